This is an optimization exercise on Yosys and OpenROAD, whose aim is small area, not a production implementation. At most, simulation tests tie the RTL to the original design; equivalence was not proved. Runs are listed by start time; runs that overlapped did not see each other's results, and the first one shown may already differ from the original design. Some runs may be left out. An edit can pass the tests and still lose a function that they never use. Function not checked in runs 3 to 7: the RTL went through the layout flow alone. The clock port is modelled as an ideal driver; clocking choices that lean on that would not hold on a real chip. Power is estimated from default activity; no workload was simulated.

==> run.sh <==
#!/bin/bash
# synth_recipe.tcl (not shown) runs the flow's synth.tcl, then flattens the netlist and writes it again
# the make line also repeats each setting of config.mk as NAME=value (left out here)
make -C /OpenROAD-flow-scripts/flow DESIGN_CONFIG=/design/flow/config.mk WORK_HOME=/design/flow/orfs CLKGATE_MAP_FILE= SYNTH_SCRIPT=/design/flow/synth_recipe.tcl finish
==> config.mk <==
export PLATFORM = sky130hd
export DESIGN_NAME = tic_tac_toe_top
export DESIGN_NICKNAME = tic_tac_toe_top
export VERILOG_FILES = /design/flow/design.v
export SDC_FILE = /design/flow/constraint.sdc
export NUM_CORES = 4
export LEC_CHECK = 0
export CAP_MARGIN = 20
export CORE_MARGIN = 2
export CORE_UTILIZATION = 40
export SLEW_MARGIN = 20
==> constraint.sdc <==
create_clock -name core_clock -period 5.0 [get_ports {clk}]
set_input_delay 1.0000 -clock core_clock [delete_from_list [all_inputs] [get_ports {clk}]]
set_output_delay 1.0000 -clock core_clock [all_outputs]
set_load 0.01 [all_outputs]
==> design.v <==
`timescale 1ns / 1ps
module submission(
    input last_player,  
    output [4:1] x, 
    input [4:1] y, 
    input reset,  
    input reset2,  
    output player_out, 
    input clk, 
    output [3:0] z 
    );
reg [3:0] Z;
reg play;
wire sclk_en;
clk_div3 clk_div(
   .clk(clk),
   .rst(reset),
   .sclk_en(sclk_en)
);
reg[1:0] PS, NS;
parameter st_1 = 2'b00, st_2 = 2'b01, st_3 = 2'b10, st_4 = 2'b11;
reg [4:1]col;
always@(posedge clk)
   if (reset)
      PS <= st_1;
   else if (sclk_en)
      PS <= NS;
always@(*)
begin
   begin
      case(PS)       
         st_1:begin
            col = 4'b0111;
            NS = st_2;
         end
         st_2:begin
            col = 4'b1011;
            NS = st_3;
         end
         st_3:begin
            col = 4'b1101;
            NS = st_4;
         end
         st_4:begin
            col = 4'b1110;
            NS = st_1;
         end
         default: begin col = 4'b0111; NS = st_2; end
      endcase
   end
   if (last_player == 1'b0)
      begin
      play = 1'b1;
      end
   else if(last_player == 1'b1)
      begin
      play = 1'b0;
      end 
   else
      begin
      play = 1'b0;
      end
end
always@(posedge clk)
begin
   if (reset)
      Z <= 4'b0000;
   else if (sclk_en)
   begin
      if (col[1] == 0 && y[3] == 0) 
         begin
         Z <= 4'b0001;
         end
      else if (col[1] == 0 && y[2] == 0)
         begin
         Z <= 4'b0100;
         end
      else if (col[1] == 0 && y[1] == 0)
         begin
         Z <= 4'b0111;
         end
      else if (col[2] == 0 && y[3] == 0)
         begin
         Z <= 4'b0010;
         end
      else if (col[2] == 0 && y[2] == 0)
         begin
         Z <= 4'b0101;
         end
      else if (col[2] == 0 && y[1] == 0)
         begin
         Z <= 4'b1000;
         end
      else if (col[3] == 0 && y[3] == 0)
         begin
         Z <= 4'b0011;
         end
      else if (col[3] == 0 && y[2] == 0)
         begin
         Z <= 4'b0110;
         end
      else if (col[3] == 0 && y[1] == 0)
         begin
         Z <= 4'b1001;
         end 
      else if (col[4] == 0 && y[4] == 0)  
         begin
         Z <= 4'b1111;
         end
      else 
         begin
         Z <= 4'b1111;
         end
      if (reset2 == 1)
         begin
         Z <= 4'b0000;
         end
   end
end
assign x = col;
assign player_out = play;  
assign z = Z;  
endmodule
module clk_div3 (
   input clk,
   input rst,
   output sclk_en
);
localparam integer MAX_COUNT = 100; 
integer div_cnt;
reg tmp_clk; 
always @ (posedge clk)              
begin
   if (rst)
      begin
      tmp_clk <= 1'b0;
      div_cnt <= 0;
      end
   else if (div_cnt == MAX_COUNT) 
      begin
      tmp_clk <= ~tmp_clk; 
      div_cnt <= 0;
      end 
   else
      div_cnt <= div_cnt + 1;  
end 
assign sclk_en = (div_cnt == MAX_COUNT) && !tmp_clk;  
endmodule
`timescale 1ns / 1ps
module game(
input reset,
input [4:0] move,  
input clk,
output last_player,
output [1:0] pos1,pos2,pos3,pos4,pos5,pos6,pos7,pos8,pos9 
    );
reg [17:0] pos_reg;
reg last_play;
always@(posedge clk)
    begin
    if(reset)
        begin
        pos_reg <= 18'b000000000000000000;
        last_play <= 1'b1;
        end
    else if(move == 5'b00001 && pos_reg[1:0] == 2'b00)  
        begin
        pos_reg[1:0] <= 2'b01;  
        last_play <= 1'b0;
        end
    else if(move == 5'b00010 && pos_reg[3:2] == 2'b00)
        begin
        pos_reg[3:2] <= 2'b01;  
        last_play <= 1'b0;
        end
    else if(move == 5'b00011 && pos_reg[5:4] == 2'b00)
        begin
        pos_reg[5:4] <= 2'b01;  
        last_play <= 1'b0;
        end
    else if(move == 5'b00100 && pos_reg[7:6] == 2'b00)
        begin
        pos_reg[7:6] <= 2'b01;  
        last_play <= 1'b0;
        end
    else if(move == 5'b00101 && pos_reg[9:8] == 2'b00)
        begin
        pos_reg[9:8] <= 2'b01;  
        last_play <= 1'b0;
        end
    else if(move == 5'b00110 && pos_reg[11:10] == 2'b00)
        begin
        pos_reg[11:10] <= 2'b01;  
        last_play <= 1'b0;
        end
    else if(move == 5'b00111 && pos_reg[13:12] == 2'b00)
         begin
         pos_reg[13:12] <= 2'b01;  
         last_play <= 1'b0;
         end
    else if(move == 5'b01000 && pos_reg[15:14] == 2'b00)
         begin
         pos_reg[15:14] <= 2'b01;  
         last_play <= 1'b0;
         end
    else if(move == 5'b01001 && pos_reg[17:16] == 2'b00)
         begin
         pos_reg[17:16] <= 2'b01;  
         last_play <= 1'b0;
         end
    else if(move == 5'b10001 && pos_reg[1:0] == 2'b00) 
         begin
         pos_reg[1:0] <= 2'b10;  
         last_play <= 1'b1;
         end
    else if(move == 5'b10010 && pos_reg[3:2] == 2'b00)
         begin
         pos_reg[3:2] <= 2'b10;  
         last_play <= 1'b1;
         end
    else if(move == 5'b10011 && pos_reg[5:4] == 2'b00)
         begin
         pos_reg[5:4] <= 2'b10;  
         last_play <= 1'b1;
         end
    else if(move == 5'b10100 && pos_reg[7:6] == 2'b00)
         begin
         pos_reg[7:6] <= 2'b10;  
         last_play <= 1'b1;
         end
    else if(move == 5'b10101 && pos_reg[9:8] == 2'b00)
         begin
         pos_reg[9:8] <= 2'b10;  
         last_play <= 1'b1;
         end
    else if(move == 5'b10110 && pos_reg[11:10] == 2'b00)
         begin
         pos_reg[11:10] <= 2'b10;  
         last_play <= 1'b1;
         end
    else if(move == 5'b10111 && pos_reg[13:12] == 2'b00)
          begin
          pos_reg[13:12] <= 2'b10;  
          last_play <= 1'b1;
          end
    else if(move == 5'b11000 && pos_reg[15:14] == 2'b00)
          begin
          pos_reg[15:14] <= 2'b10;  
          last_play <= 1'b1;
          end
    else if(move == 5'b11001 && pos_reg[17:16] == 2'b00)
          begin
          pos_reg[17:16] <= 2'b10;  
          last_play <= 1'b1;
          end
    else if (move == 5'b10000 || move == 5'b00000)  
          begin
          pos_reg <= 18'b000000000000000000;
          last_play <= 1'b1;
          end
    else
        begin
        pos_reg <= pos_reg;
        end
    end
assign pos1 = pos_reg[1:0];  
assign pos2 = pos_reg[3:2];
assign pos3 = pos_reg[5:4];
assign pos4 = pos_reg[7:6];
assign pos5 = pos_reg[9:8];
assign pos6 = pos_reg[11:10];
assign pos7 = pos_reg[13:12];
assign pos8 = pos_reg[15:14];
assign pos9 = pos_reg[17:16];
assign last_player = last_play;
endmodule
`timescale 1ns / 1ps
module win_detector(
input clk,
input rst,
input [1:0] pos1,pos2,pos3,pos4,pos5,pos6,pos7,pos8,pos9,
output [1:0] win,
output reset
    );
wire finclk_en;
wire auto_reset;
clk_div4 clk_div4(
.clk(clk),
.rst(rst),
.sclk_en(finclk_en)
);
count_to_five count_to_five(
.clk(clk),
.rst(rst),
.en(finclk_en),
.in(win),
.reset(auto_reset)
);
reg res;
reg [1:0]  win_signal;
always@(posedge clk)
    begin
    if (rst)
    begin
    win_signal <= 2'b00;
    res <= 0;
    end
    else if (auto_reset == 0)
    begin
    if(pos1 == 2'b01 && pos2 == 2'b01 && pos3 == 2'b01 ||  
        pos4 == 2'b01 && pos5 == 2'b01 && pos6 == 2'b01 ||
        pos7 == 2'b01 && pos8 == 2'b01 && pos9 == 2'b01 ||
        pos1 == 2'b01 && pos5 == 2'b01 && pos9 == 2'b01 ||
        pos7 == 2'b01 && pos5 == 2'b01 && pos3 == 2'b01 ||
        pos1 == 2'b01 && pos4 == 2'b01 && pos7 == 2'b01 ||
        pos2 == 2'b01 && pos5 == 2'b01 && pos8 == 2'b01 ||
        pos3 == 2'b01 && pos6 == 2'b01 && pos9 == 2'b01)
        begin
            win_signal <= 2'b01;
            res <= 0;
        end
    else if(pos1 == 2'b10 && pos2 == 2'b10 && pos3 == 2'b10 ||  
            pos4 == 2'b10 && pos5 == 2'b10 && pos6 == 2'b10 ||
            pos7 == 2'b10 && pos8 == 2'b10 && pos9 == 2'b10 ||
            pos1 == 2'b10 && pos5 == 2'b10 && pos9 == 2'b10 ||
            pos7 == 2'b10 && pos5 == 2'b10 && pos3 == 2'b10 ||
            pos1 == 2'b10 && pos4 == 2'b10 && pos7 == 2'b10 ||
            pos2 == 2'b10 && pos5 == 2'b10 && pos8 == 2'b10 ||
            pos3 == 2'b10 && pos6 == 2'b10 && pos9 == 2'b10)
            begin
                win_signal <= 2'b10;
                res <= 0;
            end
    else if(pos1 > 0 && pos2 > 0 && pos3 > 0 && pos4 > 0 &&
            pos5 > 0 && pos6 > 0 && pos7 > 0 && pos8 > 0 &&
            pos9 > 0 && win_signal != 2'b10 && win_signal != 2'b10)  
        begin 
        win_signal <= 2'b11;
        res <= 0;
        end
    else 
        begin
        win_signal <= 2'b00;
        res <= 0;
        end
    end
    else if(auto_reset == 1)
        begin 
        win_signal <= 2'b00;
        res <= 1;
        end
end
assign reset = res;
assign win = win_signal;
endmodule
module clk_div4 (
   input clk,
   input rst,
   output sclk_en
);
localparam integer MAX_COUNT = 1000; 
integer div_cnt;
reg tmp_clk; 
always @ (posedge clk)              
begin
   if (rst)
      begin
      tmp_clk <= 1'b0;
      div_cnt <= 0;
      end
   else if (div_cnt == MAX_COUNT) 
      begin
      tmp_clk <= ~tmp_clk; 
      div_cnt <= 0;
      end 
   else
      div_cnt <= div_cnt + 1;  
end 
assign sclk_en = (div_cnt == MAX_COUNT) && !tmp_clk;  
endmodule
module count_to_five (input clk,  
input rst,
input en,
input [1:0] in,
output reset
);
reg PS,NS;
parameter [1:0] IDLE = 2'b00, COUNT = 2'b01;
reg res;
integer  cnt_dig;
always@(posedge clk)
if (rst)
    PS <= IDLE;
else if (en)
    PS <= NS;
always@(posedge clk)
begin
    if (rst)
        begin
        NS <= IDLE;
        res <= 0;
        cnt_dig <= 0;
        end
    else if (en)
    case(PS)
        IDLE:
            begin
            if (in == 2'b00)
                begin
                res <= 0;
                NS <= IDLE;
                end
            else   
                begin
                NS <= COUNT;
                res <= 0;
                cnt_dig <= 0;
                end
            end
         COUNT:
            begin
            if(cnt_dig < 12)  
                begin
                cnt_dig <= cnt_dig + 1;
                NS <= COUNT;
                res <= 0;
                end
            else if (cnt_dig == 12)  
                begin
                NS <= IDLE;
                res <= 1;
                end
            end
         default:
            begin
             if (in == 2'b00)
                 begin
                 res <= 0;
                 NS <= IDLE;
                 end
             else
                 begin
                 NS <= COUNT;
                 res <= 0;
                 end
             end
         endcase
end
assign reset = res;
endmodule
module BC_DEC(    input CLK,
                  input RST,
                  input [1:0] pos1,pos2,pos3,pos4,pos5,pos6,pos7,pos8,pos9,
                  input [1:0] win,
                  input player,  
                  output [3:0] DISP_EN,
                  output [7:0] SEGMENTS);
   reg  [1:0] cnt_dig; 
   reg [3:0]   digit;
   reg [7:0] seg;
   wire   sclk_en;
   wire disp_clk; 
   clk_div my_clk(.clk(CLK),  
                  .rst(RST),
                  .sclk_en(sclk_en));
   clk_div2 clock_for_display(.clk(CLK),
                    .rst(RST),
                    .disp_clk(disp_clk)); 
  always@ (posedge CLK)
   begin
         if (RST)
            cnt_dig <= 2'b00;
         else if (sclk_en)
            cnt_dig <= cnt_dig + 1;
   end 
   assign DISP_EN = (cnt_dig==0)? 4'b1110: 
                    (cnt_dig==1)? 4'b1101:
                    (cnt_dig==2)? 4'b1011: 
                    (cnt_dig==3)? 4'b0111: 4'b1111;
   always @ (posedge CLK)
   begin
   if (RST)
      seg <= 8'b11111111;
   else if (sclk_en)
   begin
   seg <= 8'b11111111;
   if (win == 0)  
    begin
      case (cnt_dig)
        3:begin  
            case (player)
            0:seg <= 8'b10011111;
            1:seg <= 8'b00100101;
            endcase
          end
        2:begin 
         case (pos3)
            0:seg[4] <= 1;
            1:seg[4] <= 0;
            2:seg[4] <= disp_clk;
            default: seg[4] <= 1;
          endcase
          case (pos6)
             0:seg[1] <= 1;
             1:seg[1] <= 0;
             2:seg[1] <= disp_clk;
             default: seg[1] <= 1;
          endcase
          case (pos9)
             0:seg[7] <= 1;
             1:seg[7] <= 0;
             2:seg[7] <= disp_clk;
             default: seg[7] <= 1;
          endcase
         end
        1:begin  
          case (pos2)
             0:seg[4] <= 1;
             1:seg[4] <= 0;
             2:seg[4] <= disp_clk;
             default: seg[4] <= 1;
           endcase
           case (pos5)
              0:seg[1] <= 1;
              1:seg[1] <= 0;
              2:seg[1] <= disp_clk;
              default: seg[1] <= 1;
           endcase
           case (pos8)
              0:seg[7] <= 1;
              1:seg[7] <= 0;
              2:seg[7] <= disp_clk;
              default: seg[7] <= 1;
           endcase
          end
         0:  
         begin 
          case (pos1)
             0:seg[4] <= 1;
             1:seg[4] <= 0;
             2:seg[4] <= disp_clk;
             default: seg[4] <= 1;
           endcase
           case (pos4)
              0:seg[1] <= 1;
              1:seg[1] <= 0;
              2:seg[1] <= disp_clk;
              default: seg[1] <= 1;
           endcase
           case (pos7)
              0:seg[7] <= 1;
              1:seg[7] <= 0;
              2:seg[7] <= disp_clk;
              default: seg[7] <= 1;
           endcase
          end
          default: seg <= 8'b11111111;
        endcase
      end
    else if(win == 1) 
        begin
        case(cnt_dig)
           1:seg <= {1'b1,disp_clk,disp_clk,5'b11111};
           2:seg <= {1'b1,disp_clk,disp_clk,5'b11111};
           3:seg <= {1'b1,disp_clk,disp_clk,5'b11111};
           0:seg <= {1'b1,disp_clk,disp_clk,5'b11111};
           default: seg <= 8'b11111111;
        endcase
        end 
    else if(win == 2) 
         begin
         case(cnt_dig)
            1:seg <= {disp_clk,disp_clk,1'b1,disp_clk,disp_clk,1'b1,disp_clk,1'b1};
            2:seg <= {disp_clk,disp_clk,1'b1,disp_clk,disp_clk,1'b1,disp_clk,1'b1};
            3:seg <= {disp_clk,disp_clk,1'b1,disp_clk,disp_clk,1'b1,disp_clk,1'b1};
            0:seg <= {disp_clk,disp_clk,1'b1,disp_clk,disp_clk,1'b1,disp_clk,1'b1};
            default: seg <= 8'b11111111;
          endcase
          end
    else if(win == 3) 
        begin
         case(cnt_dig)
            1:seg <= 8'b01100001;
            2:seg <= 8'b11111111;
            3:seg <= 8'b11100001;
            0:seg <= 8'b10011111;
            default: seg <= 8'b11111111;
          endcase
          end
    end
    end 
assign SEGMENTS = seg;
endmodule
module clk_div (  input clk,
                  input rst,
                  output sclk_en);
  localparam integer MAX_COUNT = 22; 
  integer div_cnt;
  reg tmp_clk; 
   always @ (posedge clk)              
   begin
         if (rst) begin
            tmp_clk <= 1'b0;
            div_cnt <= 0;
         end else if (div_cnt == MAX_COUNT) 
         begin
            tmp_clk <= ~tmp_clk; 
            div_cnt <= 0;
         end else
            div_cnt <= div_cnt + 1;  
   end 
   assign sclk_en = (div_cnt == MAX_COUNT) && !tmp_clk; 
endmodule
module clk_div2 (  input clk,
                  input rst,
                  output disp_clk);
  localparam integer MAX_COUNT = 1000; 
  integer div_cnt;
  reg tmp_clk; 
   always @ (posedge clk)              
   begin
         if (rst) begin
            tmp_clk <= 1'b0;
            div_cnt <= 0;
         end else if (div_cnt == MAX_COUNT) 
         begin
            tmp_clk <= ~tmp_clk; 
            div_cnt <= 0;
         end else
            div_cnt <= div_cnt + 1;  
   end 
   assign disp_clk = tmp_clk; 
endmodule
`timescale 1ns / 1ps
module tic_tac_toe_top(
    input reset,
    input clk,
    output [3:0] DISP_EN,
    output [7:0] SEGMENTS,
    output [4:1] COL,
    input [4:1] ROW
    );
wire [3:0] zz;
wire reset2;
wire pp;
wire last_player;
submission submit_move(
.last_player(last_player),
.reset(reset),
.x(COL),
.y(ROW),
.clk(clk),
.player_out(pp),
.z(zz),
.reset2(reset2)
);
wire[1:0] pos1,pos2,pos3,pos4,pos5,pos6,pos7,pos8,pos9;
wire [1:0] win;
game game_controller(
.clk(clk),
.reset(reset),
.move({pp,zz}),  
.pos1(pos1),
.pos2(pos2),
.pos3(pos3),
.pos4(pos4),
.pos5(pos5),
.pos6(pos6),
.pos7(pos7),
.pos8(pos8),
.pos9(pos9),
.last_player(last_player)
);
win_detector win_detector(
.clk(clk),
.rst(reset),
.pos1(pos1),
.pos2(pos2),
.pos3(pos3),
.pos4(pos4),
.pos5(pos5),
.pos6(pos6),
.pos7(pos7),
.pos8(pos8),
.pos9(pos9),
.win(win),
.reset(reset2)
);
BC_DEC seven_segment_display(
.player({!last_player}),
.pos1(pos1),
.pos2(pos2),
.pos3(pos3),
.pos4(pos4),
.pos5(pos5),
.pos6(pos6),
.pos7(pos7),
.pos8(pos8),
.pos9(pos9),
.win(win),
.CLK(clk),
.RST(reset),
.DISP_EN(DISP_EN),
.SEGMENTS(SEGMENTS)
);
endmodule
==> results of run 1 <==
## metrics by stage
stage,instance area [um2],util,setup WS [ns]
final,11300,0.464,1.91
after global routing,11300,0.464,1.81
after CTS,11300,0.464,1.89
after detailed placement,10400,0.427,2.29
after global placement,10400,0.427,2.35
after floorplan,10000,-,2.76
## per-layer routing
layer,track usage,vias up
li1,-,4225
met1,0.231,3720
met2,0.261,115
met3,0.0217,35
met4,0.0438,0
met5,0,-
## synth_stat cells (all sizes together), types with 3 or more instances
master,instances,share of area
nand3,63,0.032
a31oi,6,0.0037
ha,22,0.027
nand2,87,0.033
nor4,44,0.030
clkbuf,32,0.012
nor4b,8,0.0076
nor2,211,0.079
nor3,33,0.017
o211ai,8,0.0060
nand2b,38,0.024
o21ai,22,0.011
mux2i,19,0.019
o22ai,13,0.0081
or3,19,0.012
a21oi,25,0.012
xor2,65,0.057
a21o,3,0.0022
inv,44,0.016
xnor2,54,0.047
dfxtp,204,0.41
or2,8,0.0050
nor2b,11,0.0069
a211o,3,0.0026
or4,10,0.0079
buf,13,0.0074
and3,22,0.014
a22oi,16,0.012
nand4,45,0.029
and2,10,0.0062
and4,18,0.016
## final cells by class
class,instances,area share
clock buffer,28,0.0570
clock inverter,15,0.0223
inverter,44,0.0146
multi-input combinational,915,0.492
sequential,204,0.360
tap,324,0.0357
timing repair buffer,22,0.0183
## worst max-delay path by stage
stage / start / endpoint / slack, ns / cells past startpoint
floorplan: win_detector.count_to_five.cnt_dig[14] / win_detector.count_to_five.cnt_dig[11] / 2.76 / 8
global placement: win_detector.count_to_five.cnt_dig[14] / win_detector.count_to_five.cnt_dig[8] / 2.35 / 6
detailed placement: win_detector.count_to_five.cnt_dig[14] / win_detector.count_to_five.cnt_dig[8] / 2.29 / 6
CTS: seven_segment_display.cnt_dig[0] / DISP_EN[0] / 1.89 / 4
global route: seven_segment_display.cnt_dig[0] / DISP_EN[0] / 1.81 / 4
finish: seven_segment_display.cnt_dig[0] / DISP_EN[0] / 1.91 / 4
## logic make-up after synthesis
| group | after synthesis |
|---|---|
| AND/OR/NAND/NOR | 636 |
| flip-flops | 204 |
| XOR/XNOR | 119 |
| AO/OA/AOI/OAI | 117 |
| buffers and inverters | 89 |
| adder cells (fa/ha/maj) | 22 |
| multiplexers | 20 |
| other | 1 |
## power breakdown
| part | total, mW | internal, mW | leakage [nW] | switching (mW) |
|---|---|---|---|---|
| Combinational | 0.0678 | 0.0218 | 1.86 | 0.0460 |
| Sequential | 1.64 | 1.63 | 1.65 | 0.0106 |
| Clock | 1.96 | 1.28 | 0.444 | 0.673 |
| Total | 3.67 | 2.94 | 3.95 | 0.729 |
==> out/qor.txt, run 1 <==
Seq/Total Area, Yosys -> 0.408
Largest net degree at the start of global routing -> 44
Reg2reg start -> win_detector.count_to_five.cnt_dig[14]
Slew Viols, Final -> 0
Reg2Reg Depth -> 6
Crit Path Max Fanout -> 6
Hold path depth -> 1
Async S/R FF share, synth -> 0
Met1 WL -> 10500 um
Post-CTS Resized -> 0
Clock buffer depth -> 3
Required time worst endpoint -> 4.00 ns
Mux cell area share after synthesis -> 0.0201
Antenna-violating nets left -> 0
Row Count -> 57
Maxcap violations -> 0
FF-to-FF setup slack -> 2.28 ns
Post-CTS Setup Inserts -> 0
RSZ-0062 raised after global routing -> no
Highest Clock Rate -> 324 MHz
HP Start -> win_detector.clk_div4.div_cnt[0]
Non-filler instance count after layout -> 1552
Initial antenna violation count -> 0
WL met3 -> 707 um
Leakage -> 3.95 nW
Clock-pin slew on the worst setup and hold paths -> 0.05 ns
Multi-input gate area -> 5580 um2
GRT Overall Usage -> 0.163
Seq cells post-synth -> 204
Outcome -> finished clean
Vias in the first global route -> 7583
Post-synth EDFFs -> 0
Fin. Hold Viols -> 0
Mapped Area -> 10000 um2
CP arrival -> 2.09 ns
Worst slew margin -> 0.414
Synth Area in Compound Gates -> 0.0778
Port Buf Inserts -> 19
CP dominant cell by count -> inv_1
Synth Flop Type -> dfxtp_1
Fill cell count -> 2330
Hpwl dp -> 14300 um
Minimum clock period -> 3.09 ns
Register area -> 4080 um2
Final nets -> 1239
Main combinational cell family by area after synthesis -> simple AND/OR/NAND/NOR gates
Fraction of layout cells with a size suffix above 1 -> 0.0570
CTS sink count -> 204
Final GP Congestion -> 0.870
Area growth syn-to-layout -> 13.3%
Mapped Cells -> 1208
Worst-Margin Slew -> 0.871 ns
Worst VDD drop -> 191 uV
Post-synthesis adder-cell area fraction -> 0.0275
Die X -> 162 um
Synth unique cells -> 64
Met2 WL post-DR -> 9130 um
Clock root buffer -> clkbuf_16
Tot Pwr -> 3.67 mW
TNS Setup -> 0 ns
Diodes inserted -> 0
YS warnings -> 9
Synth Area in XOR/XNOR -> 0.104
Routed length per placed instance -> 13.4 um
Worst setup path class -> flop to primary output
GRT overflow -> 0
DR pass1 iterations -> 5
Hold Path End -> win_detector.clk_div4.div_cnt[0]
Total core area -> 24500 um2
Hold slack -> 0.456 ns
Power per cell area -> 323 nW/um2
H-tree Lvls -> 1
Net Count, Synth -> 1236
Most frequent cells in the layout -> 211 x nor2_1, 204 x dfxtp_1, 87 x nand2_1
Worst hold path class -> flop to flop
CP peak stage delay -> 0.57 ns
Fin crit share -> 0.618
Crit path buffers/inverters -> 3
Die area -> 26300 um2
Top Metal Used -> met4
Vias per std cell -> 5.22
Worst clock skew -> 0.0185 ns
Die height -> 162 um
CTS Buf Count -> 24
Critical Path Sink Type -> primary output
Post-CTS Hold Buffers -> 0
Reg-to-reg endpoint -> win_detector.count_to_five.cnt_dig[8]
DRC viols -> 0
Skew-Pair Late Insertion Delay -> 0.51 ns
CP max-delay cell -> clkdlybuf4s50_1
Final Setup Violations -> 0
Final WL -> 20900 um
Critical-path cell list -> inv_1 -> ha_1 -> inv_1 -> clkdlybuf4s50_1
CTS tree -> built
Syn Area/Cell -> 8.29 um2
Commonest non-fill, non-tap cell in the layout -> nor2_1
Vias -> 8095
Initial core utilization -> 0.409
Placed Cells -> 1509
I/O Pins -> 22
Critical path launch point type -> flop
Simple-gate share of the synthesized area -> 0.326
Family with the most delay on the worst path -> buffers and inverters
DRT iter0 DRCs -> 458
First-pass GRT wire length -> 36700 um
==> inputs of run 2 (changes only) <==
==> design.v (replaced) <==
module tic_tac_toe_top(
    input reset,
    input clk,
    output [3:0] DISP_EN,
    output [7:0] SEGMENTS,
    output [4:1] COL,
    input [4:1] ROW
    );
reg       p;       
reg [4:0] dcnt;    
reg [1:0] dig;     
reg [6:0] kcnt;    
reg [1:0] ps;      
reg [9:0] acnt;    
reg       act;     
reg [3:0] k;       
reg [8:0] occ;     
reg [8:0] own;     
reg       turn;    
reg [1:0] wreg;    
reg [7:1] seg;
wire disp_en = ~p & (&dcnt);
wire kp_en   = ~p & (&kcnt);
wire fin_en  = ~p & (&acnt);
wire blink   = ~(p ^ acnt[0]);
wire auto_reset = act & k[3] & k[2] & k[1];
wire [1:0] win = auto_reset ? 2'b00 : wreg;
assign COL = (ps == 2'd0) ? 4'b0111 :
             (ps == 2'd1) ? 4'b1011 :
             (ps == 2'd2) ? 4'b1101 : 4'b1110;
wire r3 = ~ROW[3];
wire r2 = ROW[3] & ~ROW[2];
wire r1 = ROW[3] & ROW[2] & ~ROW[1];
wire c1 = (ps == 2'd3), c2 = (ps == 2'd2), c3 = (ps == 2'd1);
wire [8:0] sel = {c3 & r1, c2 & r1, c1 & r1,
                  c3 & r2, c2 & r2, c1 & r2,
                  c3 & r3, c2 & r3, c1 & r3};
wire take = |(sel & ~occ);
wire [8:0] b1 = occ & ~own;
wire [8:0] b2 = occ & own;
function line(input [8:0] b);
   line = (b[0] & b[1] & b[2]) | (b[3] & b[4] & b[5]) | (b[6] & b[7] & b[8]) |
          (b[0] & b[4] & b[8]) | (b[6] & b[4] & b[2]) | (b[0] & b[3] & b[6]) |
          (b[1] & b[4] & b[7]) | (b[2] & b[5] & b[8]);
endfunction
wire l1 = line(b1);
wire l2 = line(b2);
wire full = &occ;
wire [8:0] sv = ~occ | (own & {9{blink}});
reg [7:1] nseg;
always @(*) begin
   nseg = 7'b1111111;
   case (win)
      2'b00: case (dig)
         2'd3: nseg = turn ? 7'b0010010 : 7'b1001111;
         2'd2: begin nseg[4] = sv[2]; nseg[1] = sv[5]; nseg[7] = sv[8]; end
         2'd1: begin nseg[4] = sv[1]; nseg[1] = sv[4]; nseg[7] = sv[7]; end
         2'd0: begin nseg[4] = sv[0]; nseg[1] = sv[3]; nseg[7] = sv[6]; end
      endcase
      2'b01: nseg = {1'b1, blink, blink, 4'b1111};
      2'b10: nseg = {blink, blink, 1'b1, blink, blink, 1'b1, blink};
      2'b11: case (dig)
         2'd1: nseg = 7'b0110000;
         2'd2: nseg = 7'b1111111;
         2'd3: nseg = 7'b1110000;
         2'd0: nseg = 7'b1001111;
      endcase
   endcase
end
always @(posedge clk) begin
   if (reset) begin
      p <= 1'b0;
      dcnt <= 5'd9;
      dig <= 2'd0;
      kcnt <= 7'd27;
      ps <= 2'd0;
      acnt <= 10'd23;
      act <= 1'b0;
      k <= 4'd0;
      occ <= 9'd0;
      turn <= 1'b0;
      seg <= 7'b1111111;
   end else begin
      p <= ~p;
      dcnt <= (&dcnt) ? 5'd9 : dcnt + 5'd1;
      kcnt <= (&kcnt) ? 7'd27 : kcnt + 7'd1;
      acnt <= (&acnt) ? 10'd23 : acnt + 10'd1;
      if (disp_en) begin
         dig <= dig + 2'd1;
         seg <= nseg;
      end
      if (kp_en) begin
         ps <= ps + 2'd1;
         if (auto_reset) begin
            occ <= 9'd0;
            turn <= 1'b0;
         end else if (take) begin
            occ <= occ | sel;
            turn <= ~turn;
         end
      end
      if (fin_en) begin
         if (act)
            {act, k} <= {act, k} + 5'd1;
         else
            act <= |win;
      end
   end
end
always @(posedge clk) begin
   own <= (own & occ) | ({9{turn}} & ~occ);
   if (~p)
      wreg <= l1 ? 2'b01 : l2 ? 2'b10 : full ? 2'b11 : 2'b00;
end
assign DISP_EN = (dig == 2'd0) ? 4'b1110 :
                 (dig == 2'd1) ? 4'b1101 :
                 (dig == 2'd2) ? 4'b1011 : 4'b0111;
assign SEGMENTS = {seg, 1'b1};
endmodule
==> run 2 against run 1 <==
  * Sequential share of layout area grew 1.3 points
  * Hold slack got worse by 0.051 ns
  * Clock-buffer cell count decreased by 16
  * Still clean on timing, DRC and antenna
  * Largest power group is now sequential cells
  * Via count is 69% lower
  * Wire length shrank 69%
  * Core utilization is 1.9 points higher
  * Worst setup slack gained 0.22 ns
  * Sequential power down 68%
  * Combinational power rose by 3.7%
  * First-iteration DRC count fell by 68%
==> out/qor.txt, run 2 <==
Outcome -> finished clean
Required time worst endpoint -> 4.00 ns
Hpwl dp -> 4580 um
Hold path depth -> 1
I/O Pins -> 22
YS warnings -> 1
Slew Viols, Final -> 0
CTS Buf Count -> 9
Port Buf Inserts -> 19
DRT iter0 DRCs -> 148
Mapped Cells -> 339
Final GP Congestion -> 0.917
Most frequent cell after synthesis -> dfxtp_1
Antenna-violating nets left -> 0
Diodes inserted -> 0
Async S/R FF share, synth -> 0
Hold Path End -> dcnt[0]
GRT overflow -> 0
Mux cell area share after synthesis -> 0.00331
Worst setup path class -> flop to primary output
Die height -> 90.9 um
Maxcap violations -> 0
Largest net degree at the start of global routing -> 30
Non-filler instance count after layout -> 467
H-tree Lvls -> 3
Seq cells post-synth -> 60
Leakage -> 1.26 nW
Commonest non-fill, non-tap cell in the layout -> dfxtp_1
Post-CTS Setup Inserts -> 0
Area contributors post-synth -> dfxtp_1 32%, edfxtp_1 11%, ha_1 7.0%
Simple-gate share of the synthesized area -> 0.245
Routed length per placed instance -> 13.9 um
Fin crit share -> 0.574
CTS sink count -> 60
Worst hold path class -> flop to flop
GRT Overall Usage -> 0.166
Row Count -> 31
CP arrival -> 1.87 ns
Synth cell count leaders -> 49 x dfxtp_1, 39 x nand2_1, 28 x inv_1
Highest Clock Rate -> 349 MHz
Skew-Pair Late Insertion Delay -> 0.34 ns
DRC viols -> 0
Reg2reg start -> ps[0]
Syn Area/Cell -> 8.91 um2
Reg-to-reg endpoint -> occ[1]
Critical path launch point type -> flop
Placed Cells -> 451
Post-synth EDFFs -> 11
TNS Setup -> 0 ns
Final Setup Violations -> 0
FF-to-FF setup slack -> 2.97 ns
Post-synth top area cell -> dfxtp_1
Vias -> 2487
Clock-pin slew on the worst setup and hold paths -> 0.06 ns
Minimum clock period -> 2.87 ns
Synth Area in XOR/XNOR -> 0.0580
Net Count, Synth -> 362
Area growth syn-to-layout -> 16.5%
Post-CTS Hold Buffers -> 0
Worst VDD drop -> 204 uV
Main combinational cell family by area after synthesis -> simple AND/OR/NAND/NOR gates
Vias per std cell -> 5.33
Total core area -> 7290 um2
Initial core utilization -> 0.414
Post-CTS Resized -> 0
Worst-Margin Slew -> 0.672 ns
Clock buffer depth -> 2
Synth Area in Compound Gates -> 0.140
Die area -> 8270 um2
RSZ-0062 raised after global routing -> no
Final WL -> 6510 um
Synth Flop Type -> dfxtp_1
Die X -> 90.9 um
Vias in the first global route -> 2319
CTS tree -> built
Worst clock skew -> 0.00563 ns
Mapped Area -> 3020 um2
Final nets -> 386
HP Start -> dcnt[0]
Most frequent cells in the layout -> 49 x dfxtp_1, 39 x nand2_1, 28 x inv_1
Seq/Total Area, Yosys -> 0.434
First-pass GRT wire length -> 11200 um
DR pass1 iterations -> 5
Fraction of layout cells with a size suffix above 1 -> 0.0625
Post-synthesis adder-cell area fraction -> 0.0704
Power per cell area -> 309 nW/um2
Clock root buffer -> clkbuf_8
Initial antenna violation count -> 0
Worst slew margin -> 0.552
Synth unique cells -> 51
Fin. Hold Viols -> 0
Yosys top cell area share -> 0.325
Critical Path Sink Type -> primary output
Reg2Reg Depth -> 7
Crit Path Max Fanout -> 6
==> run 2: worst max-delay path, stage by stage (launching register included) <==
cell             delay [ns]
dfxtp_1                0.45
inv_1                  0.13
ha_1                   0.31
inv_1                  0.11
clkdlybuf4s50_1        0.53
==> run 2: where the power goes <==
part / total [mW] / switching, mW / internal, mW
registers: 0.531 / 0.0217 / 0.510
clock network: 0.485 / 0.191 / 0.294
logic: 0.0703 / 0.0378 / 0.0325
==> run 2: cell type report <==
class / count / area (um2)
multi-input combinational: 244 / 1570
sequential: 60 / 1310
clock buffer: 12 / 145
clock inverter: 4 / 71.3
timing repair buffer: 20 / 198
tap: 99 / 124
fill: 762 / 3770
inverter: 28 / 105
==> run 2: logic make-up (layout without fill, tap and decap cells) <==
kind of cell               count (synthesis)  after routing
adders and majority gates                 17             17
other                                      1              1
muxes                                      1              1
buffers and inverters                     35             64
AOI/OAI and AO/OA                         64             64
xor gates and xnor gates                  20             20
DFF                                       60             60
and+or+nand+nor                          141            141
==> run 2: per-layer routing <==
layer	GRT usage	vias up	part of all wire
li1	-	1255	-
met1	0.231	1157	0.48
met2	0.248	61	0.46
met3	0.0359	14	0.042
met4	0.0745	0	0.017
met5	0	-	0
==> run 2: how the worst max path moves through the flow <==
| stage | from | end | slack (ns) |
|---|---|---|---|
| final | dig[0] | DISP_EN[0] | 2.13 |
| after global routing | dig[0] | DISP_EN[0] | 1.99 |
| after CTS | dig[0] | DISP_EN[0] | 2.10 |
| after detailed placement | ROW[3] | turn | 2.29 |
| after global placement | ROW[3] | turn | 2.28 |
| after floorplan | ROW[3] | turn | 2.97 |
==> run 2: through the flow <==
| stage | hold WS (ns) | total power [mW] | cell area (um2) | util | setup slack [ns] |
|---|---|---|---|---|---|
| floorplan | 0.376 | 0.595 | 3020 | - | 2.97 |
| global placement | 0.387 | 0.611 | 3300 | 0.453 | 2.28 |
| detailed placement | 0.391 | 0.612 | 3300 | 0.453 | 2.29 |
| CTS | 0.407 | 1.10 | 3520 | 0.483 | 2.10 |
| global route | 0.426 | 1.14 | 3520 | 0.483 | 1.99 |
| finish | 0.404 | 1.09 | 3520 | 0.483 | 2.13 |
==> inputs of run 3 (changes only) <==
--- a/design.v
+++ b/design.v
@@ -14,2 +14,3 @@
 reg [9:0] acnt;    
+reg       blink;
 reg       act;     
@@ -21,11 +22,13 @@
 reg [7:1] seg;
-wire disp_en = ~p & (&dcnt);
-wire kp_en   = ~p & (&kcnt);
-wire fin_en  = ~p & (&acnt);
-wire blink   = ~(p ^ acnt[0]);
+wire dterm = (dcnt == 5'b10010);
+wire kterm = (kcnt == 7'b1101001);
+wire aterm = (acnt == 10'b1010011011);
+wire disp_en = ~p & dterm;
+wire kp_en   = ~p & kterm;
+wire fin_en  = ~p & aterm;
 wire auto_reset = act & k[3] & k[2] & k[1];
 wire [1:0] win = auto_reset ? 2'b00 : wreg;
-assign COL = (ps == 2'd0) ? 4'b0111 :
-             (ps == 2'd1) ? 4'b1011 :
-             (ps == 2'd2) ? 4'b1101 : 4'b1110;
+wire g0 = (dig == 2'b00), g1 = (dig == 2'b01), g2 = (dig == 2'b11), g3 = (dig == 2'b10);
+wire q0 = (ps == 2'b00), q1 = (ps == 2'b01), q2 = (ps == 2'b11), q3 = (ps == 2'b10);
+assign COL = {~q0, ~q1, ~q2, ~q3};
 wire r3 = ~ROW[3];
@@ -33,3 +36,3 @@
 wire r1 = ROW[3] & ROW[2] & ~ROW[1];
-wire c1 = (ps == 2'd3), c2 = (ps == 2'd2), c3 = (ps == 2'd1);
+wire c1 = q3, c2 = q2, c3 = q1;
 wire [8:0] sel = {c3 & r1, c2 & r1, c1 & r1,
@@ -53,16 +56,15 @@
    case (win)
-      2'b00: case (dig)
-         2'd3: nseg = turn ? 7'b0010010 : 7'b1001111;
-         2'd2: begin nseg[4] = sv[2]; nseg[1] = sv[5]; nseg[7] = sv[8]; end
-         2'd1: begin nseg[4] = sv[1]; nseg[1] = sv[4]; nseg[7] = sv[7]; end
-         2'd0: begin nseg[4] = sv[0]; nseg[1] = sv[3]; nseg[7] = sv[6]; end
-      endcase
+      2'b00: begin
+         if (g3) nseg = turn ? 7'b0010010 : 7'b1001111;
+         if (g2) begin nseg[4] = sv[2]; nseg[1] = sv[5]; nseg[7] = sv[8]; end
+         if (g1) begin nseg[4] = sv[1]; nseg[1] = sv[4]; nseg[7] = sv[7]; end
+         if (g0) begin nseg[4] = sv[0]; nseg[1] = sv[3]; nseg[7] = sv[6]; end
+      end
       2'b01: nseg = {1'b1, blink, blink, 4'b1111};
       2'b10: nseg = {blink, blink, 1'b1, blink, blink, 1'b1, blink};
-      2'b11: case (dig)
-         2'd1: nseg = 7'b0110000;
-         2'd2: nseg = 7'b1111111;
-         2'd3: nseg = 7'b1110000;
-         2'd0: nseg = 7'b1001111;
-      endcase
+      2'b11: begin
+         if (g1) nseg = 7'b0110000;
+         if (g3) nseg = 7'b1110000;
+         if (g0) nseg = 7'b1001111;
+      end
    endcase
@@ -72,7 +74,8 @@
       p <= 1'b0;
-      dcnt <= 5'd9;
-      dig <= 2'd0;
-      kcnt <= 7'd27;
-      ps <= 2'd0;
-      acnt <= 10'd23;
+      dcnt <= 5'b11111;
+      dig <= 2'b00;
+      kcnt <= 7'b1111111;
+      ps <= 2'b00;
+      acnt <= 10'b1111111111;
+      blink <= 1'b0;
       act <= 1'b0;
@@ -84,7 +87,9 @@
       p <= ~p;
-      dcnt <= (&dcnt) ? 5'd9 : dcnt + 5'd1;
-      kcnt <= (&kcnt) ? 7'd27 : kcnt + 7'd1;
-      acnt <= (&acnt) ? 10'd23 : acnt + 10'd1;
+      dcnt <= dterm ? 5'b11111 : {dcnt[3:0], dcnt[4] ^ dcnt[2]};
+      kcnt <= kterm ? 7'b1111111 : {kcnt[5:0], kcnt[6] ^ kcnt[5]};
+      acnt <= aterm ? 10'b1111111111 : {acnt[8:0], acnt[9] ^ acnt[6]};
+      if (aterm)
+         blink <= ~blink;
       if (disp_en) begin
-         dig <= dig + 2'd1;
+         dig <= {dig[0], ~dig[1]};
          seg <= nseg;
@@ -92,3 +97,3 @@
       if (kp_en) begin
-         ps <= ps + 2'd1;
+         ps <= {ps[0], ~ps[1]};
          if (auto_reset) begin
@@ -114,5 +119,3 @@
 end
-assign DISP_EN = (dig == 2'd0) ? 4'b1110 :
-                 (dig == 2'd1) ? 4'b1101 :
-                 (dig == 2'd2) ? 4'b1011 : 4'b0111;
+assign DISP_EN = {~g3, ~g2, ~g1, ~g0};
 assign SEGMENTS = {seg, 1'b1};
==> run 3 against run 2 <==
  * Register-to-register slack got worse by 0.02 ns
  * Clock skew is 0.0030 ns higher
  * Flip-flop and latch count grew 1
  * Combinational power down 62%
  * Cell count decreased by 9.0%
  * Sequential power decreased by 3.8%
  * Via count shrank 9.1%
  * Worst setup slack worse by 0.069 ns
  * Power down 9.5%
  * Largest cell class unchanged
  * Die area shrank 6.7%
  * Non-clock buffer count did not move
  * Global-route usage rose by 0.81 points
==> out/qor.txt, run 3 <==
Outcome -> finished clean
Critical path launch point type -> flop
Post-CTS Hold Buffers -> 0
Final Setup Violations -> 0
DRC viols -> 0
Most frequent cells in the layout -> 50 x dfxtp_1, 29 x nand2_1, 21 x nor2_1, 21 x inv_1, 19 x clkdlybuf4s50_1
Initial core utilization -> 0.413
Pre-CTS setup slack -> 2.25 ns
Net Count, Synth -> 319
Area contributors post-synth -> dfxtp_1 36%, edfxtp_1 12%, nand2_1 3.9%
Most frequent cell after synthesis -> dfxtp_1
DRT iter0 DRCs -> 111
Clock buffer depth -> 2
Family with the most delay on the worst path -> flip-flops
Crit path buffers/inverters -> 2
Port Buf Inserts -> 19
Highest Clock Rate -> 340 MHz
CP arrival -> 1.94 ns
Post-synth EDFFs -> 11
Async S/R FF share, synth -> 0
Required time worst endpoint -> 4.00 ns
DR pass1 iterations -> 4
Mapped Cells -> 308
RSZ-0062 raised after global routing -> no
Post-synth top area cell -> dfxtp_1
Seq cells post-synth -> 61
I/O Pins -> 22
Minimum clock period -> 2.94 ns
Yosys top cell area share -> 0.356
YS warnings -> 1
Fraction of layout cells with a size suffix above 1 -> 0.0881
CTS tree -> built
Final worst-path setup slack -> 2.06 ns
Clock root buffer -> clkbuf_8
Hpwl dp -> 4270 um
Diodes inserted -> 0
Final nets -> 335
Vias per std cell -> 5.32
Fin crit share -> 0.588
Vias -> 2260
Post-CTS Resized -> 0
HP Start -> acnt[8]
Die height -> 87.8 um
CP peak stage delay -> 0.61 ns
Synth Flop Type -> dfxtp_1
Die area -> 7710 um2
Power per cell area -> 301 nW/um2
Setup crit start -> ps[1]
Maxcap violations -> 0
Fill cell count -> 660
Worst-Margin Slew -> 0.703 ns
H-tree Lvls -> 3
Synth unique cells -> 54
TNS Setup -> 0 ns
Reg2reg start -> ps[1]
Fin. Hold Viols -> 0
Final GP Congestion -> 0.819
Worst setup path class -> flop to primary output
Commonest non-fill, non-tap cell in the layout -> dfxtp_1
GRT Overall Usage -> 0.174
CTS sink count -> 61
Critical-path cell list -> nor2b_1 -> inv_1 -> clkdlybuf4s50_1
Worst clock skew -> 0.00868 ns
Vias in the first global route -> 2092
Critical Path Sink Type -> primary output
Worst VDD drop -> 234 uV
Routed length per placed instance -> 14.6 um
First-pass GRT wire length -> 10200 um
Die X -> 87.8 um
Worst slew margin -> 0.532
Worst hold path class -> flop to flop
Initial antenna violation count -> 0
Syn Area/Cell -> 9.12 um2
Mapped Area -> 2810 um2
Hold slack -> 0.429 ns
Seq/Total Area, Yosys -> 0.474
CP max-delay cell -> dfxtp_1
Synth cell count leaders -> 50 x dfxtp_1, 29 x nand2_1, 21 x inv_1, 21 x nor2_1, 15 x a21oi_1
Slew Viols, Final -> 0
Post-CTS Setup Inserts -> 0
Area growth syn-to-layout -> 16.4%
Final WL -> 6220 um
Clock-pin slew on the worst setup and hold paths -> 0.07 ns
Row Count -> 30
Largest net degree at the start of global routing -> 30
Total core area -> 6790 um2
Leakage -> 1.12 nW
Skew-Pair Late Insertion Delay -> 0.35 ns
CTS Buf Count -> 9
Antenna-violating nets left -> 0
Crit Path Max Fanout -> 12
GRT overflow -> 0
[run 3: cell families (layout without fill, tap and decap cells)]
group	after synthesis	after routing	share of synthesized area
compound gates	64	64	0.151
xor+xnor	8	8	0.0249
fa+ha+maj	5	5	0.0223
buf+inv	36	57	0.0499
flops	61	61	0.474
mux	5	5	0.0178
other cells	1	1	0.00134
simple gates	128	128	0.259
[run 3: final cells by class]
type	instances	area (um2)	share of cell area
Tap cell	96	120	0.0367
Clock buffer	14	194	0.0593
Timing Repair Buffer	20	198	0.0604
Clock inverter	2	11.3	0.00344
Sequential cell	61	1330	0.407
Multi-Input combinational cell	211	1340	0.409
Inverter	21	78.8	0.0241
[run 3: power by group]
part           internal, mW  total [mW]  switching (mW)
logic                0.0114      0.0270          0.0156
clock network         0.251       0.445           0.194
registers             0.505       0.511         0.00588
total                 0.767       0.983           0.216
[run 3: worst paths after layout]
check	endpoint	depth (start not counted)	slack, ns
setup / recovery	COL[1]	3	2.06
hold / removal	acnt[9]	1	0.43
setup reg to reg	occ[4]	5	2.95
hold reg to reg	acnt[9]	1	0.43
[run 3: through the flow]
stage / utilization / std cells / area [um2] / power, mW
floorplan: - / 308 / 2810 / 0.540
global placement: 0.451 / 409 / 3070 / 0.549
detailed placement: 0.451 / 409 / 3070 / 0.549
CTS: 0.481 / 425 / 3270 / 0.994
global route: 0.481 / 425 / 3270 / 1.01
finish: 0.481 / 425 / 3270 / 0.983
[run 3: routing by layer]
layer  GRT usage  wire (um)  part of all wire  up-vias
met5           0          0                 0        -
met2       0.265       2870              0.46       55
li1            -          -                 -     1137
met1       0.226       2920              0.47     1056
met3      0.0566        332             0.053       12
met4      0.0783         93             0.015        0
==> inputs of run 4 (changes only) <==
--- a/config.mk
+++ b/config.mk
@@ -9,3 +9,6 @@
 export CORE_MARGIN = 2
-export CORE_UTILIZATION = 40
+export CORE_UTILIZATION = 70
+export CTS_BUF_LIST = sky130_fd_sc_hd__clkbuf_2 sky130_fd_sc_hd__clkbuf_4 sky130_fd_sc_hd__clkbuf_8
+export CTS_CLUSTER_DIAMETER = 200
+export CTS_CLUSTER_SIZE = 60
 export SLEW_MARGIN = 20
==> run 4 against run 3 <==
  * Still clean on timing, DRC and antenna
  * Flip-flop and latch count unchanged
  * Via count grew 4.7%
  * Non-clock buffer count is the same
  * Critical path type unchanged
  * Register-to-register slack got worse by 0.02 ns
  * Highest routed layer unchanged
  * Worst setup slack better by 0.026 ns
  * Area after synthesis unchanged
==> out/qor.txt, run 4 <==
Outcome -> finished clean
Initial antenna violation count -> 0
Synth unique cells -> 54
Yosys top cell area share -> 0.356
Row Count -> 23
Seq/Total Area, Yosys -> 0.474
YS warnings -> 1
Syn Area/Cell -> 9.12 um2
Die height -> 67.3 um
Post-CTS Setup Inserts -> 0
Minimum clock period -> 2.91 ns
Power per cell area -> 304 nW/um2
Die X -> 67.3 um
Most frequent cell after synthesis -> dfxtp_1
Highest Clock Rate -> 343 MHz
Seq cells post-synth -> 61
Worst VDD drop -> 284 uV
Critical path launch point type -> flop
Worst clock skew -> 0.00386 ns
DR pass1 iterations -> 5
Net Count, Synth -> 319
Final WL -> 6060 um
Die area -> 4540 um2
CTS Buf Count -> 9
Area contributors post-synth -> dfxtp_1 36%, edfxtp_1 12%, nand2_1 3.9%
Vias per std cell -> 6.24
Commonest non-fill, non-tap cell in the layout -> dfxtp_1
Worst-Margin Slew -> 0.837 ns
Total core area -> 3940 um2
Sw Share -> 0.209
Synth Flop Type -> dfxtp_1
Clock buffer depth -> 2
Reg-to-reg endpoint -> occ[4]
First-pass GRT wire length -> 9580 um
GRT overflow -> 0
Async S/R FF share, synth -> 0
Synth cell count leaders -> 50 x dfxtp_1, 29 x nand2_1, 21 x inv_1, 21 x nor2_1, 15 x a21oi_1
Tot Pwr -> 0.974 mW
Post-CTS Hold Buffers -> 0
CTS tree -> built
Clock root buffer -> clkbuf_8
I/O Pins -> 22
Antenna-violating nets left -> 0
Psw -> 0.203 mW
Port Buf Inserts -> 19
Most frequent cells in the layout -> 50 x dfxtp_1, 29 x nand2_1, 21 x nor2_1, 21 x inv_1, 19 x clkdlybuf4s50_1
Crit Path Max Fanout -> 12
Seq pwr share -> 0.525
Reg2reg start -> ps[1]
Vias in the first global route -> 2052
RSZ-0062 raised after global routing -> no
Required time worst endpoint -> 4.00 ns
Pre-CTS setup slack -> 2.19 ns
Clock power share -> 0.446
Routed length per placed instance -> 16.0 um
Final Setup Violations -> 0
Worst slew margin -> 0.437
Post-synth EDFFs -> 11
Largest net degree at the start of global routing -> 24
Fin crit share -> 0.583
Mapped Area -> 2810 um2
Final worst-path setup slack -> 2.09 ns
Vias -> 2366
Mapped Cells -> 308
CP arrival -> 1.91 ns
Leakage -> 1.12 nW
Reg2Reg Depth -> 5
Final nets -> 335
Final GP Congestion -> 0.880
Hpwl dp -> 4110 um
Clock-pin slew on the worst setup and hold paths -> 0.06 ns
Worst hold path class -> flop to flop
GRT Overall Usage -> 0.287
Post-synth top area cell -> dfxtp_1
Diodes inserted -> 0
CTS sink count -> 61
Area growth syn-to-layout -> 14.2%
CP Capture Point -> COL[1]
Maxcap violations -> 0
Slew Viols, Final -> 0
Fin. Hold Viols -> 0
FF-to-FF setup slack -> 2.93 ns
Logic pwr share -> 0.028
Skew-Pair Late Insertion Delay -> 0.33 ns
Worst setup path class -> flop to primary output
Initial core utilization -> 0.712
Fraction of layout cells with a size suffix above 1 -> 0.0912
Internal power -> 0.770 mW
Setup crit start -> ps[1]
Critical Path Sink Type -> primary output
Post-CTS Resized -> 0
TNS Setup -> 0 ns
Final Util -> 0.813
DRT iter0 DRCs -> 321
DRC viols -> 0
H-tree Lvls -> 3
[run 4: cell counts after synthesis]
No cell type changed its count.
[run 4: cell families after synthesis]
kind of cell	synth area share
AO/OA/AOI/OAI	0.151
buffers and inverters	0.0499
XOR/XNOR	0.0249
multiplexers	0.0178
other	0.00134
AND/OR/NAND/NOR	0.259
adder cells (fa/ha/maj)	0.0223
flip-flops	0.474
[run 4: final cells by class]
class	instances	area, um2
well taps	50	62.6
clock inverters	4	46.3
multi-input cells	211	1340
inverters	21	78.8
fillers	273	736
clock buffers	12	153
flip-flops and latches	61	1330
repair buffers	20	198
[run 4: worst min path at each step]
| stage | startpoint | end | cells past startpoint |
|---|---|---|---|
| floorplan | acnt[2] | acnt[3] | 1 |
| global placement | acnt[8] | acnt[9] | 1 |
| detailed placement | acnt[2] | acnt[3] | 1 |
| CTS | acnt[2] | acnt[3] | 1 |
| global route | dcnt[1] | dcnt[2] | 1 |
| finish | acnt[2] | acnt[3] | 1 |
[run 4: per-stage QoR]
stage          hold slack (ns)  instance area [um2]  cells
6_report                 0.432                 3210    379
5_1_grt                  0.462                 3210    379
4_1_cts                  0.436                 3210    379
3_5_place_dp             0.420                 3010    363
3_3_place_gp             0.414                 3010    363
2_1_floorplan            0.406                 2810    308
[run 4: critical path: stages, from the launching register on]
cell and delay (ns):
dfxtp_1 0.57, nor2b_1 0.41, inv_1 0.10, clkdlybuf4s50_1 0.49
[run 4: metal layers]
| layer | part of all wire | wire (um) | track usage | up-vias |
|---|---|---|---|---|
| li1 | - | - | - | 1137 |
| met3 | 0.062 | 378 | 0.0533 | 15 |
| met2 | 0.48 | 2940 | 0.472 | 101 |
| met4 | 0.021 | 126 | 0.140 | 0 |
| met1 | 0.43 | 2620 | 0.362 | 1113 |
| met5 | 0 | 0 | 0 | - |
[run 4: power by group through the flow]
stage | Sequential [mW] | Clock, mW | Combinational, mW
global route | 0.512 | 0.458 | 0.0298
finish | 0.512 | 0.435 | 0.0275
floorplan | 0.519 | 0 | 0.0203
detailed placement | 0.522 | 0 | 0.0267
CTS | 0.512 | 0.438 | 0.0272
global placement | 0.522 | 0 | 0.0258
==> inputs of run 5 (changes only) <==
==> flow/run.sh (new file) <==
#!/bin/bash
# Standard ORFS layout, with small port buffers and a small clock tree.
set -euo pipefail
bash standard.sh synth > synth.log 2>&1
bash standard.sh \
  "BUFFER_PORTS_ARGS=-buffer_cell sky130_fd_sc_hd__buf_1" \
  "CTS_ARGS=-sink_clustering_enable -repair_clock_nets -dont_use_dummy_load -buf_list sky130_fd_sc_hd__clkbuf_4 -sink_clustering_size 30 -sink_clustering_max_diameter 200" \
  finish > layout.log 2>&1
==> standard.sh (new file) <==
#!/bin/bash
# synth_recipe.tcl (not shown) runs the flow's synth.tcl, then flattens the netlist and writes it again
# the make line also repeats each setting of config.mk as NAME=value (left out here)
make -C /OpenROAD-flow-scripts/flow DESIGN_CONFIG=/design/flow/config.mk WORK_HOME=/design/flow/orfs CLKGATE_MAP_FILE= SYNTH_SCRIPT=/design/flow/synth_recipe.tcl "${@:-finish}"
--- a/config.mk
+++ b/config.mk
@@ -10,5 +10,2 @@
 export CORE_UTILIZATION = 70
-export CTS_BUF_LIST = sky130_fd_sc_hd__clkbuf_2 sky130_fd_sc_hd__clkbuf_4 sky130_fd_sc_hd__clkbuf_8
-export CTS_CLUSTER_DIAMETER = 200
-export CTS_CLUSTER_SIZE = 60
 export SLEW_MARGIN = 20
removed: run.sh
==> run 5 against run 4 <==
  * Wire length shrank 4.4%
  * Maximum frequency grew 10%
  * Synthesized cell count is the same
  * Sequential share of layout area grew 3.5 points
  * Highest routed layer unchanged
  * Area after synthesis is the same
  * Power shrank 21%
  * Via count shrank 3.1%
  * Global-route usage grew 0.17 points
  * Flip-flop and latch count is the same
  * Combinational power shrank 12%
  * Cell area shrank 7.8%
  * Worst setup slack gained 0.28 ns
  * Critical endpoint unchanged
==> out/qor.txt, run 5 <==
First-pass GRT wire length -> 9690 um
Final WL -> 5800 um
Yosys top cell area share -> 0.356
Worst slew margin -> 0.532
Worst clock skew -> 0.0197 ns
Met2 Track Usage GR -> 0.415
Highest Clock Rate -> 379 MHz
Clock root buffer -> clkbuf_4
Final nets -> 335
Die area -> 4540 um2
DRC viols -> 0
Final GP Congestion -> 0.873
Maxcap violations -> 0
Synth cell count leaders -> 50 x dfxtp_1, 29 x nand2_1, 21 x inv_1, 21 x nor2_1, 15 x a21oi_1
Power per cell area -> 260 nW/um2
GRT overflow -> 0
CTS tree -> built
Fraction of layout cells with a size suffix above 1 -> 0.0714
Worst setup path class -> flop to primary output
CTS sink count -> 61
RSZ-0062 raised after global routing -> no
Minimum clock period -> 2.64 ns
H-tree Lvls -> 3
YS warnings -> 1
CP peak stage delay -> 0.59 ns
Family with the most delay on the worst path -> flip-flops
Final Setup Violations -> 0
Vias in the first global route -> 2053
Post-CTS Hold Buffers -> 0
Synth unique cells -> 54
Initial antenna violation count -> 0
Post-synth EDFFs -> 11
Grt met1 use -> 0.398
Clock buffer depth -> 2
Post-CTS Resized -> 0
Initial core utilization -> 0.712
Area growth syn-to-layout -> 5.26%
Outcome -> finished clean
Vias -> 2292
Crit Path Max Fanout -> 12
Total core area -> 3940 um2
Port Buf Inserts -> 19
Leakage -> 0.992 nW
Skew-Pair Late Insertion Delay -> 0.40 ns
Worst hold path class -> flop to flop
Fin. Hold Viols -> 0
Critical Path Sink Type -> primary output
Net Count, Synth -> 319
Commonest non-fill, non-tap cell in the layout -> dfxtp_1
GRT Overall Usage -> 0.288
Required time worst endpoint -> 4.00 ns
Routed length per placed instance -> 15.6 um
Die X -> 67.3 um
Final Util -> 0.750
I/O Pins -> 22
Synth Flop Type -> dfxtp_1
Syn Area/Cell -> 9.12 um2
Worst-Margin Slew -> 0.702 ns
Async S/R FF share, synth -> 0
TNS Setup -> 0 ns
Seq/Total Area, Yosys -> 0.474
CP arrival -> 1.64 ns
Slew Viols, Final -> 0
Worst VDD drop -> 173 uV
CP max-delay cell -> dfxtp_1
Most frequent cells in the layout -> 50 x dfxtp_1, 29 x nand2_1, 21 x nor2_1, 21 x inv_1, 19 x buf_1
DR pass1 iterations -> 5
GRT met3 Usage -> 0.0700
Die height -> 67.3 um
Mapped Cells -> 308
Post-synth top area cell -> dfxtp_1
Most frequent cell after synthesis -> dfxtp_1
DRT iter0 DRCs -> 432
Post-CTS Setup Inserts -> 0
Clock-pin slew on the worst setup and hold paths -> 0.10 ns
Fin crit share -> 0.527
Diodes inserted -> 0
Busiest grt layer -> met2
Antenna-violating nets left -> 0
Hpwl dp -> 3940 um
Critical-path cell list -> nor2b_1 -> inv_1 -> buf_1
Area contributors post-synth -> dfxtp_1 36%, edfxtp_1 12%, nand2_1 3.9%
Critical path launch point type -> flop
Largest net degree at the start of global routing -> 38
CTS Buf Count -> 9
Seq cells post-synth -> 61
Row Count -> 23
Crit path buffers/inverters -> 2
Vias per std cell -> 6.16
Mapped Area -> 2810 um2
-- run 5: cell types whose count changed in the layout (fill, tap and decap cells not counted), sizes merged --
cell	previous run	this run
buf	1	20
bufinv	1	0
clkbuf	12	9
clkdlybuf4s50	19	0
clkinv	2	0
inv	22	21
-- run 5: kinds of logic after synthesis --
kind of cell             Yosys count  synth area share
other                              1           0.00134
adder cells (fa/ha/maj)            5            0.0223
buffers and inverters             36            0.0499
XOR/XNOR                           8            0.0249
multiplexers                       5            0.0178
AO/OA/AOI/OAI                     64             0.151
AND/OR/NAND/NOR                  128             0.259
flip-flops                        61             0.474
-- run 5: where the power goes --
part	internal, mW	leakage (nW)	switching [mW]
Sequential	0.505	0.540	0.00609
Clock	0.0835	0.0414	0.151
Combinational	0.00917	0.411	0.0151
-- run 5: path summary, 6_finish.rpt --
check        startpoint       to  slack, ns  depth (start not counted)
min             kcnt[1]  kcnt[2]       0.43                          1
max reg2reg       ps[1]   occ[4]       2.90                          5
min reg2reg     kcnt[1]  kcnt[2]       0.43                          1
max               ps[1]   COL[1]       2.36                          3
-- run 5: routing by layer --
metal / routed length (um) / share of wire
met5: 0 / 0
met4: 124 / 0.021
met3: 446 / 0.077
met2: 2640 / 0.46
met1: 2590 / 0.45
-- run 5: metrics by stage --
| step | hold WS [ns] | setup WS [ns] | std cells | total power, mW | area [um2] |
|---|---|---|---|---|---|
| floorplan | 0.406 | 2.98 | 308 | 0.540 | 2810 |
| global placement | 0.413 | 2.66 | 363 | 0.546 | 2890 |
| detailed placement | 0.419 | 2.60 | 363 | 0.546 | 2890 |
| CTS | 0.434 | 2.36 | 372 | 0.772 | 2960 |
| global route | 0.457 | 2.19 | 372 | 0.801 | 2960 |
| finish | 0.427 | 2.36 | 372 | 0.770 | 2960 |
-- run 5: cell type report --
cell class              count  area [um2]
clock buffers               9        67.6
fillers                   293         986
flip-flops and latches     61        1330
inverters                  21        78.8
multi-input cells         211        1340
repair buffers             20        78.8
well taps                  50        62.6
-- run 5: worst register-to-register path, stage by stage (launching register included) --
cell and delay [ns]:
dfxtp_1 0.59, nor2b_1 0.42, a32oi_1 0.15, a21boi_0 0.24
nor3b_1 0.41, a32o_1 0.23
==> inputs of run 6 (changes only) <==
==> flow/run.sh (replaced) <==
#!/bin/bash
# Standard ORFS layout, with small port buffers and a small clock tree.
set -euo pipefail
bash standard.sh synth > synth.log 2>&1
bash standard.sh \
  "BUFFER_PORTS_ARGS=-buffer_cell sky130_fd_sc_hd__buf_1" \
  "CTS_ARGS=-sink_clustering_enable -repair_clock_nets -dont_use_dummy_load -buf_list sky130_fd_sc_hd__clkbuf_8 -sink_clustering_size 64 -sink_clustering_max_diameter 200" \
  finish > layout.log 2>&1
==> run 6 against run 5 <==
  * Still clean on timing, DRC and antenna
  * Synthesized cell count stayed put
  * Global-route usage is 0.60 points higher
  * Worst setup slack better by 0.082 ns
  * Area after synthesis unchanged
  * Non-clock buffer count did not move
  * Via count is 0.65% higher
  * Clock skew shrank 0.0073 ns
  * Power grew 11%
  * Sequential share of layout area is 0.84 points lower
  * Register-to-register slack improved by 0.05 ns
  * Critical path type unchanged
  * Critical endpoint unchanged
==> out/qor.txt, run 6 <==
Grt met1 use -> 0.400
Synth unique cells -> 54
Antenna-violating nets left -> 0
Post-synth top area cell -> dfxtp_1
Total core area -> 3940 um2
Routed length per placed instance -> 16.0 um
Worst-Margin Slew -> 0.680 ns
Port Buf Inserts -> 19
GRT overflow -> 0
Synth Flop Type -> dfxtp_1
Worst setup path class -> flop to primary output
CP max-delay cell -> dfxtp_1
Mapped Area -> 2810 um2
Synth cell count leaders -> 50 x dfxtp_1, 29 x nand2_1, 21 x inv_1, 21 x nor2_1, 15 x a21oi_1
Yosys top cell area share -> 0.356
Sw Share -> 0.214
Row Count -> 23
DRT iter0 DRCs -> 445
Syn Area/Cell -> 9.12 um2
Net Count, Synth -> 319
Final nets -> 335
Post-CTS Resized -> 0
Clock-pin slew on the worst setup and hold paths -> 0.06 ns
Outcome -> finished clean
Post-CTS Hold Buffers -> 0
Async S/R FF share, synth -> 0
Largest net degree at the start of global routing -> 38
Initial core utilization -> 0.712
Pre-CTS setup slack -> 2.60 ns
Seq pwr share -> 0.597
CTS Buf Count -> 9
CP peak stage delay -> 0.57 ns
Worst hold path class -> flop to flop
Post-route cell area -> 3010 um2
Fraction of layout cells with a size suffix above 1 -> 0.0714
TNS Setup -> 0 ns
Leakage -> 1.02 nW
Mapped Cells -> 308
Busiest grt layer -> met2
Vias in the first global route -> 2070
Seq/Total Area, Yosys -> 0.474
Commonest non-fill, non-tap cell in the layout -> dfxtp_1
Fin. Hold Viols -> 0
Critical path launch point type -> flop
DR pass1 iterations -> 5
Most frequent cells in the layout -> 50 x dfxtp_1, 29 x nand2_1, 21 x nor2_1, 21 x inv_1, 19 x buf_1
Area contributors post-synth -> dfxtp_1 36%, edfxtp_1 12%, nand2_1 3.9%
Die area -> 4540 um2
Clock buffer depth -> 2
Diodes inserted -> 0
Met2 Track Usage GR -> 0.447
Hpwl dp -> 3940 um
Crit Path Max Fanout -> 12
Worst VDD drop -> 248 uV
Initial antenna violation count -> 0
Vias -> 2307
Tot Pwr -> 0.858 mW
H-tree Lvls -> 3
Power per cell area -> 285 nW/um2
Maxcap violations -> 0
Most frequent cell after synthesis -> dfxtp_1
Final Util -> 0.764
CP arrival -> 1.56 ns
Post-CTS Setup Inserts -> 0
GRT met3 Usage -> 0.0633
CTS sink count -> 61
Worst slew margin -> 0.547
Minimum clock period -> 2.56 ns
Final Setup Violations -> 0
Vias per std cell -> 6.20
Slew Viols, Final -> 0
Post-synth EDFFs -> 11
I/O Pins -> 22
Final WL -> 5960 um
CTS tree -> built
Final worst-path setup slack -> 2.44 ns
Clock power share -> 0.375
Clock root buffer -> clkbuf_8
GRT Overall Usage -> 0.294
Logic pwr share -> 0.028
Critical Path Sink Type -> primary output
Worst clock skew -> 0.0124 ns
YS warnings -> 1
Skew-Pair Late Insertion Delay -> 0.33 ns
Psw -> 0.183 mW
Required time worst endpoint -> 4.00 ns
Internal power -> 0.675 mW
Final GP Congestion -> 0.873
Highest Clock Rate -> 391 MHz
RSZ-0062 raised after global routing -> no
DRC viols -> 0
Critical-path cell list -> nor2b_1 -> inv_1 -> buf_1
DP Area -> 2890 um2
Area growth syn-to-layout -> 7.26%
Die X -> 67.3 um
First-pass GRT wire length -> 9890 um
Seq cells post-synth -> 61
Fin crit share -> 0.511
Die height -> 67.3 um
[run 6: cell counts after synthesis]
No cell type changed its count.
[run 6: logic make-up (layout without fill, tap and decap cells)]
| family | Yosys count | after routing | share of synthesized area |
|---|---|---|---|
| other | 1 | 1 | 0.00134 |
| adder cells (fa/ha/maj) | 5 | 5 | 0.0223 |
| buffers and inverters | 36 | 50 | 0.0499 |
| XOR/XNOR | 8 | 8 | 0.0249 |
| multiplexers | 5 | 5 | 0.0178 |
| AO/OA/AOI/OAI | 64 | 64 | 0.151 |
| flip-flops | 61 | 61 | 0.474 |
| AND/OR/NAND/NOR | 128 | 128 | 0.259 |
[run 6: routing by layer]
layer | vias to the layer above | wire length [um]
li1 | 1137 | -
met1 | 1073 | 2670
met2 | 81 | 2800
met3 | 16 | 371
met4 | 0 | 121
met5 | - | 0
[run 6: path summary, 6_finish.rpt]
check | cells past startpoint | slack (ns) | end | from
worst max-delay path | 3 | 2.44 | COL[1] | ps[1]
worst min-delay path | 1 | 0.42 | kcnt[2] | kcnt[1]
worst max register to register | 5 | 2.95 | occ[4] | ps[1]
worst min register to register | 1 | 0.42 | kcnt[2] | kcnt[1]
[run 6: through the flow]
stage,std cells,hold WS [ns]
5_1_grt,372,0.449
4_1_cts,372,0.429
3_5_place_dp,363,0.419
3_3_place_gp,363,0.413
6_report,372,0.424
2_1_floorplan,308,0.406
[run 6: power by group through the flow]
stage	clock (mW)	sequential, mW	combinational [mW]
6_report	0.321	0.512	0.0245
4_1_cts	0.322	0.512	0.0245
3_3_place_gp	0	0.522	0.0236
3_5_place_dp	0	0.522	0.0241
5_1_grt	0.346	0.513	0.0277
2_1_floorplan	0	0.519	0.0203
[run 6: worst max-delay path: cells and delay by family (launching register included)]
| kind | cells | cell delay [ns] |
|---|---|---|
| DFF | 1 | 0.57 |
| buffers and inverters | 2 | 0.24 |
| and+or+nand+nor | 1 | 0.41 |
[run 6: cell type report]
class,count,area [um2]
Multi-Input combinational cell,211,1340
Clock buffer,9,124
Sequential cell,61,1330
Timing Repair Buffer,20,78.8
Inverter,21,78.8
Tap cell,50,62.6
Fill cell,283,930
==> inputs of run 7 (changes only) <==
==> flow/run.sh (replaced) <==
#!/bin/bash
# Standard ORFS layout with area recovery after floorplan (restructure and
# downsizing), minimum-size port buffers and a clock tree of small buffers.
set -euo pipefail
W=$(pwd)
export FLOW_DIR=$W/flow
export AREA_LIB=$W/area.lib
export RESTRUCTURE_DIR=$W/restructure
mkdir -p $RESTRUCTURE_DIR
PLAT=$FLOW_HOME/platforms/sky130hd
python3 flow/filter_lib.py $PLAT/lib/sky130_fd_sc_hd__tt_025C_1v80.lib $AREA_LIB > filter_lib.log 2>&1
bash standard.sh synth > synth.log 2>&1
bash standard.sh \
  "POST_FLOORPLAN_TCL=$FLOW_DIR/post_floorplan.tcl" \
  "BUFFER_PORTS_ARGS=-buffer_cell sky130_fd_sc_hd__buf_1" \
  "CTS_ARGS=-sink_clustering_enable -repair_clock_nets -dont_use_dummy_load -buf_list sky130_fd_sc_hd__clkbuf_4" \
  finish > layout.log 2>&1
==> flow/downsize.tcl (new file) <==
# Size every combinational cell and flip-flop down to the smallest cell of the
# same family (same name up to the drive-strength suffix); repair_design and
# repair_timing later size up whatever then needs it.
proc cell_area {name} {
  set lc [get_lib_cells -quiet */$name]
  if {$lc == ""} { return -1 }
  if {[get_property $lc dont_use]} { return -1 }
  return [get_property $lc area]
}
set n_down 0
foreach inst [get_cells *] {
  set m [get_property $inst ref_name]
  if {![regexp {^(sky130_fd_sc_hd__[a-z0-9]+)_([0-9]+)$} $m -> base size]} continue
  if {[string match *clkbuf* $base] || [string match *clkinv* $base]} continue
  set best $m
  set ba [cell_area $m]
  foreach s {0 1 2} {
    set c ${base}_$s
    set a [cell_area $c]
    if {$a > 0 && $a < $ba} { set best $c; set ba $a }
  }
  if {$best != $m} {
    replace_cell $inst [get_lib_cells */$best]
    incr n_down
  }
}
puts "downsize: $n_down cells sized down"
==> flow/filter_lib.py (new file) <==
#!/usr/bin/env python3
"""Copy a Liberty file without the low-power (lpflow_*) and probe cells, which
include every cell the platform marks don't-use, so that restructure (ABC)
cannot map to them. Usage: filter_lib.py IN OUT"""
import re, sys
src, dst = sys.argv[1], sys.argv[2]
banned = re.compile(r'sky130_fd_sc_hd__(lpflow_|probe)')
text = open(src).read()
out, pos = [], 0
for m in re.finditer(r'\n\s*cell\s*\(\s*"?([A-Za-z0-9_]+)"?\s*\)\s*\{', text):
    if m.start() < pos:
        continue
    name = m.group(1)
    if not banned.match(name):
        continue
    # find the end of this cell group by brace matching
    depth, i = 0, m.end() - 1
    while True:
        c = text[i]
        if c == '{':
            depth += 1
        elif c == '}':
            depth -= 1
            if depth == 0:
                break
        i += 1
    out.append(text[pos:m.start()])
    pos = i + 1
out.append(text[pos:])
open(dst, 'w').write(''.join(out))
==> flow/post_floorplan.tcl (new file) <==
# Area recovery after floorplan: resynthesize the combinational logic for area
# with ABC (registers untouched), then size cells down.
restructure -liberty_file $::env(AREA_LIB) -target area \
  -tiehi_port {sky130_fd_sc_hd__conb_1 HI} -tielo_port {sky130_fd_sc_hd__conb_1 LO} \
  -work_dir $::env(RESTRUCTURE_DIR)
source $::env(FLOW_DIR)/downsize.tcl
report_design_area
==> run 7 against run 6 <==
  * Die area did not move
  * Wire length fell by 10%
  * Via count fell by 4.1%
  * Worst setup slack improved by 0.037 ns
  * Global-route usage fell by 2.6 points
  * First-iteration DRC count fell by 69%
  * Synthesized cell count did not move
  * Non-clock buffer count did not move
  * Combinational power rose by about 20%
  * Area after synthesis did not move
  * Cell count fell by 3.5%
  * Largest cell class is now flip-flops and latches
==> out/qor.txt, run 7 <==
Reg-to-reg endpoint -> occ[1]
Reg2reg start -> kcnt[5]
Reg2Reg Depth -> 5
Async S/R FF share, synth -> 0
Logic pwr share -> 0.037
Highest Clock Rate -> 397 MHz
Most frequent cells in the layout -> 50 x dfxtp_1, 42 x clkinv_1, 19 x buf_1
Tot Pwr -> 0.787 mW
Mapped Cells -> 308
Fill cell count -> 302
Vias -> 2212
Pre-CTS setup slack -> 2.50 ns
Post-synth EDFFs -> 11
Clock buffer depth -> 2
CP max-delay cell -> nor2_1
Final Util -> 0.703
Clock-pin slew on the worst setup and hold paths -> 0.10 ns
Die height -> 67.3 um
Seq pwr share -> 0.675
Critical path launch point type -> flop
Seq/Total Area, Yosys -> 0.474
Fraction of layout cells with a size suffix above 1 -> 0.0324
Final GP Congestion -> 1.01
Area contributors post-synth -> dfxtp_1 36%, edfxtp_1 12%, nand2_1 3.9%
Final WL -> 5350 um
Die area -> 4540 um2
Clock power share -> 0.288
Synth unique cells -> 54
GRT Overall Usage -> 0.268
Routed length per placed instance -> 14.9 um
First-pass GRT wire length -> 8890 um
Area growth syn-to-layout -> -1.29%
Fin. Hold Viols -> 0
Worst-Margin Slew -> 0.880 ns
Post-CTS Resized -> 0
Worst clock skew -> 0.0317 ns
Post-CTS Setup Inserts -> 0
HP Start -> kcnt[4]
CP arrival -> 1.52 ns
CP peak stage delay -> 0.40 ns
Syn Area/Cell -> 9.12 um2
Net Count, Synth -> 319
Clock root buffer -> clkbuf_4
Row Count -> 23
GRT overflow -> 0
Port Buf Inserts -> 19
Final nets -> 317
Post-route cell area -> 2770 um2
CTS Buf Count -> 9
Required time worst endpoint -> 4.00 ns
Hold Path End -> kcnt[5]
Minimum clock period -> 2.52 ns
Worst hold path class -> flop to flop
Internal power -> 0.609 mW
FF-to-FF setup slack -> 2.55 ns
DRC viols -> 0
Diodes inserted -> 0
Die X -> 67.3 um
DRT iter0 DRCs -> 139
Vias per std cell -> 6.16
Skew-Pair Late Insertion Delay -> 0.39 ns
Seq cells post-synth -> 61
Synth cell count leaders -> 50 x dfxtp_1, 29 x nand2_1, 21 x inv_1, 21 x nor2_1, 15 x a21oi_1
Leakage -> 0.874 nW
Commonest non-fill, non-tap cell in the layout -> dfxtp_1
Worst VDD drop -> 200 uV
CTS sink count -> 61
Final Setup Violations -> 0
Fin crit share -> 0.504
TNS Setup -> 0 ns
CTS tree -> built
Largest net degree at the start of global routing -> 32
DP Area -> 2710 um2
Post-synth top area cell -> dfxtp_1
Power per cell area -> 284 nW/um2
Initial core utilization -> 0.712
Hpwl dp -> 3890 um
Mapped Area -> 2810 um2
Final worst-path setup slack -> 2.48 ns
Worst setup path class -> flop to primary output
Total core area -> 3940 um2
Sw Share -> 0.227
H-tree Lvls -> 3
Critical-path cell list -> nor2_1 -> clkinv_1 -> buf_1
Most frequent cell after synthesis -> dfxtp_1
RSZ-0062 raised after global routing -> no
I/O Pins -> 22
Worst slew margin -> 0.407
Yosys top cell area share -> 0.356
Hold path depth -> 1
Outcome -> finished clean
DR pass1 iterations -> 4
YS warnings -> 1
Initial antenna violation count -> 0
Psw -> 0.178 mW
Post-CTS Hold Buffers -> 0
Vias in the first global route -> 1951
Synth Flop Type -> dfxtp_1
Crit Path Max Fanout -> 7
Critical Path Sink Type -> primary output
Antenna-violating nets left -> 0
Slew Viols, Final -> 0
Maxcap violations -> 0
run 7: cell count changes in the layout (fill, tap and decap cells not counted), sizes merged, moves of 5 or more:
cell,before,now
ha,5,0
o22ai,2,12
a21oi,15,10
or2,10,15
nor4,4,18
mux2i,5,0
nand4,9,3
nand2,29,11
inv,21,0
o221ai,0,5
clkinv,0,42
nor3,5,14
o21a,0,9
run 7: how the worst max path moves through the flow:
| stage | from | end | cells after the start |
|---|---|---|---|
| finish | dig[0] | DISP_EN[0] | 3 |
| global route | kcnt[5] | occ[7] | 5 |
| CTS | dig[1] | DISP_EN[0] | 3 |
| detailed placement | reset | occ[1] | 5 |
| global placement | reset | occ[1] | 5 |
| floorplan | reset | occ[7] | 5 |
run 7: final cells by class:
type,instances,area [um2],share of cell area
sequential,61,1330,0.480
multi-input combinational,177,1070,0.388
inverter,42,158,0.0569
timing repair buffer,20,78.8,0.0284
clock buffer,9,67.6,0.0244
tap,50,62.6,0.0226
run 7: routing by layer:
metal / vias to the layer above / track usage / share of wire
met5: - / 0 / 0
met4: 0 / 0.145 / 0.0088
met3: 4 / 0.0617 / 0.062
met2: 76 / 0.401 / 0.45
met1: 1023 / 0.360 / 0.48
li1: 1109 / - / -
run 7: metrics by stage:
| stage | std cells | hold slack, ns |
|---|---|---|
| after floorplan | 308 | 0.406 |
| after global placement | 350 | 0.413 |
| after detailed placement | 350 | 0.425 |
| after CTS | 359 | 0.437 |
| after global routing | 359 | 0.459 |
| final | 359 | 0.439 |
run 7: worst max-delay path: cells and delay by family, from the launching register on:
family / cells / cell delay [ns]
flops: 1 / 0.35
simple gates: 1 / 0.40
buf+inv: 2 / 0.39
run 7: cell families after synthesis:
kind of cell	Yosys count	share of synthesized area
simple gates	128	0.259
fa+ha+maj	5	0.0223
compound gates	64	0.151
other cells	1	0.00134
xor+xnor	8	0.0249
flops	61	0.474
buf+inv	36	0.0499
mux	5	0.0178
run 7: power by group through the flow:
stage	clock (mW)	combinational [mW]	sequential, mW
after floorplan	0	0.0203	0.519
after global placement	0	0.0287	0.542
final	0.227	0.0293	0.531
after global routing	0.253	0.0333	0.534
after detailed placement	0	0.0290	0.542
after CTS	0.234	0.0292	0.531
==> inputs of run 8 (changes only) <==
--- a/design.v
+++ b/design.v
@@ -21,3 +21,2 @@
 reg [1:0] wreg;    
-reg [7:1] seg;
 wire dterm = (dcnt == 5'b10010);
@@ -51,22 +50,20 @@
 wire full = &occ;
+reg [1:0] sm;      
+reg       sa, sb, sc;
 wire [8:0] sv = ~occ | (own & {9{blink}});
-reg [7:1] nseg;
-always @(*) begin
-   nseg = 7'b1111111;
-   case (win)
-      2'b00: begin
-         if (g3) nseg = turn ? 7'b0010010 : 7'b1001111;
-         if (g2) begin nseg[4] = sv[2]; nseg[1] = sv[5]; nseg[7] = sv[8]; end
-         if (g1) begin nseg[4] = sv[1]; nseg[1] = sv[4]; nseg[7] = sv[7]; end
-         if (g0) begin nseg[4] = sv[0]; nseg[1] = sv[3]; nseg[7] = sv[6]; end
-      end
-      2'b01: nseg = {1'b1, blink, blink, 4'b1111};
-      2'b10: nseg = {blink, blink, 1'b1, blink, blink, 1'b1, blink};
-      2'b11: begin
-         if (g1) nseg = 7'b0110000;
-         if (g3) nseg = 7'b1110000;
-         if (g0) nseg = 7'b1001111;
-      end
-   endcase
-end
+wire na = (win == 2'b00) ? (g3 ? ~turn : (g0 & sv[6]) | (g1 & sv[7]) | (g2 & sv[8])) :
+          (win == 2'b11) ? ~g1 : blink;
+wire nb = (win == 2'b00) ? (g3 ? ~turn : (g0 & sv[0]) | (g1 & sv[1]) | (g2 & sv[2])) :
+          (win == 2'b11) ? (g0 | g2) : blink;
+wire nc = (win == 2'b00) ? (g3 ? ~turn : (g0 & sv[3]) | (g1 & sv[4]) | (g2 & sv[5])) :
+          (win == 2'b11) ? (g0 | g2) : blink;
+wire m0 = (sm == 2'b00), m1 = (sm == 2'b01), m2 = (sm == 2'b10), m3 = (sm == 2'b11);
+wire x3 = g0, x0 = g1, x2 = g3;
+wire [7:1] seg = {sa | m1,
+                  m0 ? ~x3 : m3 ? ~x0 : sa,
+                  m0 ? (~x3 | ~sa) : m1 ? sa : m2 ? 1'b1 : ~x0,
+                  sb | m1,
+                  m0 ? (~x3 | sa) : m1 ? 1'b1 : m2 ? sa : sb,
+                  ~m3 | sb,
+                  sc | m1};
 always @(posedge clk) begin
@@ -84,3 +81,4 @@
       turn <= 1'b0;
-      seg <= 7'b1111111;
+      sm <= 2'b01;
+      {sa, sb, sc} <= 3'b111;
    end else begin
@@ -94,3 +92,4 @@
          dig <= {dig[0], ~dig[1]};
-         seg <= nseg;
+         sm <= win;
+         {sa, sb, sc} <= {na, nb, nc};
       end
==> run 8 against run 7 <==
  * Synthesized cell count shrank 0.97%
  * Via count grew 2.8%
  * Worst setup slack lost 0.38 ns
  * Critical path depth grew 3
  * Power shrank 6.3%
  * Clock power shrank 2%
  * Area after synthesis shrank 0.89%
  * Die area shrank 0.83%
  * Largest power group unchanged
==> out/qor.txt, run 8 <==
Post-synth EDFFs -> 11
Skew-Pair Late Insertion Delay -> 0.40 ns
Port Buf Inserts -> 19
Clock buffer depth -> 2
Hold Path End -> acnt[6]
Vias in the first global route -> 2101
Post-CTS Setup Inserts -> 0
Total core area -> 3740 um2
Seq/Total Area, Yosys -> 0.464
Worst slew margin -> 0.439
Register area -> 1290 um2
Vias per std cell -> 6.39
DR pass1 iterations -> 6
Area contributors post-synth -> dfxtp_1 35%, edfxtp_1 12%, nand2b_1 3.8%
Final nets -> 316
Most frequent cells in the layout -> 52 x clkinv_1, 48 x dfxtp_1, 19 x buf_1
Synth cell count leaders -> 48 x dfxtp_1, 22 x nand2_1, 21 x inv_1
Yosys top cell area share -> 0.345
Commonest non-fill, non-tap cell in the layout -> clkinv_1
Initial core utilization -> 0.744
Synth Flop Type -> dfxtp_1
HP Start -> acnt[5]
Placed Cells -> 347
Final Util -> 0.735
Routed length per placed instance -> 15.8 um
Post-CTS Hold Buffers -> 0
DP Area -> 2690 um2
Post-route cell area -> 2750 um2
Tot Pwr -> 0.737 mW
CTS tree -> built
First-pass GRT wire length -> 9250 um
Post-CTS Resized -> 0
CTS sink count -> 59
Non-filler instance count after layout -> 356
Net Count, Synth -> 316
Async S/R FF share, synth -> 0
CTS Buf Count -> 9
Initial antenna violation count -> 0
Multi-input gate area -> 1060 um2
Diodes inserted -> 0
GRT Overall Usage -> 0.278
YS warnings -> 1
Worst VDD drop -> 231 uV
Critical Path Sink Type -> flop
Leakage -> 0.848 nW
Power per cell area -> 268 nW/um2
Worst clock skew -> 0.0411 ns
Final Setup Violations -> 0
Fill cell count -> 294
Hpwl dp -> 4080 um
DRT iter0 DRCs -> 273
Slew Viols, Final -> 0
Die height -> 67.1 um
Maxcap violations -> 0
Die X -> 67.1 um
Fin crit share -> 0.579
Final WL -> 5640 um
Vias -> 2274
I/O Pins -> 22
Clock-pin slew on the worst setup and hold paths -> 0.11 ns
Seq cells post-synth -> 59
Reg2reg start -> k[2]
H-tree Lvls -> 3
CP arrival -> 3.16 ns
Die area -> 4500 um2
Worst setup path class -> flop to flop
Antenna-violating nets left -> 0
Most frequent cell after synthesis -> dfxtp_1
Post-synth top area cell -> dfxtp_1
Final GP Congestion -> 0.930
Largest net degree at the start of global routing -> 31
Critical path launch point type -> flop
Area growth syn-to-layout -> -1.12%
Minimum clock period -> 2.90 ns
Fin. Hold Viols -> 0
Mapped Area -> 2780 um2
Worst hold path class -> flop to flop
TNS Setup -> 0 ns
Highest Clock Rate -> 345 MHz
Fraction of layout cells with a size suffix above 1 -> 0.0325
DRC viols -> 0
Syn Area/Cell -> 9.13 um2
Reg2Reg Depth -> 6
GRT overflow -> 0
FF-to-FF setup slack -> 2.10 ns
Clock root buffer -> clkbuf_4
Crit Path Max Fanout -> 8
Synth unique cells -> 54
Outcome -> finished clean
Reg-to-reg endpoint -> occ[3]
Hold path depth -> 1
Required time worst endpoint -> 5.26 ns
Row Count -> 22
RSZ-0062 raised after global routing -> no
Mapped Cells -> 305
Worst-Margin Slew -> 0.834 ns
-- run 8: cell count changes after synthesis, sizes merged, moves of 4 or more --
cell	delta
a21boi	+10
nand2	-7
nand2b	+12
or4	+4
nand3	+4
a22o	-4
a21oi	-6
-- run 8: kinds of logic after synthesis --
logic type / Yosys count / synth area share
AND/OR/NAND/NOR: 129 / 0.270
AO/OA/AOI/OAI: 66 / 0.160
other: 1 / 0.00135
multiplexers: 3 / 0.0112
buffers and inverters: 35 / 0.0499
adder cells (fa/ha/maj): 5 / 0.0225
flip-flops: 59 / 0.464
XOR/XNOR: 7 / 0.0220
-- run 8: critical path: stages (launching register included) --
cell and delay (ns):
dfxtp_1 0.32, clkinv_1 0.11, nor4_1 0.76, clkinv_1 0.37
o21ai_0 0.75, clkinv_1 0.30, o21a_1 0.17
-- run 8: how the worst max path moves through the flow --
stage,from,end,slack (ns),cells after the start
global route,k[2],occ[3],1.83,6
finish,k[2],occ[3],2.10,6
detailed placement,k[2],occ[6],2.15,6
floorplan,ROW[2],occ[1],2.93,5
CTS,k[2],occ[3],2.13,6
global placement,k[2],occ[6],2.25,6
-- run 8: per-stage QoR --
| stage | setup WS [ns] | hold slack [ns] |
|---|---|---|
| final | 2.10 | 0.405 |
| after global routing | 1.83 | 0.423 |
| after CTS | 2.13 | 0.410 |
| after detailed placement | 2.15 | 0.419 |
| after global placement | 2.25 | 0.408 |
| after floorplan | 2.93 | 0.401 |
-- run 8: cell type report --
cell class	instances	area share
sequential	59	0.469
multi-input combinational	168	0.385
inverter	52	0.0709
timing repair buffer	20	0.0286
clock buffer	9	0.0245
tap	48	0.0218
-- run 8: where the power goes --
group / internal, mW / total [mW] / switching (mW)
logic: 0.00747 / 0.0212 / 0.0137
registers: 0.489 / 0.493 / 0.00412
clock network: 0.0835 / 0.223 / 0.140
total: 0.580 / 0.737 / 0.157
-- run 8: layer usage --
layer	global-route usage	wire [um]	share of wire
met1	0.352	2460	0.44
met2	0.426	2490	0.44
met3	0.0878	514	0.091
met4	0.138	174	0.031
met5	0	0	0
==> inputs of run 9 (changes only) <==
--- a/design.v
+++ b/design.v
@@ -17,4 +17,5 @@
 reg [3:0] k;       
-reg [8:0] occ;     
-reg [8:0] own;     
+reg [8:0] b1;      
+reg [8:0] b2;      
+wire [8:0] occ = b1 | b2;
 reg       turn;    
@@ -40,4 +41,2 @@
 wire take = |(sel & ~occ);
-wire [8:0] b1 = occ & ~own;
-wire [8:0] b2 = occ & own;
 function line(input [8:0] b);
@@ -52,3 +51,3 @@
 reg       sa, sb, sc;
-wire [8:0] sv = ~occ | (own & {9{blink}});
+wire [8:0] sv = ~b1 & (~b2 | {9{blink}});
 wire na = (win == 2'b00) ? (g3 ? ~turn : (g0 & sv[6]) | (g1 & sv[7]) | (g2 & sv[8])) :
@@ -79,3 +78,4 @@
       k <= 4'd0;
-      occ <= 9'd0;
+      b1 <= 9'd0;
+      b2 <= 9'd0;
       turn <= 1'b0;
@@ -98,6 +98,10 @@
          if (auto_reset) begin
-            occ <= 9'd0;
+            b1 <= 9'd0;
+            b2 <= 9'd0;
             turn <= 1'b0;
          end else if (take) begin
-            occ <= occ | sel;
+            if (turn)
+               b2 <= b2 | sel;
+            else
+               b1 <= b1 | sel;
             turn <= ~turn;
@@ -114,3 +118,2 @@
 always @(posedge clk) begin
-   own <= (own & occ) | ({9{turn}} & ~occ);
    if (~p)
==> run 9 against run 8 <==
  * Still clean on timing, DRC and antenna
  * Clock skew shrank 0.022 ns
  * Highest routed layer unchanged
  * Synthesized cell count grew 6.6%
  * Worst setup slack lost 0.035 ns
  * Largest cell class unchanged
  * Core utilization shrank 4.6 points
  * Wire length shrank 0.67%
  * Clock-buffer cell count is the same
  * Cell count grew 0.84%
  * Critical path type is now flop to primary output
  * Non-clock buffer count grew 1
  * Flip-flop and latch count is the same
  * Combinational power grew 13%
  * Critical path depth shrank 1
==> out/qor.txt, run 9 <==
Outcome -> finished clean
Maxcap violations -> 0
Largest regs -> acnt (10), b1 (9), b2 (9)
Antenna-violating nets left -> 0
H-tree Lvls -> 3
Final nets -> 317
Row Count -> 23
Clock root buffer -> clkbuf_4
Post-CTS Resized -> 0
Synth cell count leaders -> 57 x dfxtp_1, 49 x nand2_1, 28 x nor2_1
Vias in the first global route -> 2024
CTS Buf Count -> 9
Psw -> 0.161 mW
Slew Viols, Final -> 0
Yosys top cell area share -> 0.402
Minimum clock period -> 2.93 ns
Largest net degree at the start of global routing -> 34
Skew-Pair Late Insertion Delay -> 0.38 ns
Critical Path Sink Type -> primary output
I/O Pins -> 22
Reg2Reg Depth -> 5
Hold path depth -> 1
Synth unique cells -> 65
DRT iter0 DRCs -> 348
Post-synth top area cell -> dfxtp_1
Reg2reg start -> kcnt[5]
Sw Share -> 0.220
RSZ-0062 raised after global routing -> no
Worst VDD drop -> 196 uV
Power per cell area -> 269 nW/um2
CTS sink count -> 59
Pre-CTS setup slack -> 2.38 ns
Worst slew margin -> 0.409
Vias per std cell -> 6.31
GRT Overall Usage -> 0.273
Seq/Total Area, Yosys -> 0.423
Setup crit start -> dig[0]
Hpwl dp -> 3980 um
Worst hold path class -> flop to flop
Seq cells post-synth -> 59
Required time worst endpoint -> 4.00 ns
Area growth syn-to-layout -> -4.27%
Post-CTS Hold Buffers -> 0
TNS Setup -> 0 ns
CTS tree -> built
Fin. Hold Viols -> 0
Hold Path End -> acnt[6]
Worst-Margin Slew -> 0.878 ns
Critical path launch point type -> flop
Logic pwr share -> 0.033
Highest Clock Rate -> 341 MHz
Die height -> 67.7 um
Routed length per placed instance -> 15.6 um
Crit Path Max Fanout -> 8
GRT overflow -> 0
Initial antenna violation count -> 0
Hold slack -> 0.435 ns
Final GP Congestion -> 0.945
Leakage -> 0.837 nW
Internal power -> 0.570 mW
Commonest non-fill, non-tap cell in the layout -> dfxtp_1
Mapped Area -> 2840 um2
Clock power share -> 0.307
Async S/R FF share, synth -> 0
Syn Area/Cell -> 8.74 um2
Port Buf Inserts -> 19
FF-to-FF setup slack -> 2.67 ns
DR pass1 iterations -> 6
Final Setup Violations -> 0
Mapped Cells -> 325
Fraction of layout cells with a size suffix above 1 -> 0.0388
Final worst-path setup slack -> 2.07 ns
Most frequent cells in the layout -> 57 x dfxtp_1, 52 x clkinv_1, 20 x o32ai_1
Reg-to-reg endpoint -> b1[6]
Post-CTS Setup Inserts -> 0
Vias -> 2265
DRC viols -> 0
Initial core utilization -> 0.720
Synth Flop Type -> dfxtp_1
First-pass GRT wire length -> 9180 um
Final WL -> 5600 um
Final Util -> 0.690
Most flop-heavy register -> acnt
Die X -> 67.7 um
Diodes inserted -> 0
Post-synth EDFFs -> 2
Tot Pwr -> 0.731 mW
Most frequent cell after synthesis -> dfxtp_1
Seq pwr share -> 0.660
Fin crit share -> 0.586
Max reg flops -> 10
CP arrival -> 1.93 ns
Clock buffer depth -> 2
Total core area -> 3940 um2
Clock-pin slew on the worst setup and hold paths -> 0.09 ns
Net Count, Synth -> 336
YS warnings -> 1
Worst clock skew -> 0.0192 ns
Worst setup path class -> flop to primary output
HP Start -> acnt[5]
Die area -> 4580 um2
Area contributors post-synth -> dfxtp_1 40%, nand2_1 6.5%, nor2_1 3.7%
[run 9: area by class of cell]
class                           count  area (um2)
Sequential cell                    59        1200
Clock buffer                        9        67.6
Multi-Input combinational cell    168        1110
Fill cell                         341        1220
Tap cell                           50        62.6
Timing Repair Buffer               21        86.3
Inverter                           52         195
[run 9: layer usage]
metal | part of all wire | wire length [um] | vias up | global-route usage
met1 | 0.46 | 2600 | 1044 | 0.363
met3 | 0.061 | 341 | 8 | 0.0683
li1 | - | - | 1128 | -
met2 | 0.46 | 2590 | 85 | 0.408
met4 | 0.012 | 65 | 0 | 0.138
met5 | 0 | 0 | - | 0
[run 9: metrics by stage]
| stage | cell area (um2) | cells |
|---|---|---|
| floorplan | 2840 | 325 |
| global placement | 2650 | 350 |
| detailed placement | 2650 | 350 |
| CTS | 2720 | 359 |
| global route | 2720 | 359 |
| finish | 2720 | 359 |
[run 9: logic make-up after synthesis]
kind of cell,after synthesis,share of synthesized area
DFF,59,0.423
xor gates and xnor gates,7,0.0216
other,1,0.00132
and+or+nand+nor,157,0.300
buffers and inverters,24,0.0410
muxes,2,0.00705
AOI/OAI and AO/OA,70,0.184
adders and majority gates,5,0.0220
[run 9: worst max-delay path, cell delays in order (launching register included)]
cell      delay [ns]
dfxtp_1         0.43
clkinv_1        0.13
nor2_1          0.47
o221ai_1        0.23
o41a_1          0.15
buf_1           0.13
[run 9: worst max path at each step]
stage,end,slack [ns],cells after the start
floorplan,b1[0],2.68,6
global placement,b1[7],2.31,5
detailed placement,turn,2.38,9
CTS,SEGMENTS[5],2.04,5
global route,SEGMENTS[5],1.92,5
finish,SEGMENTS[5],2.07,5
[run 9: power by group through the flow]
stage / registers (mW) / logic (mW) / clock network [mW]
after CTS: 0.483 / 0.0236 / 0.231
after detailed placement: 0.494 / 0.0235 / 0
after floorplan: 0.494 / 0.0196 / 0
after global routing: 0.484 / 0.0268 / 0.253
final: 0.483 / 0.0240 / 0.224
after global placement: 0.494 / 0.0232 / 0
==> inputs of run 10 (changes only) <==
==> flow/post_floorplan.tcl (replaced) <==
# Area recovery after floorplan: resynthesize the combinational logic for area
# with ABC (registers untouched), a few passes as each pass starts from the
# last one's mapping, then size cells down.
for {set i 0} {$i < 4} {incr i} {
  restructure -liberty_file $::env(AREA_LIB) -target area \
    -tiehi_port {sky130_fd_sc_hd__conb_1 HI} -tielo_port {sky130_fd_sc_hd__conb_1 LO} \
    -work_dir $::env(RESTRUCTURE_DIR)
  report_design_area
}
source $::env(FLOW_DIR)/downsize.tcl
report_design_area
==> run 10 against run 9 <==
  * Flip-flop and latch count unchanged
  * Sequential share of layout area up 0.77 points
  * Global-route usage decreased by 0.33 points
  * Non-clock buffer count grew 1
  * Power fell by 0.15%
  * Register-to-register slack lost 0.25 ns
  * Wire length shrank 1.3%
  * Largest power group unchanged
  * Highest routed layer unchanged
==> out/qor.txt, run 10 <==
Outcome -> finished clean
DR pass1 iterations -> 5
Fraction of layout cells with a size suffix above 1 -> 0.0391
Die X -> 67.7 um
Mapped Cells -> 325
Final nets -> 315
Final WL -> 5530 um
CTS Buf Count -> 9
H-tree Lvls -> 3
Worst-Margin Slew -> 0.618 ns
Worst clock skew -> 0.0375 ns
Yosys top cell area share -> 0.402
Hold Path End -> acnt[9]
Worst slew margin -> 0.582
Vias in the first global route -> 1931
Skew-Pair Late Insertion Delay -> 0.41 ns
Reg2Reg Depth -> 6
Hold slack -> 0.404 ns
Post-CTS Hold Buffers -> 0
Logic pwr share -> 0.030
Die height -> 67.7 um
Port Buf Inserts -> 19
TNS Setup -> 0 ns
Leakage -> 0.855 nW
Commonest non-fill, non-tap cell in the layout -> dfxtp_1
CP max-delay cell -> nor2_1
Clock buffer depth -> 2
Die area -> 4580 um2
Non-filler instance count after layout -> 357
Largest regs -> acnt (10), b1 (9), b2 (9)
Final worst-path setup slack -> 2.09 ns
Fin crit share -> 0.581
Maxcap violations -> 0
Syn Area/Cell -> 8.74 um2
Minimum clock period -> 2.91 ns
Required time worst endpoint -> 4.00 ns
CTS sink count -> 59
Family with the most delay on the worst path -> simple AND/OR/NAND/NOR gates
Mapped Area -> 2840 um2
Psw -> 0.160 mW
Area growth syn-to-layout -> -5.90%
Row Count -> 23
Final Setup Violations -> 0
Reg-to-reg endpoint -> b2[2]
Area contributors post-synth -> dfxtp_1 40%, nand2_1 6.5%, nor2_1 3.7%
Synth Flop Type -> dfxtp_1
Critical path launch point type -> flop
Clock root buffer -> clkbuf_4
Vias per std cell -> 6.32
DRT iter0 DRCs -> 229
Synth cell count leaders -> 57 x dfxtp_1, 49 x nand2_1, 28 x nor2_1
Diodes inserted -> 0
Initial core utilization -> 0.720
CTS tree -> built
Power per cell area -> 273 nW/um2
Synth unique cells -> 65
Highest Clock Rate -> 344 MHz
Internal power -> 0.570 mW
First-pass GRT wire length -> 8950 um
FF-to-FF setup slack -> 2.42 ns
Post-CTS Resized -> 0
Worst VDD drop -> 187 uV
Pre-CTS setup slack -> 1.78 ns
Initial antenna violation count -> 0
Slew Viols, Final -> 0
Seq pwr share -> 0.661
Crit Path Max Fanout -> 7
Most flop-heavy register -> acnt
Routed length per placed instance -> 15.5 um
Seq/Total Area, Yosys -> 0.423
Most frequent cells in the layout -> 57 x dfxtp_1, 49 x clkinv_1, 20 x o22ai_1
Placed Cells -> 348
Crit path buffers/inverters -> 2
Reg2reg start -> kcnt[1]
YS warnings -> 1
I/O Pins -> 22
Critical-path cell list -> clkinv_1 -> nor2_1 -> o221ai_1 -> o41a_1 -> buf_1
Largest net degree at the start of global routing -> 35
GRT overflow -> 0
Async S/R FF share, synth -> 0
CP peak stage delay -> 0.46 ns
Clock-pin slew on the worst setup and hold paths -> 0.11 ns
Antenna-violating nets left -> 0
Max reg flops -> 10
DRC viols -> 0
Hpwl dp -> 3980 um
Sw Share -> 0.219
Post-synth EDFFs -> 2
Critical Path Sink Type -> primary output
Hold path depth -> 1
Final GP Congestion -> 0.954
HP Start -> acnt[8]
GRT Overall Usage -> 0.269
Fin. Hold Viols -> 0
Net Count, Synth -> 336
Post-CTS Setup Inserts -> 0
Worst hold path class -> flop to flop
Worst setup path class -> flop to primary output
Seq cells post-synth -> 59
Vias -> 2257
Total core area -> 3940 um2
Fill cell count -> 324
RSZ-0062 raised after global routing -> no
Clock power share -> 0.308
CP arrival -> 1.91 ns
Most frequent cell after synthesis -> dfxtp_1
Post-synth top area cell -> dfxtp_1
==> run 10: kinds of logic (layout without fill, tap and decap cells) <==
group	count (synthesis)	in the layout	share of synthesized area
and+or+nand+nor	157	83	0.300
buffers and inverters	24	80	0.0410
AOI/OAI and AO/OA	70	83	0.184
muxes	2	0	0.00705
adders and majority gates	5	0	0.0220
xor gates and xnor gates	7	1	0.0216
other	1	1	0.00132
DFF	59	59	0.423
==> run 10: metal layers <==
metal	vias up	track usage	routed length, um
met4	0	0.148	131
met5	-	0	0
met3	11	0.0633	483
li1	1101	-	-
met2	118	0.384	2260
met1	1027	0.374	2650
==> run 10: how the worst max path moves through the flow <==
stage / startpoint / end / slack, ns / depth (start not counted)
detailed placement: ROW[3] / b2[0] / 1.78 / 8
global placement: ROW[3] / b2[8] / 1.82 / 8
floorplan: ROW[2] / b1[0] / 2.68 / 6
finish: dig[0] / SEGMENTS[5] / 2.09 / 5
global route: dig[0] / SEGMENTS[5] / 1.95 / 5
CTS: dig[0] / SEGMENTS[5] / 2.09 / 5
==> run 10: power by group through the flow <==
stage / Clock, mW / Combinational, mW / Sequential, mW
6_report: 0.225 / 0.0222 / 0.483
5_1_grt: 0.248 / 0.0252 / 0.484
4_1_cts: 0.230 / 0.0221 / 0.483
3_5_place_dp: 0 / 0.0220 / 0.494
3_3_place_gp: 0 / 0.0218 / 0.493
2_1_floorplan: 0 / 0.0196 / 0.494
==> run 10: layout make-up <==
class | instances | area [um2] | area share
inverter | 49 | 184 | 0.0688
tap | 50 | 62.6 | 0.0234
clock buffer | 9 | 67.6 | 0.0253
timing repair buffer | 22 | 93.8 | 0.0351
sequential | 59 | 1200 | 0.449
multi-input combinational | 168 | 1060 | 0.398
==> run 10: through the flow <==
| stage | power, mW | area [um2] | utilization |
|---|---|---|---|
| finish | 0.730 | 2670 | 0.678 |
| global route | 0.757 | 2670 | 0.678 |
| CTS | 0.735 | 2670 | 0.678 |
| detailed placement | 0.516 | 2610 | 0.661 |
| global placement | 0.515 | 2610 | 0.661 |
| floorplan | 0.513 | 2840 | - |
==> inputs of run 11 (changes only) <==
--- a/flow/run.sh
+++ b/flow/run.sh
@@ -2,3 +2,4 @@
 # Standard ORFS layout with area recovery after floorplan (restructure and
-# downsizing), minimum-size port buffers and a clock tree of small buffers.
+# downsizing), minimum-size port buffers and a hand-built two-level clock tree
+# of small buffers (clock_tree.tcl, run just before CTS).
 set -euo pipefail
@@ -8,2 +9,5 @@
 export RESTRUCTURE_DIR=$W/restructure
+export CLK_GROUPS=6
+export CLK_LEAF=sky130_fd_sc_hd__clkbuf_4
+export CLK_ROOT=sky130_fd_sc_hd__clkbuf_2
 mkdir -p $RESTRUCTURE_DIR
@@ -14,2 +18,3 @@
   "POST_FLOORPLAN_TCL=$FLOW_DIR/post_floorplan.tcl" \
+  "PRE_CTS_TCL=$FLOW_DIR/clock_tree.tcl" \
   "BUFFER_PORTS_ARGS=-buffer_cell sky130_fd_sc_hd__buf_1" \
==> flow/clock_tree.tcl (new file) <==
# A small two-level clock tree built by hand before CTS (which then leaves the
# buffered clock net alone): the flip-flops are split into CLK_GROUPS groups
# by position (k-means), each group driven by a CLK_LEAF buffer at its
# centroid, and one CLK_ROOT buffer at the centroid of the leaves drives the
# leaf buffers, so every flip-flop sees the same two buffer levels.
proc inst_xy {inst} {
  set bb [$inst getBBox]
  return [list [expr {([$bb xMin] + [$bb xMax]) / 2.0}] [expr {([$bb yMin] + [$bb yMax]) / 2.0}]]
}
set dbu [[ord::get_db_tech] getDbUnitsPerMicron]
set sinks {}
foreach p [get_pins -hierarchical */CLK] {
  lassign [inst_xy [[sta::sta_to_db_pin $p] getInst]] x y
  lappend sinks [list $p $x $y]
}
set ng $::env(CLK_GROUPS)
# farthest-point seeding, then k-means (Manhattan distance)
set cents [list [lrange [lindex $sinks 0] 1 2]]
while {[llength $cents] < $ng} {
  set far {}; set fd -1
  foreach e $sinks {
    set d 1e30
    foreach c $cents {
      set dd [expr {abs([lindex $e 1] - [lindex $c 0]) + abs([lindex $e 2] - [lindex $c 1])}]
      if {$dd < $d} { set d $dd }
    }
    if {$d > $fd} { set fd $d; set far [lrange $e 1 2] }
  }
  lappend cents $far
}
# k-means with a cap on the group size, so that no leaf buffer drives many
# more flip-flops than the others
set cap [expr {int(ceil(double([llength $sinks]) / $ng)) + 1}]
for {set it 0} {$it < 50} {incr it} {
  set order {}
  foreach e $sinks {
    set ds {}
    for {set g 0} {$g < $ng} {incr g} {
      lassign [lindex $cents $g] cx cy
      lappend ds [list $g [expr {abs([lindex $e 1] - $cx) + abs([lindex $e 2] - $cy)}]]
    }
    set ds [lsort -real -index 1 $ds]
    lappend order [list [lindex $ds 0 1] $e $ds]
  }
  set groups [lrepeat $ng {}]
  foreach o [lsort -real -index 0 $order] {
    foreach gd [lindex $o 2] {
      set g [lindex $gd 0]
      set grp [lindex $groups $g]
      if {[llength $grp] < $cap} {
        lappend grp [lindex $o 1]
        lset groups $g $grp
        break
      }
    }
  }
  set cents {}
  foreach grp $groups {
    set sx 0; set sy 0; set k [llength $grp]
    foreach e $grp { set sx [expr {$sx + [lindex $e 1]}]; set sy [expr {$sy + [lindex $e 2]}] }
    if {$k == 0} { set k 1 }
    lappend cents [list [expr {$sx / $k}] [expr {$sy / $k}]]
  }
}
set rx 0; set ry 0; set nl 0
for {set g 0} {$g < $ng} {incr g} {
  set grp [lindex $groups $g]
  if {[llength $grp] == 0} continue
  set lp {}
  foreach e $grp { lappend lp [lindex $e 0] }
  lassign [lindex $cents $g] cx cy
  set rx [expr {$rx + $cx}]; set ry [expr {$ry + $cy}]; incr nl
  insert_buffer -buffer_cell $::env(CLK_LEAF) -net clk -load_pins $lp \
    -location [list [expr {$cx / $dbu}] [expr {$cy / $dbu}]] \
    -buffer_name clkleaf_$g -net_name clknet_leaf_$g
  puts "clock tree: leaf $g drives [llength $grp] flip-flops"
}
insert_buffer -buffer_cell $::env(CLK_ROOT) -net clk \
  -location [list [expr {$rx / $nl / $dbu}] [expr {$ry / $nl / $dbu}]] \
  -buffer_name clkroot -net_name clknet_root
set_propagated_clock [all_clocks]
==> run 11 against run 10 <==
  * Wire length shrank 2.9%
  * Global-route usage shrank 2.3 points
  * Power shrank 4.5%
  * Largest power group unchanged
  * First-iteration DRC count shrank 16%
  * Via count shrank 1.9%
  * Critical endpoint unchanged
==> out/qor.txt, run 11 <==
Commonest non-fill, non-tap cell in the layout -> dfxtp_1
GRT Overall Usage -> 0.246
Internal power -> 0.547 mW
Most flop-heavy register -> acnt
Largest regs -> acnt (10), b1 (9), b2 (9)
Synth Flop Type -> dfxtp_1
Crit path buffers/inverters -> 2
Diodes inserted -> 0
Sw Share -> 0.215
Slew Viols, Final -> 0
GRT overflow -> 0
Die height -> 67.7 um
Seq/Total Area, Yosys -> 0.423
CP Capture Point -> SEGMENTS[5]
WL met3 -> 507 um
Critical path launch point type -> flop
Psw -> 0.150 mW
Tot Pwr -> 0.697 mW
I/O Pins -> 22
Critical Path Sink Type -> primary output
Leakage -> 0.845 nW
Clock power share -> 0.276
Worst hold path class -> flop to flop
Reg2reg start -> kcnt[5]
FF-to-FF setup slack -> 2.42 ns
Max reg flops -> 10
TNS Setup -> 0 ns
Worst clock skew -> 0.0239 ns
Family with the most delay on the worst path -> simple AND/OR/NAND/NOR gates
Antenna-violating nets left -> 0
Minimum clock period -> 2.97 ns
Routed length per placed instance -> 15.1 um
CP peak stage delay -> 0.45 ns
Reg2Reg Depth -> 6
Vias in the first global route -> 1874
Yosys top cell area share -> 0.402
Worst-Margin Slew -> 0.614 ns
Met1 WL -> 2540 um
Net Count, Synth -> 336
Port Buf Inserts -> 19
Initial antenna violation count -> 0
Post-synth top area cell -> dfxtp_1
Worst slew margin -> 0.585
Initial core utilization -> 0.720
Fin crit share -> 0.594
Post-CTS Resized -> 0
Final GP Congestion -> 0.954
Die area -> 4580 um2
Worst VDD drop -> 237 uV
Hold slack -> 0.444 ns
DRC viols -> 0
Seq cells post-synth -> 59
YS warnings -> 1
Largest net degree at the start of global routing -> 35
Post-CTS Hold Buffers -> 0
Synth cell count leaders -> 57 x dfxtp_1, 49 x nand2_1, 28 x nor2_1
CP arrival -> 1.97 ns
Final WL -> 5370 um
Synth unique cells -> 65
Most frequent cell after synthesis -> dfxtp_1
Post-CTS Setup Inserts -> 0
RSZ-0062 raised after global routing -> no
Seq pwr share -> 0.693
Critical path depth -> 5
CP max-delay cell -> nor2_1
Required time worst endpoint -> 4.00 ns
Total core area -> 3940 um2
Syn Area/Cell -> 8.74 um2
Row Count -> 23
Skew-Pair Late Insertion Delay -> 0.44 ns
Highest Clock Rate -> 337 MHz
Vias per std cell -> 6.24
Vias -> 2214
Crit Path Max Fanout -> 7
Critical-path cell list -> clkinv_1 -> nor2_1 -> o221ai_1 -> o41a_1 -> buf_1
Maxcap violations -> 0
DRT iter0 DRCs -> 193
Die X -> 67.7 um
Final Setup Violations -> 0
Mapped Area -> 2840 um2
Mapped Cells -> 325
First-pass GRT wire length -> 8820 um
Worst setup path class -> flop to primary output
Fin. Hold Viols -> 0
Async S/R FF share, synth -> 0
Final nets -> 313
Most frequent cells in the layout -> 57 x dfxtp_1, 49 x clkinv_1, 20 x o22ai_1
Area growth syn-to-layout -> -6.52%
Setup crit start -> dig[0]
Clock-pin slew on the worst setup and hold paths -> 0.10 ns
Fraction of layout cells with a size suffix above 1 -> 0.0328
Hpwl dp -> 3980 um
DR pass1 iterations -> 5
Logic pwr share -> 0.032
Outcome -> finished clean
Hold path depth -> 1
Power per cell area -> 263 nW/um2
Post-synth EDFFs -> 2
Area contributors post-synth -> dfxtp_1 40%, nand2_1 6.5%, nor2_1 3.7%
Reg-to-reg endpoint -> b2[2]
Top Metal Used -> met4
Met2 WL post-DR -> 2270 um
## run 11: worst min-delay path by stage
stage	slack, ns	startpoint	end
2_1_floorplan	0.41	acnt[2]	acnt[3]
3_3_place_gp	0.41	kcnt[1]	kcnt[2]
3_5_place_dp	0.42	acnt[8]	acnt[9]
4_1_cts	0.45	acnt[8]	acnt[9]
5_1_grt	0.46	acnt[8]	acnt[9]
6_report	0.44	acnt[8]	acnt[9]
## run 11: routing by layer
metal,track usage,vias up
li1,-,1091
met1,0.369,1011
met2,0.388,108
met3,0.0333,4
met4,0.0281,0
met5,0,-
## run 11: cells by family after synthesis
group                      after synthesis  synth area share
and+or+nand+nor                        157             0.300
other                                    1           0.00132
xor gates and xnor gates                 7            0.0216
AOI/OAI and AO/OA                       70             0.184
adders and majority gates                5            0.0220
DFF                                     59             0.423
buffers and inverters                   24            0.0410
muxes                                    2           0.00705
## run 11: power groups by stage
| stage | clock, mW | sequential, mW | combinational, mW |
|---|---|---|---|
| floorplan | 0 | 0.494 | 0.0196 |
| global placement | 0 | 0.493 | 0.0218 |
| detailed placement | 0 | 0.494 | 0.0220 |
| CTS | 0.199 | 0.483 | 0.0221 |
| global route | 0.214 | 0.484 | 0.0253 |
| finish | 0.192 | 0.483 | 0.0221 |
## run 11: per-stage QoR
step / std cells / util / area [um2] / worst slack [ns]
2_1_floorplan: 325 / - / 2840 / 2.68
3_3_place_gp: 348 / 0.661 / 2610 / 1.82
3_5_place_dp: 348 / 0.661 / 2610 / 1.78
4_1_cts: 355 / 0.673 / 2660 / 1.99
5_1_grt: 355 / 0.673 / 2660 / 1.85
6_report: 355 / 0.673 / 2660 / 2.03
## run 11: cell type report, without the clock buffers
cell class / count / area (um2)
repair buffers: 22 / 93.8
fillers: 324 / 1290
well taps: 50 / 62.6
multi-input cells: 168 / 1060
flip-flops and latches: 59 / 1200
inverters: 49 / 184
==> inputs of run 12 (changes only) <==
--- a/config.mk
+++ b/config.mk
@@ -10,2 +10,3 @@
 export CORE_UTILIZATION = 70
+export GPL_TIMING_DRIVEN = 0
 export SLEW_MARGIN = 20
==> run 12 against run 11 <==
  * Via count decreased by 0.86%
  * Worst setup slack got worse by 0.082 ns
  * Maximum frequency is 2.7% lower
  * Global-route usage rose by 0.35 points
  * Die area unchanged
  * Hold slack gained 0.00054 ns
  * Synthesized cell count did not move
  * Register-to-register slack barely moved
  * Cell count fell by 0.56%
  * Sequential share of layout area is 0.24 points higher
  * Clock skew increased by 0.00067 ns
==> out/qor.txt, run 12 <==
Outcome -> finished clean
Async S/R FF share, synth -> 0
Critical Path Sink Type -> primary output
Post-synth top area cell -> dfxtp_1
Worst clock skew -> 0.0246 ns
Area growth syn-to-layout -> -7.00%
Post-route cell area -> 2640 um2
Skew-Pair Late Insertion Delay -> 0.45 ns
Routed length per placed instance -> 15.2 um
Worst slew margin -> 0.362
DRT iter0 DRCs -> 308
Final WL -> 5380 um
Initial antenna violation count -> 0
Placed Cells -> 346
Worst hold path class -> flop to flop
Max reg flops -> 10
YS warnings -> 1
Leakage -> 0.835 nW
Slew Viols, Final -> 0
Required time worst endpoint -> 4.00 ns
Most frequent cell after synthesis -> dfxtp_1
Post-CTS Setup Inserts -> 0
Worst setup path class -> flop to primary output
Highest Clock Rate -> 327 MHz
Minimum clock period -> 3.05 ns
DRC viols -> 0
Fin crit share -> 0.611
Initial core utilization -> 0.720
Die height -> 67.7 um
Yosys top cell area share -> 0.402
Busiest grt layer -> met1
Synth unique cells -> 65
Final nets -> 311
Syn Area/Cell -> 8.74 um2
Power per cell area -> 265 nW/um2
Fraction of layout cells with a size suffix above 1 -> 0.0297
Antenna-violating nets left -> 0
GRT met3 Usage -> 0.0267
Seq cells post-synth -> 59
Hpwl dp -> 3980 um
Worst VDD drop -> 231 uV
Fill cell count -> 350
DR pass1 iterations -> 8
Area contributors post-synth -> dfxtp_1 40%, nand2_1 6.5%, nor2_1 3.7%
I/O Pins -> 22
Final Setup Violations -> 0
RSZ-0062 raised after global routing -> no
Clock-pin slew on the worst setup and hold paths -> 0.11 ns
GRT Overall Usage -> 0.249
Most frequent cells in the layout -> 57 x dfxtp_1, 49 x clkinv_1, 20 x o22ai_1
Row Count -> 23
Most flop-heavy register -> acnt
Critical path launch point type -> flop
DP Area -> 2590 um2
TNS Setup -> 0 ns
Mapped Cells -> 325
Largest regs -> acnt (10), b1 (9), b2 (9)
Vias per std cell -> 6.22
Largest net degree at the start of global routing -> 35
Mapped Area -> 2840 um2
GRT overflow -> 0
Non-filler instance count after layout -> 353
First-pass GRT wire length -> 9050 um
Met2 Track Usage GR -> 0.368
Die X -> 67.7 um
Crit Path Max Fanout -> 7
Final GP Congestion -> 0.971
Grt met1 use -> 0.388
Port Buf Inserts -> 19
Worst-Margin Slew -> 0.949 ns
Die area -> 4580 um2
Post-CTS Resized -> 0
Commonest non-fill, non-tap cell in the layout -> dfxtp_1
Synth cell count leaders -> 57 x dfxtp_1, 49 x nand2_1, 28 x nor2_1
Total core area -> 3940 um2
Diodes inserted -> 0
Maxcap violations -> 0
Synth Flop Type -> dfxtp_1
Net Count, Synth -> 336
Vias -> 2195
Post-CTS Hold Buffers -> 0
Fin. Hold Viols -> 0
Post-synth EDFFs -> 2
Seq/Total Area, Yosys -> 0.423
CP arrival -> 2.05 ns
Vias in the first global route -> 1892
==> run 12: cell counts after synthesis <==
No cell type changed its count.
==> run 12: path summary, 6_finish.rpt <==
kind / from / endpoint / slack, ns / cells past startpoint
worst max-delay path: dig[0] / SEGMENTS[5] / 1.95 / 5
worst min register to register: acnt[8] / acnt[9] / 0.44 / 1
worst max register to register: kcnt[1] / b1[8] / 2.43 / 6
worst min-delay path: acnt[8] / acnt[9] / 0.44 / 1
==> run 12: per-layer routing <==
layer | wire length (um) | part of all wire
met3 | 450 | 0.084
met1 | 2660 | 0.49
met4 | 88 | 0.016
met2 | 2180 | 0.41
met5 | 0 | 0
==> run 12: critical path: stages (launching register included) <==
cell	delay, ns
dfxtp_1	0.44
clkinv_1	0.17
nor2_1	0.48
o221ai_1	0.22
o41a_1	0.15
buf_1	0.13
==> run 12: power by group <==
| group | total (mW) | switching [mW] | internal (mW) |
|---|---|---|---|
| combinational | 0.0217 | 0.0145 | 0.00713 |
| clock | 0.197 | 0.136 | 0.0605 |
| sequential | 0.483 | 0.00364 | 0.479 |
| total | 0.701 | 0.154 | 0.547 |
==> run 12: area by class of cell, without the clock buffers <==
cell class / count / area (um2) / share of cell area
well taps: 50 / 62.6 / 0.0237
inverters: 49 / 184 / 0.0696
repair buffers: 19 / 72.6 / 0.0275
flip-flops and latches: 59 / 1200 / 0.455
multi-input cells: 168 / 1070 / 0.404
plain buffers: 1 / 3.75 / 0.00142
==> run 12: cells by family (layout without fill, tap and decap cells) <==
family,after synthesis,in the layout,synth area share
flops,59,59,0.423
simple gates,157,83,0.300
buf+inv,24,76,0.0410
fa+ha+maj,5,0,0.0220
xor+xnor,7,1,0.0216
other cells,1,1,0.00132
compound gates,70,83,0.184
mux,2,0,0.00705
==> run 12: through the flow <==
stage	hold WS [ns]	worst slack (ns)	total power, mW	util
floorplan	0.406	2.68	0.513	-
global placement	0.413	1.32	0.514	0.656
detailed placement	0.422	1.79	0.515	0.657
CTS	0.439	1.98	0.706	0.670
global route	0.462	1.84	0.730	0.670
finish	0.444	1.95	0.701	0.670
==> inputs of run 13 (changes only) <==
==> flow/run.sh (replaced) <==
#!/bin/bash
# Layout flow: the standard synthesis, its combinational logic remapped for
# area (resynth.sh; registers untouched), then the standard ORFS layout with
# area recovery after floorplan (post_floorplan.tcl), minimum-size port
# buffers and a hand-built two-level clock tree (clock_tree.tcl, before CTS).
set -euo pipefail
W=$(pwd)
export FLOW_DIR=$W/flow
export AREA_LIB=$W/area.lib
export RESTRUCTURE_DIR=$W/restructure
export CLK_GROUPS=6
export CLK_LEAF=sky130_fd_sc_hd__clkbuf_4
export CLK_ROOT=sky130_fd_sc_hd__clkbuf_2
export RESTRUCTURE_PASSES=${RESTRUCTURE_PASSES:-0}
mkdir -p $RESTRUCTURE_DIR
PLAT=$FLOW_HOME/platforms/$FLOW_PLATFORM
RES=$W/orfs/results/$FLOW_PLATFORM/tic_tac_toe_top/base
python3 flow/filter_lib.py $PLAT/lib/sky130_fd_sc_hd__tt_025C_1v80.lib $AREA_LIB > filter_lib.log 2>&1
bash standard.sh synth > synth.log 2>&1
cp $RES/1_2_yosys.v $W/standard_synth.v
bash flow/resynth.sh $W/standard_synth.v $W/resynth.v > resynth.log 2>&1
cp $W/resynth.v $RES/1_2_yosys.v
rm -f $RES/1_synth.odb $RES/1_synth.sdc
bash standard.sh \
  "POST_FLOORPLAN_TCL=$FLOW_DIR/post_floorplan.tcl" \
  "PRE_CTS_TCL=$FLOW_DIR/clock_tree.tcl" \
  "BUFFER_PORTS_ARGS=-buffer_cell sky130_fd_sc_hd__buf_1" \
  finish > layout.log 2>&1
--- a/flow/post_floorplan.tcl
+++ b/flow/post_floorplan.tcl
@@ -3,3 +3,3 @@
 # last one's mapping, then size cells down.
-for {set i 0} {$i < 4} {incr i} {
+for {set i 0} {$i < $::env(RESTRUCTURE_PASSES)} {incr i} {
   restructure -liberty_file $::env(AREA_LIB) -target area \
==> flow/resynth.sh (new file) <==
#!/bin/bash
# resynth.sh IN.v OUT.v: remap IN.v (see resynth.ys.in) with a few ABC seeds in
# parallel and keep the smallest result. Logs: resynth_<seed>.log
set -euo pipefail
IN=$1; OUT=$2
W=$(pwd)
for s in 1 2 3 4; do
  sed -e "s#@LIB@#$AREA_LIB#g" -e "s#@IN@#$IN#" -e "s#@TOP@#$FLOW_TOP#" \
      -e "s#@T@#${DEEPSYN_T:-60}#" -e "s#@SEED@#$s#" -e "s#@OUT@#$W/resynth_$s.v#g" \
      flow/resynth.ys.in > resynth_$s.ys
  yosys -s resynth_$s.ys > resynth_$s.log 2>&1 &
done
wait
best=""; barea=""
for s in 1 2 3 4; do
  [[ -f resynth_$s.v.stat ]] || continue
  a=$(grep -a "Chip area" resynth_$s.v.stat | awk '{print $NF}')
  echo "seed $s: area $a"
  if [[ -z "$best" ]] || python3 -c "import sys; sys.exit(0 if $a < $barea else 1)"; then best=$s; barea=$a; fi
done
echo "best seed $best: area $barea"
cp resynth_$best.v $OUT
==> flow/resynth.ys.in (new file) <==
# Remap the combinational logic of the standard synthesis netlist for area:
# registers (and tie cells) stay as they are, everything else is flattened to
# gates, optimized as an AIG by ABC's &deepsyn and mapped again with amap.
read_liberty -ignore_miss_func @LIB@
read_verilog @IN@
hierarchy -top @TOP@
blackbox sky130_fd_sc_hd__*df* sky130_fd_sc_hd__conb_1
flatten
opt -purge
abc -g AND,NAND,OR,NOR,XOR,XNOR,ANDNOT,ORNOT,MUX -script +strash;&get,-n;&deepsyn,-T,@T@,-S,@SEED@;&put;strash
lut2mux
opt
opt_clean -purge
abc -liberty @LIB@ -script +strash;dch,-f;amap;topo;dnsize
opt_clean -purge
setundef -zero
splitnets
hilomap -singleton -hicell sky130_fd_sc_hd__conb_1 HI -locell sky130_fd_sc_hd__conb_1 LO
insbuf -buf sky130_fd_sc_hd__buf_1 A X
opt_clean -purge
rename -enumerate -pattern rs_%
tee -o @OUT@.stat stat -liberty @LIB@
write_verilog -noattr -noexpr -nohex -nodec @OUT@
==> run 13 against run 12 <==
  * Cell count down 1.7%
  * Area after synthesis down 17%
  * Worst setup slack got worse by 0.092 ns
  * Core utilization increased by 11 points
  * Via count decreased by 2.8%
  * Global-route usage grew 1.8 points
  * Clock skew increased by 0.0033 ns
  * Still clean on timing, DRC and antenna
  * Sequential power hardly changed
==> out/qor.txt, run 13 <==
Required time worst endpoint -> 4.00 ns
Tot Pwr -> 0.699 mW
Vias per std cell -> 6.15
Worst VDD drop -> 220 uV
Port Buf Inserts -> 19
Post-CTS Resized -> 0
Slew Viols, Final -> 0
RSZ-0062 raised after global routing -> no
CP arrival -> 2.15 ns
Power per cell area -> 273 nW/um2
Commonest non-fill, non-tap cell in the layout -> dfxtp_1
GRT Overall Usage -> 0.267
Die area -> 3870 um2
Fraction of layout cells with a size suffix above 1 -> 0.0299
Critical-path cell list -> nand2_1 -> nand2_1 -> clkinv_1 -> a221oi_1 -> nor3_1 -> or2_0 -> buf_1
Final GP Congestion -> 0.947
Most frequent cells in the layout -> 57 x dfxtp_1, 36 x clkinv_1, 24 x o22ai_1
Net Count, Synth -> 280
Worst slew margin -> 0.433
Final nets -> 309
Fin crit share -> 0.629
First-pass GRT wire length -> 8760 um
Hpwl dp -> 3730 um
Mapped Area -> 2370 um2
Crit path buffers/inverters -> 2
Post-CTS Hold Buffers -> 0
Total core area -> 3280 um2
Critical Path Sink Type -> primary output
Largest regs -> acnt (10), b1 (9), b2 (9)
Maxcap violations -> 0
DR pass1 iterations -> 6
Fin. Hold Viols -> 0
Final WL -> 5060 um
Largest net degree at the start of global routing -> 23
Area growth syn-to-layout -> 7.92%
Vias in the first global route -> 1938
Max reg flops -> 10
Die X -> 62.2 um
Die height -> 62.2 um
Highest Clock Rate -> 318 MHz
YS warnings -> 1
Skew-Pair Late Insertion Delay -> 0.43 ns
DRT iter0 DRCs -> 254
Critical path launch point type -> flop
Final Setup Violations -> 0
Clock-pin slew on the worst setup and hold paths -> 0.11 ns
Leakage -> 0.835 nW
Family with the most delay on the worst path -> simple AND/OR/NAND/NOR gates
CP dominant cell by count -> nand2_1
Vias -> 2133
Worst setup path class -> flop to primary output
CP peak stage delay -> 0.41 ns
I/O Pins -> 22
Post-CTS Setup Inserts -> 0
TNS Setup -> 0 ns
Minimum clock period -> 3.15 ns
GRT overflow -> 0
Row Count -> 21
Antenna-violating nets left -> 0
Initial core utilization -> 0.722
Mapped Cells -> 274
Syn Area/Cell -> 8.65 um2
Routed length per placed instance -> 14.6 um
Outcome -> finished clean
Worst hold path class -> flop to flop
DRC viols -> 0
Most flop-heavy register -> acnt
Worst clock skew -> 0.0278 ns
Initial antenna violation count -> 0
Diodes inserted -> 0
Worst-Margin Slew -> 0.850 ns
Crit Path Max Fanout -> 5
CP max-delay cell -> a221oi_1
Fill cell count -> 257
-- run 13: power by group --
group	internal (mW)	total, mW	switching, mW	leakage [nW]
Clock	0.0607	0.196	0.135	0.0318
Combinational	0.00617	0.0201	0.0139	0.318
Sequential	0.479	0.483	0.00379	0.485
-- run 13: per-layer routing --
| metal | GRT usage | up-vias | share of wire |
|---|---|---|---|
| li1 | - | 1057 | - |
| met1 | 0.384 | 990 | 0.48 |
| met2 | 0.454 | 80 | 0.47 |
| met3 | 0.0199 | 6 | 0.053 |
| met4 | 0.0472 | 0 | 0.0045 |
| met5 | 0 | - | 0 |
-- run 13: final timing paths --
kind | from | to | slack, ns | cells past startpoint
min reg2reg | acnt[3] | acnt[4] | 0.45 | 1
max reg2reg | kcnt[5] | b1[2] | 2.36 | 9
max | dig[1] | SEGMENTS[5] | 1.85 | 7
min | acnt[3] | acnt[4] | 0.45 | 1
-- run 13: metrics by stage --
step                      hold WS, ns  worst slack (ns)  cell area [um2]  std cells  utilization
after global routing            0.475              1.63             2560        347        0.779
final                           0.453              1.85             2560        347        0.779
after global placement          0.413              1.06             2500        339        0.761
after floorplan                 0.399              2.30             2370        274            -
after CTS                       0.462              1.85             2550        346        0.777
after detailed placement        0.432              1.54             2500        339        0.762
-- run 13: final cells by class, without the clock buffers --
cell class              instances  area [um2]  share of cell area
inverters                      36         135              0.0528
flip-flops and latches         59        1200               0.470
well taps                      46        57.6              0.0225
repair buffers                 20        76.3              0.0298
plain buffers                   1        3.75             0.00147
multi-input cells             178        1030               0.404
-- run 13: worst register-to-register path, stage by stage, from the launching register on --
cell	delay, ns
dfxtp_1	0.38
nand2_1	0.08
nor3_1	0.14
nand4b_1	0.15
nor2_1	0.20
clkinv_1	0.18
o21ai_2	0.71
nand2b_1	0.31
or3_1	0.21
o22ai_1	0.10
==> inputs of run 14 (changes only) <==
--- a/flow/run.sh
+++ b/flow/run.sh
@@ -3,3 +3,4 @@
 # area (resynth.sh; registers untouched), then the standard ORFS layout with
-# area recovery after floorplan (post_floorplan.tcl), minimum-size port
+# optional restructure passes and downsizing after floorplan
+# (post_floorplan.tcl), minimum-size port
 # buffers and a hand-built two-level clock tree (clock_tree.tcl, before CTS).
@@ -10,3 +11,4 @@
 export RESTRUCTURE_DIR=$W/restructure
-export CLK_GROUPS=6
+export CLK_GROUPS=5
+export CLK_SLEW_TARGET=0.105
 export CLK_LEAF=sky130_fd_sc_hd__clkbuf_4
==> flow/clock_tree.tcl (replaced) <==
# A small two-level clock tree built by hand before CTS (which then leaves the
# buffered clock net alone): the flip-flops are split into CLK_GROUPS groups
# by position (k-means), each group driven by a CLK_LEAF buffer at its
# centroid, and one CLK_ROOT buffer at the centroid of the leaves drives the
# leaf buffers, so every flip-flop sees the same two buffer levels.
proc inst_xy {inst} {
  set bb [$inst getBBox]
  return [list [expr {([$bb xMin] + [$bb xMax]) / 2.0}] [expr {([$bb yMin] + [$bb yMax]) / 2.0}]]
}
set dbu [[ord::get_db_tech] getDbUnitsPerMicron]
set sinks {}
foreach p [get_pins -hierarchical */CLK] {
  lassign [inst_xy [[sta::sta_to_db_pin $p] getInst]] x y
  lappend sinks [list $p $x $y]
}
# The fewest groups (from CLK_GROUPS up) whose estimated worst clock-pin
# slew stays under CLK_SLEW_TARGET (ns), leaving margin for the routed layout.
proc worst_clk_slew {} {
  estimate_parasitics -placement
  set worst 0
  foreach p [get_pins -hierarchical */CLK] {
    set s [get_property $p slew_max]
    if {$s > $worst} { set worst $s }
  }
  return $worst
}
set_propagated_clock [all_clocks]
for {set ng $::env(CLK_GROUPS)} {$ng <= 16} {incr ng} {
  set made {}
  # farthest-point seeding, then k-means (Manhattan distance)
  set cents [list [lrange [lindex $sinks 0] 1 2]]
  while {[llength $cents] < $ng} {
    set far {}; set fd -1
    foreach e $sinks {
      set d 1e30
      foreach c $cents {
        set dd [expr {abs([lindex $e 1] - [lindex $c 0]) + abs([lindex $e 2] - [lindex $c 1])}]
        if {$dd < $d} { set d $dd }
      }
      if {$d > $fd} { set fd $d; set far [lrange $e 1 2] }
    }
    lappend cents $far
  }
  # k-means with a cap on the group size, so that no leaf buffer drives many
  # more flip-flops than the others
  set cap [expr {int(ceil(double([llength $sinks]) / $ng)) + 1}]
  for {set it 0} {$it < 50} {incr it} {
    set order {}
    foreach e $sinks {
      set ds {}
      for {set g 0} {$g < $ng} {incr g} {
        lassign [lindex $cents $g] cx cy
        lappend ds [list $g [expr {abs([lindex $e 1] - $cx) + abs([lindex $e 2] - $cy)}]]
      }
      set ds [lsort -real -index 1 $ds]
      lappend order [list [lindex $ds 0 1] $e $ds]
    }
    set groups [lrepeat $ng {}]
    foreach o [lsort -real -index 0 $order] {
      foreach gd [lindex $o 2] {
        set g [lindex $gd 0]
        set grp [lindex $groups $g]
        if {[llength $grp] < $cap} {
          lappend grp [lindex $o 1]
          lset groups $g $grp
          break
        }
      }
    }
    set cents {}
    foreach grp $groups {
      set sx 0; set sy 0; set k [llength $grp]
      foreach e $grp { set sx [expr {$sx + [lindex $e 1]}]; set sy [expr {$sy + [lindex $e 2]}] }
      if {$k == 0} { set k 1 }
      lappend cents [list [expr {$sx / $k}] [expr {$sy / $k}]]
    }
  }
  set rx 0; set ry 0; set nl 0
  for {set g 0} {$g < $ng} {incr g} {
    set grp [lindex $groups $g]
    if {[llength $grp] == 0} continue
    set lp {}
    foreach e $grp { lappend lp [lindex $e 0] }
    lassign [lindex $cents $g] cx cy
    set rx [expr {$rx + $cx}]; set ry [expr {$ry + $cy}]; incr nl
    lappend made clkleaf_${ng}_$g
    insert_buffer -buffer_cell $::env(CLK_LEAF) -net clk -load_pins $lp \
      -location [list [expr {$cx / $dbu}] [expr {$cy / $dbu}]] \
      -buffer_name clkleaf_${ng}_$g -net_name clknet_leaf_${ng}_$g
    puts "clock tree: leaf $g drives [llength $grp] flip-flops"
  }
  lappend made clkroot_$ng
  insert_buffer -buffer_cell $::env(CLK_ROOT) -net clk \
    -location [list [expr {$rx / $nl / $dbu}] [expr {$ry / $nl / $dbu}]] \
    -buffer_name clkroot_$ng -net_name clknet_root_$ng
  set ws [worst_clk_slew]
  puts "clock tree: $ng leaf buffers, estimated worst clock-pin slew $ws"
  if {$ws <= $::env(CLK_SLEW_TARGET) || $ng == 16} break
  remove_buffers [get_cells $made]
}
--- a/flow/resynth.sh
+++ b/flow/resynth.sh
@@ -10,3 +10,3 @@
       flow/resynth.ys.in > resynth_$s.ys
-  yosys -s resynth_$s.ys > resynth_$s.log 2>&1 &
+  ${YOSYS_EXE:-$FLOW_HOME/../tools/install/yosys/bin/yosys} -s resynth_$s.ys > resynth_$s.log 2>&1 &
 done
==> run 14 against run 13 <==
  * Highest routed layer unchanged
  * Flip-flop and latch count is the same
  * Still clean on timing, DRC and antenna
  * Hold slack lost 0.016 ns
  * Largest power group unchanged
  * First-iteration DRC count down 7.5%
  * Largest cell class unchanged
==> out/qor.txt, run 14 <==
Outcome -> finished clean
CP arrival -> 2.49 ns
Final nets -> 290
Critical path launch point type -> flop
Seq pwr share -> 0.685
Fin crit share -> 0.697
Internal power -> 0.553 mW
Net Count, Synth -> 280
Pre-CTS setup slack -> 1.54 ns
Critical Path Sink Type -> primary output
Vias -> 2079
DR pass1 iterations -> 6
Initial antenna violation count -> 0
DRT iter0 DRCs -> 235
Worst-Margin Slew -> 0.819 ns
Clock power share -> 0.292
Area growth syn-to-layout -> 5.07%
Port Buf Inserts -> 19
Required time worst endpoint -> 4.00 ns
Syn Area/Cell -> 8.65 um2
RSZ-0062 raised after global routing -> no
Busiest grt layer -> met2
Antenna-violating nets left -> 0
Slew Viols, Final -> 0
Critical-path cell list -> nand2_1 -> nand2_1 -> clkinv_1 -> a221oi_1 -> nor3_1 -> or2_0
Leakage -> 0.816 nW
Clock-pin slew on the worst setup and hold paths -> 0.10 ns
Max reg flops -> 10
Maxcap violations -> 0
Worst hold path class -> flop to flop
TNS Setup -> 0 ns
Die area -> 3870 um2
Final GP Congestion -> 0.947
Mapped Area -> 2370 um2
Skew-Pair Late Insertion Delay -> 0.46 ns
Diodes inserted -> 0
GRT met3 Usage -> 0.0489
Grt met1 use -> 0.363
Tot Pwr -> 0.704 mW
Post-CTS Resized -> 0
Post-CTS Hold Buffers -> 0
Vias per std cell -> 6.34
Worst slew margin -> 0.454
Worst VDD drop -> 211 uV
YS warnings -> 1
I/O Pins -> 22
Die height -> 62.2 um
Post-CTS Setup Inserts -> 0
Worst setup path class -> flop to primary output
Worst clock skew -> 0.0315 ns
Final Setup Violations -> 0
Final Util -> 0.758
Crit Path Max Fanout -> 5
CP dominant cell by count -> nand2_1
Fraction of layout cells with a size suffix above 1 -> 0.0355
Most frequent cells in the layout -> 57 x dfxtp_1, 36 x clkinv_1, 24 x o22ai_1
Final WL -> 5050 um
Fill cell count -> 267
Initial core utilization -> 0.722
Commonest non-fill, non-tap cell in the layout -> dfxtp_1
Routed length per placed instance -> 15.4 um
Row Count -> 21
Minimum clock period -> 3.49 ns
Family with the most delay on the worst path -> simple AND/OR/NAND/NOR gates
Die X -> 62.2 um
Hpwl dp -> 3730 um
Mapped Cells -> 274
First-pass GRT wire length -> 8870 um
Hold path depth -> 1
Power per cell area -> 283 nW/um2
Met2 Track Usage GR -> 0.463
CP peak stage delay -> 0.59 ns
Logic pwr share -> 0.023
Most flop-heavy register -> acnt
Largest net degree at the start of global routing -> 23
Sw Share -> 0.214
Reg2Reg Depth -> 8
Fin. Hold Viols -> 0
CP max-delay cell -> a221oi_1
Vias in the first global route -> 1964
Crit path buffers/inverters -> 1
GRT overflow -> 0
Total core area -> 3280 um2
Psw -> 0.151 mW
Final worst-path setup slack -> 1.51 ns
DRC viols -> 0
Critical path depth -> 6
GRT Overall Usage -> 0.271
Largest regs -> acnt (10), b1 (9), b2 (9)
Highest Clock Rate -> 287 MHz
==> run 14: worst reg2reg max path: stages (launching register included) <==
cell	delay, ns
dfxtp_1	0.34
nand2_1	0.37
nand2_1	0.39
nor3_1	0.24
nor4_1	0.09
nor4_1	0.38
nand2b_1	0.20
or3_1	0.45
o22ai_1	0.15
==> run 14: power groups by stage <==
stage	clock [mW]	combinational (mW)	sequential [mW]
after global placement	0	0.0194	0.493
after floorplan	0	0.0126	0.492
final	0.206	0.0160	0.483
after global routing	0.229	0.0189	0.484
after detailed placement	0	0.0200	0.494
after CTS	0.212	0.0160	0.483
==> run 14: per-stage QoR <==
step / instance area, um2 / std cells / hold WS, ns
detailed placement: 2500 / 339 / 0.432
global placement: 2500 / 339 / 0.413
floorplan: 2370 / 274 / 0.399
CTS: 2480 / 327 / 0.445
global route: 2490 / 328 / 0.451
finish: 2490 / 328 / 0.436
==> run 14: area by class of cell, without the clock buffers <==
| type | instances | area [um2] | share of cell area |
|---|---|---|---|
| inverter | 36 | 135 | 0.0543 |
| multi-input combinational | 178 | 1030 | 0.415 |
| timing repair buffer | 1 | 5.00 | 0.00201 |
| tap | 46 | 57.6 | 0.0231 |
| sequential | 59 | 1200 | 0.482 |
==> run 14: metal layers <==
metal,part of all wire,vias up,routed length [um]
li1,-,1011,-
met1,0.44,969,2230
met2,0.47,86,2360
met3,0.079,13,397
met4,0.012,0,61
met5,0,-,0
==> run 14: path summary, 6_finish.rpt <==
kind,startpoint,slack [ns],to
worst max-delay path,dig[1],1.51,SEGMENTS[5]
worst min-delay path,acnt[8],0.44,acnt[9]
worst max register to register,ps[0],2.30,b1[2]
worst min register to register,acnt[8],0.44,acnt[9]

[what the ideal ports hide]
The flow's constraints put no driver on any port. The routed layouts listed below were extracted and timed again, unchanged, in two steps.
Step 1, drivers: a clkbuf_16 drives clk and a buf_2 each remaining input, both assumed.
Step 2 also shifts input and output timing later by t, the mid clock arrival at the registers, as if the neighbouring blocks saw the same clock.
Three values: no drivers, after step 1, after step 2; two values: the first two.
run	shift t [ns]	setup slack, ns	latest minus earliest clock arrival (ns)	worst slew at a driven data input, ns
run 1	0.552	1.912 / 1.863 / 2.283	0.020 / 0.020	0.04
run 2	0.363	2.131 / 2.104 / 2.247	0.006 / 0.006	0.03
run 3	0.368	2.061 / 2.034 / 2.193	0.008 / 0.009	0.04
run 4	0.356	2.087 / 2.058 / 2.114	0.004 / 0.004	0.03
run 5	0.410	2.363 / 2.338 / 2.536	0.020 / 0.020	0.04
run 6	0.355	2.444 / 2.417 / 2.548	0.013 / 0.012	0.04
run 7	0.400	2.481 / 2.457 / 2.495	0.032 / 0.033	0.03
run 8	0.404	2.104 / 2.104 / 2.104	0.041 / 0.042	0.03
run 9	0.401	2.070 / 2.043 / 2.349	0.019 / 0.019	0.03
run 10	0.417	2.094 / 2.069 / 1.696	0.037 / 0.038	0.03
run 11	0.450	2.028 / 2.004 / 1.703	0.024 / 0.024	0.03
run 12	0.464	1.946 / 1.921 / 1.746	0.025 / 0.025	0.03
run 13	0.442	1.854 / 1.830 / 1.512	0.028 / 0.028	0.03
run 14	0.469	1.513 / 1.491 / 1.960	0.032 / 0.032	0.35
After both steps every run listed still meets setup and hold. The setup slack of run 10, which loses most, moves by -0.025 ns with the drivers and by -0.398 ns with both steps.
